This is an optimization exercise on Yosys and OpenROAD, whose aim is a short achievable clock period and few clock cycles, not a production implementation.
The RTL was checked by simulation tests, not by an equivalence proof against the original design.
Runs are listed by start time; runs that overlapped did not see each other's results, and the first one shown may already differ from the original design.
Not every run is shown, and edits may drop behaviour that the tests do not exercise.
Power and IR drop assume default switching activity.

### flow/constraint.sdc
create_clock -name core_clock -period 26.0 [get_ports {clk}]
set_input_delay 5.2000 -clock core_clock [delete_from_list [all_inputs] [get_ports {clk}]]
set_output_delay 5.2000 -clock core_clock [all_outputs]
set_load 0.01 [all_outputs]
### flow/run.sh
#!/bin/bash
# synth_recipe.tcl (not shown) runs the flow's synth.tcl, then flattens the netlist and writes it again
# the make line also repeats each setting of config.mk as NAME=value (left out here)
make -C /OpenROAD-flow-scripts/flow DESIGN_CONFIG=/design/flow/config.mk WORK_HOME=/design/flow/orfs CLKGATE_MAP_FILE= SYNTH_SCRIPT=/design/flow/synth_recipe.tcl finish
### flow/config.mk
export PLATFORM = sky130hd
export DESIGN_NAME = riscvsingle
export DESIGN_NICKNAME = riscvsingle
export VERILOG_FILES = /design/flow/design.v
export SDC_FILE = /design/flow/constraint.sdc
export NUM_CORES = 4
export LEC_CHECK = 0
export CAP_MARGIN = 20
export CORE_MARGIN = 2
export CORE_UTILIZATION = 40
export SLEW_MARGIN = 20
### flow/design.v
module controller(
    input [6:0] op,
    input [2:0] funct3,
    input funct7b5,
    input Zero,
    output [1:0] ResultSrc,
    output MemWrite,
    output PCSrc,
    output ALUSrc,
    output RegWrite,
    output Jump,
    output [2:0] ImmSrc,
    output [2:0] ALUControl
);
    wire [1:0] ALUOp;
    wire Branch;
    maindec md(
        .op(op),
        .ResultSrc(ResultSrc),
        .MemWrite(MemWrite),
        .Branch(Branch),
        .ALUSrc(ALUSrc),
        .RegWrite(RegWrite),
        .Jump(Jump),
        .ImmSrc(ImmSrc),
        .ALUOp(ALUOp)
    );
    aludec ad(
        .opb5(op[5]),
        .funct3(funct3),
        .funct7b5(funct7b5),
        .ALUOp(ALUOp),
        .ALUControl(ALUControl)
    );
    assign PCSrc = (Branch & Zero) | Jump;
endmodule
module aludec(
    input opb5,
    input [2:0] funct3,
    input funct7b5,
    input [1:0] ALUOp,
    output reg [2:0] ALUControl
);
    wire RtypeSub;
    assign RtypeSub = funct7b5 & opb5;  
    always @(*) begin
        case(ALUOp)
            2'b00: ALUControl = 3'b000;  
            2'b01: ALUControl = 3'b001;  
            default: begin
                case(funct3)  
                    3'b000: begin
                        if (RtypeSub)
                            ALUControl = 3'b001;  
                        else
                            ALUControl = 3'b000;  
                    end
                    3'b001: ALUControl = 3'b110;  
                    3'b010: ALUControl = 3'b101;  
                    3'b110: ALUControl = 3'b011;  
                    3'b111: ALUControl = 3'b010;  
                    default: ALUControl = 3'b000;  
                endcase
            end
        endcase
    end
endmodule
module maindec(
    input [6:0] op,
    output reg [1:0] ResultSrc,
    output reg MemWrite,
    output reg Branch,
    output reg ALUSrc,
    output reg RegWrite,
    output reg Jump,
    output reg [2:0] ImmSrc,
    output reg [1:0] ALUOp
);
    always @(*) begin
        ResultSrc = 2'b00;
        MemWrite = 1'b0;
        Branch = 1'b0;
        ALUSrc = 1'b0;
        RegWrite = 1'b0;
        Jump = 1'b0;
        ImmSrc = 3'b000;
        ALUOp = 2'b00;
        case(op)
            7'b0000011: begin  
                RegWrite = 1'b1;
                ImmSrc = 3'b000;
                ALUSrc = 1'b1;
                MemWrite = 1'b0;
                ResultSrc = 2'b01;
                Branch = 1'b0;
                ALUOp = 2'b00;
                Jump = 1'b0;
            end
            7'b0100011: begin  
                RegWrite = 1'b0;
                ImmSrc = 3'b001;
                ALUSrc = 1'b1;
                MemWrite = 1'b1;
                ResultSrc = 2'b00;
                Branch = 1'b0;
                ALUOp = 2'b00;
                Jump = 1'b0;
            end
            7'b0110011: begin  
                RegWrite = 1'b1;
                ImmSrc = 3'b000;
                ALUSrc = 1'b0;
                MemWrite = 1'b0;
                ResultSrc = 2'b00;
                Branch = 1'b0;
                ALUOp = 2'b10;
                Jump = 1'b0;
            end
            7'b1100011: begin  
                RegWrite = 1'b0;
                ImmSrc = 3'b010;
                ALUSrc = 1'b0;
                MemWrite = 1'b0;
                ResultSrc = 2'b00;
                Branch = 1'b1;
                ALUOp = 2'b01;
                Jump = 1'b0;
            end
            7'b0010011: begin  
                RegWrite = 1'b1;
                ImmSrc = 3'b000;
                ALUSrc = 1'b1;
                MemWrite = 1'b0;
                ResultSrc = 2'b00;
                Branch = 1'b0;
                ALUOp = 2'b10;
                Jump = 1'b0;
            end
            7'b1101111: begin  
                RegWrite = 1'b1;
                ImmSrc = 3'b011;
                ALUSrc = 1'b0;
                MemWrite = 1'b0;
                ResultSrc = 2'b10;
                Branch = 1'b0;
                ALUOp = 2'b00;
                Jump = 1'b1;
            end
            7'b0110111: begin  
                RegWrite = 1'b1;
                ImmSrc = 3'b100;   
                ALUSrc = 1'b0;     
                MemWrite = 1'b0;
                ResultSrc = 2'b11;  
                Branch = 1'b0;
                ALUOp = 2'b00;    
                Jump = 1'b0;
            end
            default: begin
            end
        endcase
    end
endmodule
module datapath(
    input clk, reset,
    input [1:0] ResultSrc,
    input PCSrc, ALUSrc,
    input RegWrite,
    input [2:0] ImmSrc,
    input [2:0] ALUControl,
    output Zero,
    output [31:0] PC,
    input [31:0] Instr,
    output [31:0] ALUResult, WriteData,
    input [31:0] ReadData
);
    wire [31:0] PCNext, PCPlus4, PCTarget;
    wire [31:0] ImmExt;
    wire [31:0] SrcA, SrcB;
    wire [31:0] Result;
    wire Cout;
    flopr #(32) pcreg(
        .clk(clk),
        .reset(reset),
        .d(PCNext),
        .q(PC)
    );
    adder pcadd4(
        .a(PC),
        .b(32'd4),
        .y(PCPlus4)
    );
    adder pcaddbranch(
        .a(PC),
        .b(ImmExt),
        .y(PCTarget)
    );
    mux2 #(32) pcmux(
        .d0(PCPlus4),
        .d1(PCTarget),
        .s(PCSrc),
        .y(PCNext)
    );
    regfile rf(
        .clk(clk),
        .we3(RegWrite),
        .a1(Instr[19:15]),
        .a2(Instr[24:20]),
        .a3(Instr[11:7]),
        .wd3(Result),
        .rd1(SrcA),
        .rd2(WriteData)
    );
    extend ext(
        .instr(Instr[31:7]),
        .immsrc(ImmSrc),
        .immext(ImmExt)
    );
    mux2 #(32) srcbmux(
        .d0(WriteData),
        .d1(ImmExt),
        .s(ALUSrc),
        .y(SrcB)
    );
    alu alu(
        .a(SrcA),
        .b(SrcB),
        .select(ALUControl),
        .out(ALUResult),
        .zero(Zero),
        .Cout(Cout) 
    );
    mux3 #(32) resultmux(
        .d0(ALUResult),
        .d1(ReadData),
        .d2(PCPlus4),
        .d3(ImmExt),
        .s(ResultSrc),
        .y(Result)
    );
endmodule
module regfile(
    input clk,
    input we3,
    input [4:0] a1, a2, a3,
    input [31:0] wd3,
    output [31:0] rd1, rd2
);
    reg [31:0] registers[31:0];
    assign rd1 = (a1 == 5'b0) ? 32'b0 : registers[a1];  
    assign rd2 = (a2 == 5'b0) ? 32'b0 : registers[a2];  
    always @(posedge clk) begin
        if (we3 && (a3 != 5'b0)) begin
            registers[a3] <= wd3;
        end
    end
endmodule
module alu #(parameter N = 32)(
    output [N-1:0] out,
    output Cout,
    output zero,  
    input [N-1:0] a, b,
    input [2:0] select
);
    wire slt_xnor_to_and, slt_xor_to_and, slt_not_to_and, slt_and_to_xor, slt_xor_to_zero;
    wire [N-1:0] slt_zero_extender, add_not_to_mux, add_mux_to_sum, add_sum;
    wire [N-1:0] or_or, and_and, sll_sll ;      
    wire Cout_internal;
    assign add_not_to_mux = ~b;
    mux_2x1 mux2(.out(add_mux_to_sum), .a(b), .b(add_not_to_mux), .select(select[0]));
    adder_32 ad(.out(add_sum), .Cout(Cout_internal), .a(a), .b(add_mux_to_sum), .Cin(select[0]));
    assign slt_xnor_to_and = ~(a[N-1]^b[N-1]^select[0]);
    assign slt_xor_to_and = a[N-1]^add_sum[N-1];
    assign slt_not_to_and = ~select[1];
    assign slt_and_to_xor = slt_xnor_to_and & slt_xor_to_and & slt_not_to_and;
    assign slt_xor_to_zero = slt_and_to_xor ^ add_sum[N-1];
    zero_extender ze(.in(slt_xor_to_zero), .out(slt_zero_extender));
    assign or_or = a | b;
    assign and_and = a & b;
    assign sll_sll = a << b[4:0];  
    wire [N-1:0] in4 = {N{1'b0}};  
    wire [N-1:0] in7 = {N{1'b0}};
    mux_8x1 mux8(
        .out(out), 
        .in0(add_sum), 
        .in1(add_sum), 
        .in2(and_and), 
        .in3(or_or), 
        .in4(in4),      
        .in5(slt_zero_extender), 
        .in6(sll_sll),      
        .in7(in7),      
        .select(select)
    );
    assign Cout = Cout_internal;
    assign zero = (out == {N{1'b0}});
endmodule
module full_adder (
    input A,
    input B,
    input Cin,
    output Sum,
    output Cout
);
    assign Sum = A ^ B ^ Cin;
    assign Cout = (A & B) | (B & Cin) | (A & Cin);
endmodule
module adder_32 #(parameter N=32) (
    output [N-1:0] out,
    output Cout,
    input [N-1:0] a, b,
    input Cin
);
    wire [N:0] carry; 
    assign carry[0] = Cin;
    genvar i;
    generate
        for (i = 0; i < N; i = i + 1) begin : full_adder_block
            full_adder fa (
                .A(a[i]),
                .B(b[i]),
                .Cin(carry[i]),
                .Sum(out[i]),
                .Cout(carry[i+1])
            );
        end
    endgenerate
    assign Cout = carry[N];
endmodule
module mux_2x1 #(parameter N = 32) (
    output [N-1:0] out,
    input [N-1:0] a, b,
    input select
);
    assign out = select ? b : a;  
endmodule
module mux_8x1 #(parameter N = 32) (
    output reg [N-1:0] out,
    input [N-1:0] in0, in1, in2, in3, in4, in5, in6, in7,
    input [2:0] select
);
    always @(*) begin
        case (select)
            3'b000: out = in0;
            3'b001: out = in1;
            3'b010: out = in2;
            3'b011: out = in3;
            3'b100: out = in4;
            3'b101: out = in5;
            3'b110: out = in6;
            3'b111: out = in7;
            default: out = {N{1'b0}};  
        endcase
    end
endmodule
module zero_extender #(parameter in_width= 1, out_width=32) (
    input [in_width-1:0] in,
    output [out_width-1:0] out
);
    assign out = { {out_width-in_width{1'b0}}, in };
endmodule
module adder(
    input [31:0] a, b, 
    output [31:0] y
);
    assign y = a + b;
endmodule
module extend(
    input [31:7] instr,
    input [2:0] immsrc,
    output reg [31:0] immext
);
    always @(*) begin
        case(immsrc)
            3'b000: immext = {{20{instr[31]}}, instr[31:20]};
            3'b001: immext = {{20{instr[31]}}, instr[31:25], instr[11:7]};
            3'b010: immext = {{20{instr[31]}}, instr[7], instr[30:25], instr[11:8], 1'b0};
            3'b011: immext = {{12{instr[31]}}, instr[19:12], instr[20], instr[30:21], 1'b0};
            3'b100: immext = {instr[31:12], 12'b0};
            default: immext = 32'b0;  
        endcase
    end
endmodule
module flopr #(parameter WIDTH = 8)(
    input clk, reset,
    input [WIDTH-1:0] d,
    output reg [WIDTH-1:0] q
);
    always @(posedge clk or posedge reset) begin
        if (reset)
            q <= 0;
        else
            q <= d;
    end
endmodule
module mux2 #(parameter WIDTH = 8)(
    input [WIDTH-1:0] d0, d1,
    input s,
    output [WIDTH-1:0] y
);
    assign y = s ? d1 : d0;
endmodule
module mux3 #(parameter WIDTH = 8)(
    input [WIDTH-1:0] d0, d1, d2, d3,
    input [1:0] s,
    output [WIDTH-1:0] y
);
    assign y = (s == 2'b00) ? d0 :
               (s == 2'b01) ? d1 :
               (s == 2'b10) ? d2 : d3;   
endmodule
module riscvsingle(
    input clk, reset,
    output [31:0] PC,
    input [31:0] Instr,
    output MemWrite,
    output [31:0] ALUResult, WriteData,
    input [31:0] ReadData
);
    wire ALUSrc, RegWrite, Jump, Zero, PCSrc;
    wire [1:0] ResultSrc;
    wire [2:0] ALUControl, ImmSrc;
    controller c(
        .op(Instr[6:0]),
        .funct3(Instr[14:12]),
        .funct7b5(Instr[30]),
        .Zero(Zero),
        .ResultSrc(ResultSrc),
        .MemWrite(MemWrite),
        .PCSrc(PCSrc),
        .ALUSrc(ALUSrc),
        .RegWrite(RegWrite),
        .Jump(Jump),
        .ImmSrc(ImmSrc),
        .ALUControl(ALUControl)
    );
    datapath dp(
        .clk(clk),
        .reset(reset),
        .ResultSrc(ResultSrc),
        .PCSrc(PCSrc),
        .ALUSrc(ALUSrc),
        .RegWrite(RegWrite),
        .ImmSrc(ImmSrc),
        .ALUControl(ALUControl),
        .Zero(Zero),
        .PC(PC),
        .Instr(Instr),
        .ALUResult(ALUResult),
        .WriteData(WriteData),
        .ReadData(ReadData)
    );
endmodule
==> results of run 1 <==
[cells by family (layout without fill, tap and decap cells)]
| group | count (synthesis) | in the layout | synth area share, % |
|---|---|---|---|
| DFF | 1056 | 1056 | 55.7 |
| adders and majority gates | 85 | 85 | 2.20 |
| muxes | 781 | 781 | 23.2 |
| buffers and inverters | 318 | 703 | 3.13 |
| xor gates and xnor gates | 90 | 90 | 1.39 |
| and+or+nand+nor | 713 | 713 | 6.00 |
| AOI/OAI and AO/OA | 646 | 646 | 8.31 |
| other | 1 | 35 | 0.00662 |
[per-stage QoR]
step	util [%]	TNS (ns)	cell area (um^2)	hold slack [ns]	total power, W
4_1_cts	46.5	0	65500	0.626	0.00514
6_report	46.5	0	65600	0.617	0.00515
5_1_grt	46.5	0	65600	0.667	0.00531
3_5_place_dp	43.8	-0.514	61800	0.613	0.00354
2_1_floorplan	-	0	56700	0.597	0.00295
3_3_place_gp	43.8	-0.326	61800	0.613	0.00353
[what timing repair did]
| item | 4_1_cts | 5_1_grt |
|---|---|---|
| hold buffers | 0 | 0 |
| cloned | 1 | 0 |
| setup buffers | 3 | 0 |
| endpoints found under the setup margin | 1 | 1 |
| pin swaps | 11 | 5 |
| gates resized for setup | 22 | 14 |
[cells in the final DEF (no fill, tap or decap), types with 33 or more instances in the layout]
cell type / n
mux4_2: 412
o221ai_1: 44
xnor2_1: 59
nor2_1: 151
a21oi_1: 103
nand4_1: 36
nand3_1: 71
a21o_1: 33
a221oi_1: 48
clkbuf_16: 112
mux2_2: 109
ha_1: 34
buf_4: 283
inv_1: 39
clkdlybuf4s50_1: 151
a22oi_1: 56
edfxtp_1: 1024
nand2_1: 237
o22ai_1: 42
o21ai_0: 66
mux2i_1: 249
[where the power goes]
part	internal, W	leakage (nW)	switching (W)
combinational	0.000479	10.8	0.000856
clock	0.000910	1.74	0.000697
sequential	0.00216	9.62	0.0000486
total	0.00355	22.2	0.00160
[per-layer routing]
metal / vias to the layer above / share of wire (%)
li1: 15765 / -
met1: 20885 / 39
met2: 2587 / 45
met3: 531 / 11
met4: 12 / 5.2
met5: - / 0.034
[cell type report]
class	count	area, um^2
Clock buffer	134	2890
Antenna cell	3	7.51
Fill cell	12182	75500
Multi-Input combinational cell	2347	23900
Tap cell	1890	2360
Timing Repair Buffer	457	3970
Clock inverter	68	718
Sequential cell	1056	31600
Inverter	44	165
[state kept, by name (all words and copies together), names as in the netlist]
name	flops
dp.pcreg.q	32
dp.rf.registers	1024
[worst reg2reg max path, delay by kind of cell, from the launching register on]
family | cells | cell delay (ns)
AND/OR/NAND/NOR | 4 | 0.57
adder cells (fa/ha/maj) | 30 | 11.27
flip-flops | 1 | 0.38
buffers and inverters | 5 | 0.90
multiplexers | 2 | 0.67
XOR/XNOR | 4 | 0.83
AO/OA/AOI/OAI | 6 | 1.45
[worst max-delay path by stage]
stage                         to  cells past startpoint
global placement    ALUResult[0]                     48
CTS                 ALUResult[0]                     48
detailed placement  ALUResult[0]                     48
global route        ALUResult[0]                     48
floorplan           ALUResult[0]                     49
finish              ALUResult[0]                     48
==> out/qor.txt, run 1 <==
FF-to-FF setup slack: 9.80 ns
Nature of the critical path endpoint: output pin
Worst r2r dst: dp.pcreg.q[0]$_DFFE_PP0P_
Cts bufs inserted: 112
Synth area leader: edfxtp_1
CP Launch Type: primary input
YS warnings: 6
Sequential share of the synthesized area: 55.7%
Required time of the critical path: 20.80 ns
Setup ws final: 0.559 ns
I/O pin total: 163
Synth top area cells: edfxtp_1 54%, mux4_2 16%, mux2i_1 4.4%
Placed insts: 5,789
Setup Skew: 0.0370 ns
Primary FF master, synth: edfxtp_1
GRT met3 Usage: 6.33%
Met2 usage: 45.4%
Hold Path Origin: dp.pcreg.q[2]$_DFF_PP0_
Die Y: 380 um
# rows: 138
CP max-delay cell: mux4_2
Largest net degree at the start of global routing: 81
Most frequent cell after synthesis: edfxtp_1
Crit path buf inv count: 7
Class of the worst hold path: reg -> reg
Least-Margin Pin Slew: 1.18 ns
TritonCTS clock tree: built
Leak: 22.2 nW
GPL Wtd Cong: 0.997
Die outline area: 145,000 um^2
Yosys reg bits: 1,056
Crit Path Class: in -> out
VDD IR max: 0.0000657 V
Count of cell types in the netlist: 104
CP dominant cell by count: fa_2
DPL Wire Length: 137,000 um
Power per cell area: 78.5 nW/um^2
First-pass GRT wire length: 302,000 um
Unrepaired setup endpoints after global routing: false
Fin. Hold Viols: 0
Port bufs: 162
Die Width: 380 um
CP peak stage delay: 0.56 ns
Total grt overflow: 0
Status: finished clean
Clock-pin slew on the worst setup and hold paths: 0.06 ns
H-tree depth: 3
Syn avg cell area: 15.3 um^2
Clock Latency Late Sink: 0.75 ns
Final setup viols: 0
Hold Crit Depth: 2
Vias in the first global route: 39,044
GR Util met1: 40.0%
Core area: 141,000 um^2
DR vias: 39,780
Wire per inst: 35.9 um
Crit path from: Instr[22]
DRT Pass-1 Iters: 6
CP arrival: 20.24 ns
Synth top cells by count: 1,024 x edfxtp_1, 412 x mux4_2, 250 x mux2i_1, 237 x nand2_1, 178 x nor2_1
Initial Util: 40.1%
Cell Area, Synth: 56,600 um^2
Crit-path max FO: 22
Asr flop ratio synth: 3.03%
DRC violations left: 0
Fmax: 39.3 MHz
WL final: 216,000 um
Tmin final: 25.44 ns
Reg-to-reg startpoint: dp.rf.registers[4][1]$_DFFE_PP_
Nets: 4,149
Crit-path leading delay family: adder cells
Area share of the leading cell type in the synthesized netlist: 54.3%
Antenna violations before repair: 6
Hold EP: dp.pcreg.q[2]$_DFF_PP0_
Final period util: 97.8%
Number of synthesized flops with an enable pin: 1,024
Max cap viols: 0
Dpl ws: -0.514 ns
Reg2reg path depth: 51
Syn Inst Count: 3,690
Layout cell share with drive strength beyond 1: 27.5%
Post-route ant nets: 0
Max-slew violations: 0
Clock Tree Buf Depth: 3
Clock root buffer: clkbuf_16
Total track usage: 29.4%
Layout Cells excl Fill: 5,999
Busiest grt layer: met2
P&R area growth vs syn: 15.9%
Slew HR: 21.0%
Vias per cell: 6.63
Num Clock Sinks: 1,056
DR iter-0 viols: 5,620
Testbench counts, summed over its fixed seeds: cycles 60,147.
==> run 2: changes to the inputs <==
==> flow/design.v (replaced) <==
module decoder(
    input  [31:0] ir,
    output isR, isI, isLW, isSW, isBEQ, isJAL, isLUI,
    output useRs1, useRs2, wr,
    output [2:0] aluop,
    output [31:0] imm
);
    wire [6:0] op = ir[6:0];
    assign isR   = (op == 7'b0110011);
    assign isI   = (op == 7'b0010011);
    assign isLW  = (op == 7'b0000011);
    assign isSW  = (op == 7'b0100011);
    assign isBEQ = (op == 7'b1100011);
    assign isJAL = (op == 7'b1101111);
    assign isLUI = (op == 7'b0110111);
    assign useRs1 = isR | isI | isLW | isSW | isBEQ;
    assign useRs2 = isR | isSW | isBEQ;
    assign wr = (isR | isI | isLW | isJAL | isLUI) & (ir[11:7] != 5'd0);
    reg [2:0] aop;
    always @(*) begin
        aop = 3'b000;
        if (isR | isI) begin
            case (ir[14:12])
                3'b000: aop = (isR & ir[30]) ? 3'b001 : 3'b000;
                3'b001: aop = 3'b110;
                3'b010: aop = 3'b101;
                3'b110: aop = 3'b011;
                3'b111: aop = 3'b010;
                default: aop = 3'b000;
            endcase
        end
    end
    assign aluop = aop;
    assign imm = isSW  ? {{20{ir[31]}}, ir[31:25], ir[11:7]} :
                 isLUI ? {ir[31:12], 12'b0} :
                         {{20{ir[31]}}, ir[31:20]};
endmodule
module datapath(
    input clk, reset,
    output [31:0] PC,
    input [31:0] Instr,
    output MemWrite,
    output [31:0] ALUResult, WriteData,
    input [31:0] ReadData
);
    reg [31:0] pcF;
    reg        vD;
    reg [31:0] irD, pcD, pc4D;
    reg        vE, wrE, ldE, swE;
    reg [4:0]  rdE;
    reg [2:0]  opE;
    reg [31:0] aE, bE, sE;
    reg        laE, lbE, lsE;
    reg        wrM, ldM, swM;
    reg [4:0]  rdM;
    reg [31:0] rM, wdM;
    reg        vW;
    reg [4:0]  rdW;
    reg [31:0] ldW;
    assign PC = pcF;
    assign ALUResult = rM;
    assign WriteData = wdM;
    assign MemWrite = swM;
    wire [31:0] pcF4 = pcF + 32'd4;
    wire        btb_v   [0:15];
    wire [5:0]  btb_tag [0:15];
    wire [31:0] btb_tgt [0:15];
    wire [1:0]  btb_ctr [0:15];
    wire [3:0] fidx = pcF[5:2];
    wire fhit = btb_v[fidx] & (btb_tag[fidx] == pcF[11:6]) & btb_ctr[fidx][1];
    wire [31:0] predF = fhit ? btb_tgt[fidx] : pcF4;
    wire isR, isI, isLW, isSW, isBEQ, isJAL, isLUI, useRs1, useRs2, wrD;
    wire [2:0] aluopD;
    wire [31:0] immD;
    decoder dec(
        .ir(irD), .isR(isR), .isI(isI), .isLW(isLW), .isSW(isSW), .isBEQ(isBEQ),
        .isJAL(isJAL), .isLUI(isLUI), .useRs1(useRs1), .useRs2(useRs2), .wr(wrD),
        .aluop(aluopD), .imm(immD)
    );
    wire [4:0] rs1 = irD[19:15];
    wire [4:0] rs2 = irD[24:20];
    wire [4:0] rdD = irD[11:7];
    wire [31:0] rfv [0:31];
    assign rfv[0] = 32'd0;
    wire weM = wrM & ~ldM;
    genvar gi;
    generate
        for (gi = 1; gi < 32; gi = gi + 1) begin : rf
            reg [31:0] r;
            always @(posedge clk) begin
                if (weM && rdM == gi)
                    r <= rM;
                else if (vW && rdW == gi)
                    r <= ldW;
            end
            assign rfv[gi] = r;
        end
    endgenerate
    wire [31:0] resE;
    wire e1 = wrE & (rdE == rs1);
    wire e2 = wrE & (rdE == rs2);
    wire m1 = wrM & (rdM == rs1);
    wire m2 = wrM & (rdM == rs2);
    wire w1 = vW & (rdW == rs1);
    wire w2 = vW & (rdW == rs2);
    wire [31:0] fwd1 = e1 ? resE : (m1 & ~ldM) ? rM : w1 ? ldW : rfv[rs1];
    wire [31:0] fwd2 = e2 ? resE : (m2 & ~ldM) ? rM : w2 ? ldW : rfv[rs2];
    wire l1 = ~e1 & m1 & ldM;
    wire l2 = ~e2 & m2 & ldM;
    wire stall = vD & ( (ldE & ((useRs1 & e1) | (useRs2 & e2)))
                      | (isBEQ & (l1 | l2)) );
    wire [31:0] offD = isJAL ? {{12{irD[31]}}, irD[19:12], irD[20], irD[30:21], 1'b0}
                             : {{20{irD[31]}}, irD[7], irD[30:25], irD[11:8], 1'b0};
    wire [31:0] tgtD = pcD + offD;
    wire mt = (tgtD != pcF);
    wire mn = (pc4D != pcF);
    wire eq = (fwd1 == fwd2);
    wire takenD = isJAL | (isBEQ & eq);
    wire go = vD & ~stall;
    wire mispred = go & (takenD ? mt : mn);
    wire [31:0] nextD = takenD ? tgtD : pc4D;
    always @(posedge clk or posedge reset) begin
        if (reset) begin
            pcF <= 32'd0;
            vD <= 1'b0;
        end else if (mispred) begin
            pcF <= nextD;
            vD <= 1'b0;
        end else if (!stall) begin
            pcF <= predF;
            vD <= 1'b1;
        end
    end
    always @(posedge clk) begin
        if (!stall) begin
            irD <= Instr;
            pcD <= pcF;
            pc4D <= pcF4;
        end
    end
    wire [3:0] didx = pcD[5:2];
    wire dhit = btb_v[didx] & (btb_tag[didx] == pcD[11:6]);
    wire [1:0] dctr = btb_ctr[didx];
    wire btb_we = go & (isBEQ | isJAL);
    wire [1:0] nctr = takenD ? (isJAL ? 2'b11 : !dhit ? 2'b10 : (dctr == 2'b11) ? 2'b11 : dctr + 2'b01)
                             : (!dhit ? 2'b00 : (dctr == 2'b00) ? 2'b00 : dctr - 2'b01);
    generate
        for (gi = 0; gi < 16; gi = gi + 1) begin : btb
            reg        v;
            reg [5:0]  tag;
            reg [31:0] tgt;
            reg [1:0]  ctr;
            always @(posedge clk or posedge reset) begin
                if (reset)
                    v <= 1'b0;
                else if (btb_we && takenD && didx == gi)
                    v <= 1'b1;
            end
            always @(posedge clk) begin
                if (btb_we && didx == gi) begin
                    if (takenD) begin
                        tag <= pcD[11:6];
                        tgt <= tgtD;
                    end
                    ctr <= nctr;
                end
            end
            assign btb_v[gi] = v;
            assign btb_tag[gi] = tag;
            assign btb_tgt[gi] = tgt;
            assign btb_ctr[gi] = ctr;
        end
    endgenerate
    always @(posedge clk or posedge reset) begin
        if (reset) begin
            vE <= 1'b0;
            wrE <= 1'b0;
            ldE <= 1'b0;
            swE <= 1'b0;
        end else begin
            vE <= go;
            wrE <= go & wrD;
            ldE <= go & isLW;
            swE <= go & isSW;
        end
    end
    always @(posedge clk) begin
        if (go) begin
            rdE <= rdD;
            opE <= aluopD;
            aE <= isJAL ? pcD : isLUI ? 32'd0 : fwd1;
            bE <= isR ? fwd2 : isJAL ? 32'd4 : immD;
            sE <= fwd2;
            laE <= l1 & ~isJAL & ~isLUI;
            lbE <= l2 & isR;
            lsE <= l2;
        end
    end
    wire [31:0] opA = laE ? ldW : aE;
    wire [31:0] opB = lbE ? ldW : bE;
    wire [31:0] opS = lsE ? ldW : sE;
    wire sub = opE[0];
    wire [31:0] bx = sub ? ~opB : opB;
    wire [31:0] sum = opA + bx + {31'd0, sub};
    wire lt = (opA[31] ^ opB[31]) ? opA[31] : sum[31];
    reg [31:0] res;
    always @(*) begin
        case (opE)
            3'b010: res = opA & opB;
            3'b011: res = opA | opB;
            3'b101: res = {31'd0, lt};
            3'b110: res = opA << opB[4:0];
            default: res = sum;
        endcase
    end
    assign resE = res;
    always @(posedge clk or posedge reset) begin
        if (reset) begin
            wrM <= 1'b0;
            ldM <= 1'b0;
            swM <= 1'b0;
        end else begin
            wrM <= wrE;
            ldM <= ldE;
            swM <= swE;
        end
    end
    always @(posedge clk) begin
        rdM <= rdE;
        rM <= resE;
        wdM <= opS;
    end
    always @(posedge clk or posedge reset) begin
        if (reset)
            vW <= 1'b0;
        else
            vW <= wrM & ldM;
    end
    always @(posedge clk) begin
        rdW <= rdM;
        ldW <= ReadData;
    end
endmodule
module riscvsingle(
    input clk, reset,
    output [31:0] PC,
    input [31:0] Instr,
    output MemWrite,
    output [31:0] ALUResult, WriteData,
    input [31:0] ReadData
);
    datapath dp(
        .clk(clk),
        .reset(reset),
        .PC(PC),
        .Instr(Instr),
        .MemWrite(MemWrite),
        .ALUResult(ALUResult),
        .WriteData(WriteData),
        .ReadData(ReadData)
    );
endmodule
==> run 2 against run 1 <==
  * Non-clock buffer count increased by 125
  * Setup slack gained 15 ns
  * First-iteration DRC count grew to 3.2 times the previous value
  * Critical path type is now reg -> reg
  * Critical endpoint is now dp.btb[1].tgt[16]$_DFFE_PP_
  * Largest cell class unchanged
  * Highest routed layer unchanged
==> out/qor.txt, run 2 <==
DR WL met2: 255,000 um
Dpl ws: 16.05 ns
Clock Latency Late Sink: 0.97 ns
Power per cell area: 94.1 nW/um^2
Setup bufs post-CTS: 0
Total grt overflow: 0
Asr flop ratio synth: 2.81%
Setup TNS Final: 0 ns
Num Clock Sinks: 1,995
Clock root buffer: clkbuf_16
Wire per inst: 49.9 um
Clock-pin slew on the worst setup and hold paths: 0.06 ns
# rows: 187
TritonCTS clock tree: built
Cts bufs inserted: 226
Class of the worst hold path: reg -> reg
Placed insts: 11,714
Reg-to-reg startpoint: dp.lbE$_DFFE_PP_
Top flop regs: dp.rf.r (992), dp.btb.tgt (512), dp.btb.tag (96)
Count of cell types in the netlist: 106
Worst r2r dst: dp.btb[1].tgt[16]$_DFFE_PP_
Uppermost layer routed: met5
VDD IR max: 0.0000951 V
Total track usage: 44.6%
P&R area growth vs syn: 14.4%
Commonest non-fill, non-tap cell in the layout: edfxtp_1
CP Launch Type: flop
Layout Cells excl Fill: 12,182
Required time of the critical path: 26.51 ns
Max FFs per register: 992
Vias per cell: 7.53
Die outline area: 265,000 um^2
Synth top cells by count: 1,833 x edfxtp_1, 1,029 x mux2_2, 828 x a22oi_1, 680 x clkbuf_1, 424 x nand2_1
Post-CTS sizing: 0
Cts hold-fix bufs: 0
Largest net degree at the start of global routing: 71
Setup Skew: 0.110 ns
Routed metal-1 wire length: 212,000 um
Antenna violations before repair: 75
Hold Path Origin: dp.rdE[1]$_DFFE_PP_
DR vias: 91,755
Max-slew violations: 0
H-tree depth: 4
DPL Wire Length: 385,000 um
DRT Pass-1 Iters: 11
Layout cell share with drive strength beyond 1: 23.5%
Slew HR: 8.70%
Core area: 259,000 um^2
Most frequent cell after synthesis: edfxtp_1
Commonest non-fill, non-tap cells in the layout: 1,833 x edfxtp_1, 1,029 x mux2_2, 828 x a22oi_1
Max cap viols: 0
Die Y: 515 um
Leak: 40.3 nW
Setup ws final: 15.82 ns
Tmin final: 10.18 ns
DRC violations left: 0
Power, Total: 0.0112 W
Synth top area cells: edfxtp_1 53%, mux2_2 11%, a22oi_1 6.0%
Cell Area, Synth: 104,000 um^2
Fmax: 98.2 MHz
Final setup viols: 0
Post-route ant nets: 0
Top reg by flops: dp.rf.r
Crit path from: dp.lbE$_DFFE_PP_
Crit Path Class: reg -> reg
Filler instances: 23,424
DR iter-0 viols: 18,256
FF-to-FF setup slack: 15.82 ns
First-pass GRT wire length: 797,000 um
Hold EP: dp.rdM[1]$_DFF_P_
Reg2reg path depth: 22
Met3 WL post-DR: 79,500 um
Die Width: 515 um
Port bufs: 162
Least-Margin Pin Slew: 1.37 ns
GPL Wtd Cong: 1.04
Final period util: 39.2%
WL final: 608,000 um
Synth area leader: edfxtp_1
CP arrival: 10.69 ns
Nature of the critical path endpoint: flop
YS warnings: 2
I/O pin total: 163
Area share of the leading cell type in the synthesized netlist: 52.8%
Vias in the first global route: 84,560
Clock Tree Buf Depth: 4
Syn avg cell area: 12.2 um^2
Status: finished clean
Nets: 8,679
Primary FF master, synth: edfxtp_1
Hold Crit Depth: 0
Crit-path max FO: 49
Sequential share of the synthesized area: 56.2%
Yosys reg bits: 1,995
Unrepaired setup endpoints after global routing: false
Fin. Hold Viols: 0
Number of synthesized flops with an enable pin: 1,833
Initial Util: 40.2%
Syn Inst Count: 8,557
Final Core Density: 46.0%
-- run 2: cell types whose count changed after synthesis, sizes merged, moves of 198 or more --
cell / previous run / this run
a22oi: 58 / 828
o21ai: 82 / 280
edfxtp: 1024 / 1833
mux2: 115 / 1030
mux4: 412 / 1
clkbuf: 107 / 682
and3: 22 / 322
nand3: 71 / 270
-- run 2: how the worst max path moves through the flow --
stage                                        endpoint  slack, ns
final                     dp.btb[1].tgt[16]$_DFFE_PP_      15.82
after detailed placement   dp.btb[8].tag[3]$_DFFE_PP_      16.05
after global placement     dp.btb[8].tag[3]$_DFFE_PP_      15.89
after floorplan            dp.btb[0].tag[0]$_DFFE_PP_      17.77
after CTS                 dp.btb[1].tgt[16]$_DFFE_PP_      16.03
after global routing       dp.btb[1].tgt[8]$_DFFE_PP_      15.61
-- run 2: cell type report --
class	count	area [um^2]	area share, %
clock inverter	115	1250	1.05
sequential	1995	58600	49.1
inverter	102	388	0.325
timing repair buffer	582	5030	4.22
multi-input combinational	5638	43600	36.5
tap	3402	4260	3.57
antenna	58	145	0.122
clock buffer	290	6080	5.10
-- run 2: stage by stage --
| step | instance area (um^2) | hold slack [ns] |
|---|---|---|
| 2_1_floorplan | 104000 | 0.329 |
| 3_3_place_gp | 111000 | 0.429 |
| 3_5_place_dp | 112000 | 0.427 |
| 4_1_cts | 119000 | 0.441 |
| 5_1_grt | 119000 | 0.466 |
| 6_report | 119000 | 0.446 |
-- run 2: power breakdown --
part           internal (W)  switching [W]  total, W
clock network       0.00188        0.00140   0.00329
registers           0.00394       0.000224   0.00416
logic               0.00109        0.00269   0.00378
total               0.00691        0.00432    0.0112
-- run 2: routing by layer --
metal / vias up / global-route usage, %
met5: - / 0
met1: 46047 / 53.9
met4: 24 / 35.1
li1: 34040 / -
met2: 8897 / 65.2
met3: 2747 / 14.6
-- run 2: cell families (layout without fill, tap and decap cells) --
family          after synthesis  count (layout)  share of synthesized area, %
buf+inv                     924            1089                          3.43
fa+ha+maj                    76              76                         0.907
xor+xnor                    200             200                          1.68
other cells                   0              58                             0
flops                      1995            1995                          56.2
mux                        1155            1155                          12.3
compound gates             2258            2258                          15.7
simple gates               1949            1949                          9.72
-- run 2: critical path, stage by stage (launching register included) --
cell	delay [ns]
edfxtp_1	0.33
buf_4	0.54
mux2_2	0.58
mux2i_1	0.64
fa_1	0.33
nand2b_1	0.17
a21oi_1	0.14
o311ai_0	0.66
nand2_1	0.19
a31oi_1	0.28
xnor2_1	0.17
o21ai_0	0.72
buf_4	0.28
inv_1	0.06
o22ai_1	0.34
o2111ai_1	0.28
nor4_1	0.46
nand4_4	0.34
o21ai_4	0.22
buf_4	0.61
nand3_2	0.86
nor2_4	0.92
buf_4	0.52
Testbench counts for the RTL of run 2, summed over its fixed seeds: cycles 63,804.
==> run 3: changes to the inputs <==
--- a/flow/config.mk
+++ b/flow/config.mk
@@ -6,4 +6,5 @@
 export NUM_CORES = 4
 export LEC_CHECK = 0
+export ABC_CLOCK_PERIOD_IN_PS = 5000
 export CAP_MARGIN = 20
 export CORE_MARGIN = 2
==> run 3 against run 2 <==
  * Non-clock buffer count unchanged
  * Sequential power barely moved
  * Critical path depth did not move
  * Wire length is the same
  * Power is the same
  * Global-route usage unchanged
  * Final cell count is the same
  * Count of clock-buffer cells in the layout unchanged
==> out/qor.txt, run 3 <==
Status: finished clean
WL final: 608,000 um
Fmax: 98.2 MHz
H-tree depth: 4
Nature of the critical path endpoint: flop
DRT Pass-1 Iters: 11
Num Clock Sinks: 1,995
DR iter-0 viols: 18,256
Primary FF master, synth: edfxtp_1
Synth top area cells: edfxtp_1 53%, mux2_2 11%, a22oi_1 6.0%
CP dominant cell by count: buf_4
Cts bufs inserted: 226
Fin. Hold Viols: 0
Antenna violations before repair: 75
Commonest non-fill, non-tap cell in the layout: edfxtp_1
Total track usage: 44.6%
CP arrival: 10.69 ns
Cts hold-fix bufs: 0
Final setup viols: 0
Clock Tree Buf Depth: 4
Vias per cell: 7.53
Clock Latency Late Sink: 0.97 ns
Top flop regs: dp.rf.r (992), dp.btb.tgt (512), dp.btb.tag (96)
Reg-to-reg startpoint: dp.lbE$_DFFE_PP_
Largest net degree at the start of global routing: 71
DPL Wire Length: 385,000 um
Setup ws final: 15.82 ns
Required time of the critical path: 26.51 ns
Yosys reg bits: 1,995
Clock root buffer: clkbuf_16
I/O pin total: 163
Slew HR: 8.70%
Total grt overflow: 0
WHS: 0.446 ns
CP Launch Type: flop
Syn avg cell area: 12.2 um^2
Crit path from: dp.lbE$_DFFE_PP_
First-pass GRT wire length: 797,000 um
Synth area leader: edfxtp_1
Count of cell types in the netlist: 106
YS warnings: 2
Die Y: 515 um
# rows: 187
GPL Wtd Cong: 1.04
Crit Path Class: reg -> reg
Critical path, cell by cell: buf_4 -> mux2_2 -> mux2i_1 -> fa_1 -> nand2b_1 -> a21oi_1 -> o311ai_0 -> nand2_1 -> a31oi_1 -> xnor2_1 -> o21ai_0 -> buf_4 -> inv_1 -> o22ai_1 -> o2111ai_1 -> nor4_1 -> nand4_4 -> o21ai_4 -> buf_4 -> nand3_2 -> nor2_4 -> buf_4
Crit-path leading delay family: simple AND/OR/NAND/NOR gates
Layout Cells excl Fill: 12,182
Post-CTS sizing: 0
Max-slew violations: 0
TritonCTS clock tree: built
Max cap viols: 0
Tmin final: 10.18 ns
Syn Inst Count: 8,557
Post-route ant nets: 0
Hold Path Origin: dp.rdE[1]$_DFFE_PP_
Crit-path max FO: 49
CP peak stage delay: 0.92 ns
Commonest non-fill, non-tap cells in the layout: 1,833 x edfxtp_1, 1,029 x mux2_2, 828 x a22oi_1
Vias in the first global route: 84,560
Die Width: 515 um
Asr flop ratio synth: 2.81%
Wire per inst: 49.9 um
Unrepaired setup endpoints after global routing: false
Class of the worst hold path: reg -> reg
Leak: 40.3 nW
Initial Util: 40.2%
Core area: 259,000 um^2
Most frequent cell after synthesis: edfxtp_1
Number of synthesized flops with an enable pin: 1,833
Top reg by flops: dp.rf.r
Synth top cells by count: 1,833 x edfxtp_1, 1,029 x mux2_2, 828 x a22oi_1, 680 x clkbuf_1, 424 x nand2_1
VDD IR max: 0.0000951 V
Final period util: 39.2%
Port bufs: 162
Setup bufs post-CTS: 0
Crit path buf inv count: 5
Sequential share of the synthesized area: 56.2%
Max FFs per register: 992
Area share of the leading cell type in the synthesized netlist: 52.8%
P&R area growth vs syn: 14.4%
Power per cell area: 94.1 nW/um^2
DR vias: 91,755
Cell Area, Synth: 104,000 um^2
Dpl ws: 16.05 ns
Setup TNS Final: 0 ns
Layout cell share with drive strength beyond 1: 23.5%
Setup Skew: 0.110 ns
Die outline area: 265,000 um^2
Nets: 8,679
Clock-pin slew on the worst setup and hold paths: 0.06 ns
Placed insts: 11,714
Least-Margin Pin Slew: 1.37 ns
CP max-delay cell: nor2_4
DRC violations left: 0
-- run 3: cell counts after synthesis --
Identical to the previous run, type by type.
-- run 3: worst paths after layout --
kind / cells past startpoint / slack [ns] / endpoint
max reg2reg: 22 / 15.82 / dp.btb[1].tgt[16]$_DFFE_PP_
max: 22 / 15.82 / dp.btb[1].tgt[16]$_DFFE_PP_
max in group asynchronous: 3 / 20.24 / dp.pcF[23]$_DFFE_PP0P_
min reg2reg: 0 / 0.45 / dp.rdM[1]$_DFF_P_
min in group asynchronous: 2 / 4.60 / dp.swM$_DFF_PP0_
min: 0 / 0.45 / dp.rdM[1]$_DFF_P_
-- run 3: cells by family (layout without fill, tap and decap cells) --
| kind of cell | count (synthesis) | in the layout | share of synthesized area, % |
|---|---|---|---|
| buffers and inverters | 924 | 1089 | 3.43 |
| flip-flops | 1995 | 1995 | 56.2 |
| adder cells (fa/ha/maj) | 76 | 76 | 0.907 |
| other | 0 | 58 | 0 |
| XOR/XNOR | 200 | 200 | 1.68 |
| multiplexers | 1155 | 1155 | 12.3 |
| AO/OA/AOI/OAI | 2258 | 2258 | 15.7 |
| AND/OR/NAND/NOR | 1949 | 1949 | 9.72 |
-- run 3: layer usage --
layer | global-route usage [%] | vias to the layer above | part of all wire [%]
met5 | 0 | - | 0.024
met4 | 35.1 | 24 | 10
met3 | 14.6 | 2747 | 13
met2 | 65.2 | 8897 | 42
met1 | 53.9 | 46047 | 35
li1 | - | 34040 | -
-- run 3: cell type report --
cell class	count	area, um^2
sequential	1995	58600
clock inverter	115	1250
fill	23424	140000
clock buffer	290	6080
inverter	102	388
multi-input combinational	5638	43600
timing repair buffer	582	5030
antenna	58	145
tap	3402	4260
-- run 3: power breakdown --
part           total (W)  switching (W)  internal [W]
Combinational    0.00378        0.00269       0.00109
Sequential       0.00416       0.000224       0.00394
Clock            0.00329        0.00140       0.00188
-- run 3: metrics by stage --
step | power, W | area (um^2) | util [%]
5_1_grt | 0.0114 | 119000 | 45.9
3_3_place_gp | 0.00783 | 111000 | 42.9
6_report | 0.0112 | 119000 | 46.0
2_1_floorplan | 0.00602 | 104000 | -
3_5_place_dp | 0.00785 | 112000 | 43.0
4_1_cts | 0.0111 | 119000 | 45.9
-- run 3: worst reg2reg max path: cells and delay by family, from the launching register on --
kind	cells	cell delay (ns)
AOI/OAI and AO/OA	7	2.65
buffers and inverters	5	2.02
adders and majority gates	1	0.33
xor gates and xnor gates	1	0.17
and+or+nand+nor	6	2.99
muxes	2	1.28
DFF	1	0.33
==> run 4: changes to the inputs <==
--- a/flow/design.v
+++ b/flow/design.v
@@ -47,8 +47,10 @@
     reg        vD;
     reg [31:0] irD, pcD, pc4D;
+    reg        foldD;
     reg        vE, wrE, ldE, swE;
     reg [4:0]  rdE;
     reg [2:0]  opE;
-    reg [31:0] aE, bE, sE;
+    reg [31:0] aE, bE, bxE, sE;
+    reg        subE;
     reg        laE, lbE, lsE;
     reg        wrM, ldM, swM;
@@ -63,11 +65,21 @@
     assign MemWrite = swM;
     wire [31:0] pcF4 = pcF + 32'd4;
-    wire        btb_v   [0:15];
-    wire [5:0]  btb_tag [0:15];
-    wire [31:0] btb_tgt [0:15];
-    wire [1:0]  btb_ctr [0:15];
-    wire [3:0] fidx = pcF[5:2];
-    wire fhit = btb_v[fidx] & (btb_tag[fidx] == pcF[11:6]) & btb_ctr[fidx][1];
-    wire [31:0] predF = fhit ? btb_tgt[fidx] : pcF4;
+    wire        btb_v   [0:7];
+    wire [6:0]  btb_tag [0:7];
+    wire [31:0] btb_tgt [0:7];
+    wire [1:0]  btb_ctr [0:7];
+    wire        btb_tkv [0:7];
+    wire [31:0] btb_tki [0:7];
+    wire        btb_ntv [0:7];
+    wire [31:0] btb_nti [0:7];
+    wire [2:0] fidx = pcF[4:2];
+    wire fhit = btb_v[fidx] & (btb_tag[fidx] == pcF[11:5]) & btb_ctr[fidx][1];
+    wire        fld_v   [0:7];
+    wire [26:0] fld_tag [0:7];
+    wire [29:0] fld_tgt [0:7];
+    wire [2:0] gidx = pcF[4:2];
+    wire ghit = fld_v[gidx] & (fld_tag[gidx] == pcF[31:5]);
+    wire foldF = ~fhit & ghit;
+    wire [31:0] predF = fhit ? btb_tgt[fidx] : ghit ? {fld_tgt[gidx], 2'b00} : pcF4;
     wire isR, isI, isLW, isSW, isBEQ, isJAL, isLUI, useRs1, useRs2, wrD;
     wire [2:0] aluopD;
@@ -104,8 +116,14 @@
     wire w1 = vW & (rdW == rs1);
     wire w2 = vW & (rdW == rs2);
-    wire [31:0] fwd1 = e1 ? resE : (m1 & ~ldM) ? rM : w1 ? ldW : rfv[rs1];
-    wire [31:0] fwd2 = e2 ? resE : (m2 & ~ldM) ? rM : w2 ? ldW : rfv[rs2];
+    wire [31:0] o1 = (m1 & ~ldM) ? rM : w1 ? ldW : rfv[rs1];
+    wire [31:0] o2 = (m2 & ~ldM) ? rM : w2 ? ldW : rfv[rs2];
+    wire [31:0] fwd1 = e1 ? resE : o1;
+    wire [31:0] fwd2 = e2 ? resE : o2;
     wire l1 = ~e1 & m1 & ldM;
     wire l2 = ~e2 & m2 & ldM;
+    wire eqE;
+    wire same = (rs1 == rs2);
+    wire [31:0] kD = e1 ? o2 : o1;
+    wire eq = same | ((e1 | e2) ? eqE : (o1 == o2));
     wire stall = vD & ( (ldE & ((useRs1 & e1) | (useRs2 & e2)))
                       | (isBEQ & (l1 | l2)) );
@@ -115,9 +133,15 @@
     wire mt = (tgtD != pcF);
     wire mn = (pc4D != pcF);
-    wire eq = (fwd1 == fwd2);
     wire takenD = isJAL | (isBEQ & eq);
     wire go = vD & ~stall;
-    wire mispred = go & (takenD ? mt : mn);
+    wire mispred = go & (takenD ? mt : (mn & ~foldD));
     wire [31:0] nextD = takenD ? tgtD : pc4D;
+    wire [2:0] didx = pcD[4:2];
+    wire dhit = btb_v[didx] & (btb_tag[didx] == pcD[11:5]);
+    wire altv = dhit & (takenD ? btb_tkv[didx] : btb_ntv[didx]);
+    wire [31:0] alti = takenD ? btb_tki[didx] : btb_nti[didx];
+    wire [31:0] tgt4D = pc4D + offD;
+    wire [31:0] pc8D = pc4D + 32'd4;
+    wire [31:0] next4D = takenD ? tgt4D : pc8D;
     always @(posedge clk or posedge reset) begin
         if (reset) begin
@@ -125,6 +149,6 @@
             vD <= 1'b0;
         end else if (mispred) begin
-            pcF <= nextD;
-            vD <= 1'b0;
+            pcF <= altv ? next4D : nextD;
+            vD <= altv;
         end else if (!stall) begin
             pcF <= predF;
@@ -133,35 +157,76 @@
     end
     always @(posedge clk) begin
-        if (!stall) begin
+        if (mispred) begin
+            irD <= alti;
+            foldD <= 1'b0;
+            pcD <= nextD;
+            pc4D <= next4D;
+        end else if (!stall) begin
             irD <= Instr;
+            foldD <= foldF;
             pcD <= pcF;
             pc4D <= pcF4;
         end
     end
-    wire [3:0] didx = pcD[5:2];
-    wire dhit = btb_v[didx] & (btb_tag[didx] == pcD[11:6]);
     wire [1:0] dctr = btb_ctr[didx];
-    wire btb_we = go & (isBEQ | isJAL);
-    wire [1:0] nctr = takenD ? (isJAL ? 2'b11 : !dhit ? 2'b10 : (dctr == 2'b11) ? 2'b11 : dctr + 2'b01)
-                             : (!dhit ? 2'b00 : (dctr == 2'b00) ? 2'b00 : dctr - 2'b01);
+    reg        uwe, utk, ujal, uhit, ufold;
+    reg [2:0]  uidx;
+    reg [6:0]  utag;
+    reg [31:0] utgt;
+    reg [1:0]  uctr;
+    always @(posedge clk or posedge reset) begin
+        if (reset)
+            uwe <= 1'b0;
+        else
+            uwe <= go & (isBEQ | isJAL);
+    end
+    always @(posedge clk) begin
+        utk <= takenD;
+        ujal <= isJAL;
+        uhit <= dhit;
+        ufold <= foldD;
+        uidx <= didx;
+        utag <= pcD[11:5];
+        utgt <= tgtD;
+        uctr <= dctr;
+    end
+    wire [31:0] uins = vD ? irD : Instr;
+    wire btb_we = uwe;
+    wire takenU = utk;
+    wire [1:0] nctr = utk ? (ujal ? 2'b11 : !uhit ? 2'b10 : (uctr == 2'b11) ? 2'b11 : uctr + 2'b01)
+                          : ((uctr == 2'b00) ? 2'b00 : uctr - 2'b01);
     generate
-        for (gi = 0; gi < 16; gi = gi + 1) begin : btb
-            reg        v;
-            reg [5:0]  tag;
-            reg [31:0] tgt;
+        for (gi = 0; gi < 8; gi = gi + 1) begin : btb
+            reg        v, tkv, ntv;
+            reg [6:0]  tag;
+            reg [31:0] tgt, tki, nti;
             reg [1:0]  ctr;
             always @(posedge clk or posedge reset) begin
-                if (reset)
+                if (reset) begin
                     v <= 1'b0;
-                else if (btb_we && takenD && didx == gi)
-                    v <= 1'b1;
+                    tkv <= 1'b0;
+                    ntv <= 1'b0;
+                end else if (btb_we && uidx == gi) begin
+                    if (takenU) begin
+                        v <= 1'b1;
+                        tkv <= 1'b1;
+                        if (!uhit)
+                            ntv <= 1'b0;
+                    end else if (uhit && !ufold) begin
+                        ntv <= 1'b1;
+                    end
+                end
             end
             always @(posedge clk) begin
-                if (btb_we && didx == gi) begin
-                    if (takenD) begin
-                        tag <= pcD[11:6];
-                        tgt <= tgtD;
+                if (btb_we && uidx == gi) begin
+                    if (takenU) begin
+                        tag <= utag;
+                        tgt <= utgt;
+                        tki <= uins;
+                    end else if (uhit && !ufold) begin
+                        nti <= uins;
                     end
-                    ctr <= nctr;
+                    if (takenU || uhit)
+                        ctr <= nctr;
                 end
             end
@@ -170,6 +235,47 @@
             assign btb_tgt[gi] = tgt;
             assign btb_ctr[gi] = ctr;
+            assign btb_tkv[gi] = tkv;
+            assign btb_tki[gi] = tki;
+            assign btb_ntv[gi] = ntv;
+            assign btb_nti[gi] = nti;
         end
     endgenerate
+    reg        gwe;
+    reg [29:0] gkey, gtgt;
+    always @(posedge clk or posedge reset) begin
+        if (reset)
+            gwe <= 1'b0;
+        else
+            gwe <= go & isJAL & (rdD == 5'd0);
+    end
+    wire [31:0] pcDm4 = pcD - 32'd4;
+    always @(posedge clk) begin
+        gkey <= pcDm4[31:2];
+        gtgt <= tgtD[31:2];
+    end
+    generate
+        for (gi = 0; gi < 8; gi = gi + 1) begin : fld
+            reg        v;
+            reg [26:0] tag;
+            reg [29:0] tgt;
+            always @(posedge clk or posedge reset) begin
+                if (reset)
+                    v <= 1'b0;
+                else if (gwe && gkey[2:0] == gi)
+                    v <= 1'b1;
+            end
+            always @(posedge clk) begin
+                if (gwe && gkey[2:0] == gi) begin
+                    tag <= gkey[29:3];
+                    tgt <= gtgt;
+                end
+            end
+            assign fld_v[gi] = v;
+            assign fld_tag[gi] = tag;
+            assign fld_tgt[gi] = tgt;
+        end
+    endgenerate
+    wire [31:0] bD = isR ? fwd2 : isJAL ? 32'd4 : immD;
+    wire subD = (aluopD == 3'b001) | (aluopD == 3'b101);
     always @(posedge clk or posedge reset) begin
         if (reset) begin
@@ -190,5 +296,7 @@
             opE <= aluopD;
             aE <= isJAL ? pcD : isLUI ? 32'd0 : fwd1;
-            bE <= isR ? fwd2 : isJAL ? 32'd4 : immD;
+            bE <= bD;
+            bxE <= subD ? ~bD : bD;
+            subE <= subD;
             sE <= fwd2;
             laE <= l1 & ~isJAL & ~isLUI;
@@ -200,8 +308,23 @@
     wire [31:0] opB = lbE ? ldW : bE;
     wire [31:0] opS = lsE ? ldW : sE;
-    wire sub = opE[0];
-    wire [31:0] bx = sub ? ~opB : opB;
+    wire sub = subE;
+    wire [31:0] bx = lbE ? (ldW ^ {32{subE}}) : bxE;
     wire [31:0] sum = opA + bx + {31'd0, sub};
     wire lt = (opA[31] ^ opB[31]) ? opA[31] : sum[31];
+    wire [31:0] tk = opA ^ bx ^ kD;
+    wire [31:0] mj = (opA & bx) | (opA & tk) | (bx & tk);
+    wire eqadd = ~(tk[0] ^ sub) & (&(tk[31:1] ~^ mj[30:0]));
+    wire [31:0] shl = opA << opB[4:0];
+    reg er;
+    always @(*) begin
+        case (opE)
+            3'b010: er = ~|((opA & opB) ^ kD);
+            3'b011: er = ~|((opA | opB) ^ kD);
+            3'b101: er = (kD == {31'd0, lt});
+            3'b110: er = (shl == kD);
+            default: er = eqadd;
+        endcase
+    end
+    assign eqE = er;
     reg [31:0] res;
     always @(*) begin
@@ -210,5 +333,5 @@
             3'b011: res = opA | opB;
             3'b101: res = {31'd0, lt};
-            3'b110: res = opA << opB[4:0];
+            3'b110: res = shl;
             default: res = sum;
         endcase
==> flow/flow/run.sh (new file) <==
#!/bin/bash
# Standard ORFS layout, with timing repair asked to leave extra setup slack
# (the clock and I/O constraints are the standard flow's, unchanged).
set -euo pipefail
bash standard.sh SETUP_SLACK_MARGIN=20 finish > make.log 2>&1
==> flow/standard.sh (new file) <==
#!/bin/bash
# synth_recipe.tcl (not shown) runs the flow's synth.tcl, then flattens the netlist and writes it again
# the make line also repeats each setting of config.mk as NAME=value (left out here)
make -C /OpenROAD-flow-scripts/flow DESIGN_CONFIG=/design/flow/config.mk WORK_HOME=/design/flow/orfs CLKGATE_MAP_FILE= SYNTH_SCRIPT=/design/flow/synth_recipe.tcl "${@:-finish}"
--- a/flow/config.mk
+++ b/flow/config.mk
@@ -6,7 +6,6 @@
 export NUM_CORES = 4
 export LEC_CHECK = 0
-export ABC_CLOCK_PERIOD_IN_PS = 5000
 export CAP_MARGIN = 20
 export CORE_MARGIN = 2
-export CORE_UTILIZATION = 40
+export CORE_UTILIZATION = 30
 export SLEW_MARGIN = 20
removed: flow/run.sh
==> run 4 against run 3 <==
  * Sequential share of layout area shrank 2.4 points
  * Combinational power rose to 3.5 times the previous value
  * Clock skew is 0.028 ns lower
  * First-iteration DRC count increased by 36%
==> out/qor.txt, run 4 <==
DRT Pass-1 Iters: 17
Die Width: 694 um
Clock Tree Buf Depth: 4
Power per cell area: 136 nW/um^2
Port bufs: 162
Crit path from: dp.pcF[2]$_DFFE_PP0P_
Count of cell types in the netlist: 115
P&R area growth vs syn: 22.0%
DR vias: 123,208
Synth area leader: edfxtp_1
Crit-path max FO: 2
CP peak stage delay: 0.55 ns
Nature of the critical path endpoint: output pin
Fin. Hold Viols: 0
Hold Crit Depth: 0
Total track usage: 29.7%
Commonest non-fill, non-tap cells in the layout: 2,524 x edfxtp_1, 1,177 x mux2_2, 904 x and3_1
Crit-path leading delay family: flip-flops
Yosys reg bits: 2,775
Area of placed instances: 153,000 um^2
Clock Latency Late Sink: 1.01 ns
Post-route ant nets: 0
Worst r2r dst: dp.irD[24]$_DFFE_PP_
Sequential power share: 25.7%
Antenna violations before repair: 114
Class of the worst hold path: reg -> reg
Top reg by flops: dp.rf.r
Leak: 61.7 nW
Reg-to-reg startpoint: dp.irD[23]$_DFFE_PP_
Synth top area cells: edfxtp_1 53%, mux2_2 9.3%, and3_1 4.0%
First-pass GRT wire length: 990,000 um
Max cap viols: 0
DR iter-0 viols: 24,898
Final setup viols: 0
Least-Margin Pin Slew: 1.38 ns
DRC violations left: 0
Unrepaired setup endpoints after global routing: true
Cts bufs inserted: 304
Multi-input combinational cell area: 61,200 um^2
Syn avg cell area: 12.3 um^2
Nets: 12,209
Cts hold-fix bufs: 0
Die outline area: 481,000 um^2
Most frequent cell after synthesis: edfxtp_1
Core area: 474,000 um^2
VDD IR max: 0.0000916 V
Placed insts: 17,420
WL final: 755,000 um
Net Sw Frac: 46.7%
Fin area: 174,000 um^2
Max-slew violations: 0
I/O pin total: 163
Crit Path Class: reg -> out
Die Y: 694 um
Crit path buf inv count: 1
Vias in the first global route: 111,436
Max FFs per register: 992
Int Power: 0.0127 W
Sequential share of the synthesized area: 56.8%
Tmin final: 6.90 ns
Filler instances: 45,388
Reg area: 81,400 um^2
Total grt overflow: 0
Syn Inst Count: 11,652
# rows: 253
Area share of the leading cell type in the synthesized netlist: 53.1%
YS warnings: 2
Layout Cells excl Fill: 18,577
Layout cell share with drive strength beyond 1: 28.8%
CP max-delay cell: dfrtp_4
GPL Wtd Cong: 1.03
Slew HR: 7.77%
Initial Util: 30.1%
Clock-pin slew on the worst setup and hold paths: 0.07 ns
P_sw: 0.0111 W
Clock root buffer: clkbuf_16
CP Launch Type: flop
Final period util: 26.5%
Vias per cell: 6.63
Wire per inst: 40.6 um
Primary FF master, synth: edfxtp_1
Num Clock Sinks: 2,775
Hold EP: dp.swM$_DFF_PP0_
Largest net degree at the start of global routing: 83
Critical path, cell by cell: buf_6
DPL Wire Length: 436,000 um
Setup Skew: 0.0819 ns
Number of synthesized flops with an enable pin: 2,524
Logic pwr share: 55.8%
Setup TNS Final: 0 ns
FF-to-FF setup slack: 19.24 ns
Asr flop ratio synth: 2.38%
Status: finished clean
Commonest non-fill, non-tap cell in the layout: edfxtp_1
Hold Path Origin: dp.swE$_DFF_PP0_
Cell Area, Synth: 143,000 um^2
Clock power share: 18.4%
TritonCTS clock tree: built
Required time of the critical path: 20.80 ns
Fmax: 145 MHz
Reg2reg path depth: 24
H-tree depth: 5
Synth top cells by count: 2,524 x edfxtp_1, 1,180 x mux2_2, 924 x and3_1, 887 x clkbuf_1, 653 x nand2_1
CP arrival: 1.70 ns
## run 4: layout make-up
cell class | count | share of cell area [%]
timing repair inverter | 3 | 0.0208
multi-input combinational | 7647 | 35.2
tap | 6247 | 4.49
timing repair buffer | 1130 | 7.57
clock inverter | 138 | 0.708
inverter | 143 | 0.341
antenna | 78 | 0.112
sequential | 2775 | 46.7
clock buffer | 416 | 4.87
## run 4: layer usage
layer | track usage [%] | up-vias | share of wire, % | routed length (um)
met3 | 13.7 | 3725 | 16 | 117000
met1 | 35.2 | 61066 | 34 | 258000
met2 | 41.9 | 11848 | 40 | 306000
li1 | - | 46472 | - | -
met5 | 3.54 | - | 0.36 | 2710
met4 | 20.8 | 97 | 9.4 | 70900
## run 4: worst max path at each step
stage / to / slack (ns) / depth (start not counted)
2_1_floorplan: dp.irD[0]$_DFFE_PP_ / 20.00 / 26
3_3_place_gp: dp.irD[28]$_DFFE_PP_ / 16.22 / 25
3_5_place_dp: dp.irD[2]$_DFFE_PP_ / 16.21 / 25
4_1_cts: PC[20] / 19.05 / 1
5_1_grt: PC[2] / 19.08 / 1
6_report: PC[2] / 19.10 / 1
## run 4: timing repair
action                      CTS  global route
gates cloned                 96            17
pin swaps                   129           118
resized for setup          1496           381
setup endpoints to repair   485           356
setup buffers               270           141
## run 4: power by group through the flow
stage / Clock [W] / Combinational, W / Sequential (W)
2_1_floorplan: 0 / 0.00581 / 0.00594
3_3_place_gp: 0 / 0.0101 / 0.00617
6_report: 0.00438 / 0.0133 / 0.00611
3_5_place_dp: 0 / 0.0101 / 0.00618
5_1_grt: 0.00455 / 0.0133 / 0.00614
4_1_cts: 0.00439 / 0.0120 / 0.00609
## run 4: logic make-up (layout without fill, tap and decap cells)
| kind of cell | Yosys count | count (layout) | share of synthesized area, % |
|---|---|---|---|
| flops | 2775 | 2775 | 56.8 |
| xor+xnor | 512 | 512 | 3.17 |
| simple gates | 3067 | 3080 | 11.3 |
| other cells | 0 | 78 | 0 |
| buf+inv | 1249 | 1830 | 3.58 |
| mux | 1379 | 1379 | 10.8 |
| fa+ha+maj | 139 | 139 | 1.40 |
| compound gates | 2531 | 2537 | 12.9 |
## run 4: metrics by stage
step	total power [W]	utilization [%]	hold slack, ns	setup WS, ns
5_1_grt	0.0240	36.7	0.395	19.08
3_3_place_gp	0.0163	32.1	0.336	16.22
3_5_place_dp	0.0163	32.2	0.336	16.21
6_report	0.0238	36.7	0.374	19.10
4_1_cts	0.0224	36.0	0.364	19.05
2_1_floorplan	0.0117	-	0.326	20.00
Testbench counts for the RTL of run 4, summed over its fixed seeds: cycles 53,071.
==> run 5: changes to the inputs <==
==> flow/design.v (replaced) <==
module decoder(
    input  [31:0] ir,
    output isR, isI, isLW, isSW, isBEQ, isJAL, isLUI,
    output useRs1, useRs2, wr,
    output [2:0] aluop,
    output [31:0] imm
);
    wire [6:0] op = ir[6:0];
    assign isR   = (op == 7'b0110011);
    assign isI   = (op == 7'b0010011);
    assign isLW  = (op == 7'b0000011);
    assign isSW  = (op == 7'b0100011);
    assign isBEQ = (op == 7'b1100011);
    assign isJAL = (op == 7'b1101111);
    assign isLUI = (op == 7'b0110111);
    assign useRs1 = isR | isI | isLW | isSW | isBEQ;
    assign useRs2 = isR | isSW | isBEQ;
    assign wr = (isR | isI | isLW | isJAL | isLUI) & (ir[11:7] != 5'd0);
    reg [2:0] aop;
    always @(*) begin
        aop = 3'b000;
        if (isR | isI) begin
            case (ir[14:12])
                3'b000: aop = (isR & ir[30]) ? 3'b001 : 3'b000;
                3'b001: aop = 3'b110;
                3'b010: aop = 3'b101;
                3'b110: aop = 3'b011;
                3'b111: aop = 3'b010;
                default: aop = 3'b000;
            endcase
        end
    end
    assign aluop = aop;
    assign imm = isSW  ? {{20{ir[31]}}, ir[31:25], ir[11:7]} :
                 isLUI ? {ir[31:12], 12'b0} :
                         {{20{ir[31]}}, ir[31:20]};
endmodule
module predec(
    input  [31:0] ir,
    output [143:0] pd
);
    wire isR, isI, isLW, isSW, isBEQ, isJAL, isLUI, useRs1, useRs2, wr;
    wire [2:0] aluop;
    wire [31:0] imm;
    decoder dec(
        .ir(ir), .isR(isR), .isI(isI), .isLW(isLW), .isSW(isSW), .isBEQ(isBEQ),
        .isJAL(isJAL), .isLUI(isLUI), .useRs1(useRs1), .useRs2(useRs2), .wr(wr),
        .aluop(aluop), .imm(imm)
    );
    wire sub = (aluop == 3'b001) | (aluop == 3'b101);
    wire opok = ~aluop[2];
    wire fz = isR | isI | isLUI | isSW;
    wire [31:0] off = isJAL ? {{12{ir[31]}}, ir[19:12], ir[20], ir[30:21], 1'b0}
                            : {{20{ir[31]}}, ir[7], ir[30:25], ir[11:8], 1'b0};
    wire [31:0] s1 = 32'd1 << ir[19:15];
    wire [31:0] s2 = 32'd1 << ir[24:20];
    assign pd = {isR, isI, isLW, isSW, isBEQ, isJAL, isLUI, useRs1, useRs2, wr, aluop, sub, opok, fz,
                 imm, off, s1, s2};
endmodule
module datapath(
    input clk, reset,
    output [31:0] PC,
    input [31:0] Instr,
    output MemWrite,
    output [31:0] ALUResult, WriteData,
    input [31:0] ReadData
);
    genvar gi;
    reg [31:0] pcF, pcFn;
    wire [31:0] pcFi = ~pcFn;
    reg        vD;
    reg [31:0] irD, pcD, pc4D;
    reg [143:0] pdD;
    reg        foldD;
    reg        fuD, bprD;
    reg [31:0] bwD, bpc4D, btgD;
    reg        daD, dbD, bsmD;
    reg [4:0]  rkD;
    reg [31:0] skD;
    reg        vE, wrE, ldE, swE, fzE;
    reg [4:0]  rdE;
    reg [2:0]  opE;
    reg [31:0] aE, bE, bxE, sE, pcE;
    reg        subE;
    reg        laE, lbE, lsE;
    reg        fuE, fpE, bprE, bsmE;
    reg [31:0] bvkE, btgE, btg4E, bpc4E, bpc8E;
    reg        wrM, ldM, swM;
    reg [4:0]  rdM;
    reg [31:0] rM, rMn, wdM;
    wire [31:0] rMi = ~rMn;
    reg        vW;
    reg [4:0]  rdW;
    reg [31:0] ldW;
    assign PC = pcF;
    assign ALUResult = rM;
    assign WriteData = wdM;
    assign MemWrite = swM;
    wire [31:0] pcF4;
    inc4 incF(.x(pcFi), .y(pcF4));
    wire [2:0] fidx = pcFi[4:2];
    wire lowF = (pcFi[31:12] == 20'd0);
    wire        fld_v   [0:7];
    wire [6:0]  fld_tag [0:7];
    wire [9:0]  fld_tgt [0:7];
    wire ghit = fld_v[fidx] & (fld_tag[fidx] == pcFi[11:5]) & lowF;
    wire [31:0] gtgtF = {20'd0, fld_tgt[fidx], 2'b00};
    wire        ft_v   [0:7];
    wire [6:0]  ft_tag [0:7];
    wire [31:0] ft_bw  [0:7];
    wire [9:0]  ft_bp4 [0:7];
    wire [9:0]  ft_tgt [0:7];
    wire [1:0]  ft_ctr [0:7];
    wire        ft_tkv [0:7];
    wire [31:0] ft_tki [0:7];
    wire        ft_ntv [0:7];
    wire [31:0] ft_nti [0:7];
    wire hhit = ft_v[fidx] & (ft_tag[fidx] == pcFi[11:5]) & lowF;
    wire hpt = ft_ctr[fidx][1];
    wire [31:0] hbpc4 = {20'd0, ft_bp4[fidx], 2'b00};
    wire [31:0] htgt = {20'd0, ft_tgt[fidx], 2'b00};
    wire foldF = ~hhit & ghit;
    wire [31:0] predF = hhit ? (hpt ? htgt : hbpc4) :
                        ghit ? gtgtF : pcF4;
    wire isR, isI, isLW, isSW, isBEQ, isJAL, isLUI, useRs1, useRs2, wrD, subD, opok, fzD;
    wire [2:0] aluopD;
    wire [31:0] immD, offD, s1D, s2D;
    assign {isR, isI, isLW, isSW, isBEQ, isJAL, isLUI, useRs1, useRs2, wrD, aluopD, subD, opok, fzD,
            immD, offD, s1D, s2D} = pdD;
    wire [143:0] pdF;
    predec pF(.ir(Instr), .pd(pdF));
    wire [31:0] bwF = ft_bw[fidx];
    wire [4:0] rb1F = bwF[19:15];
    wire [4:0] rb2F = bwF[24:20];
    wire wrF = pdF[134];
    wire daF = wrF & (Instr[11:7] == rb1F);
    wire dbF = wrF & (Instr[11:7] == rb2F);
    wire [4:0] rkF = daF ? rb2F : rb1F;
    wire [4:0] rs1 = irD[19:15];
    wire [4:0] rs2 = irD[24:20];
    wire [4:0] rdD = irD[11:7];
    wire [31:0] rfv [0:31];
    assign rfv[0] = 32'd0;
    wire weM = wrM & ~ldM;
    generate
        for (gi = 1; gi < 32; gi = gi + 1) begin : rf
            reg [31:0] r;
            always @(posedge clk) begin
                if (weM && rdM == gi)
                    r <= rMi;
                else if (vW && rdW == gi)
                    r <= ldW;
            end
            assign rfv[gi] = r;
        end
    endgenerate
    wire [31:0] resE;
    wire e1 = wrE & (rdE == rs1);
    wire e2 = wrE & (rdE == rs2);
    wire m1 = wrM & (rdM == rs1);
    wire m2 = wrM & (rdM == rs2);
    wire w1 = vW & (rdW == rs1);
    wire w2 = vW & (rdW == rs2);
    reg [31:0] rd1, rd2;
    integer ri;
    always @(*) begin
        rd1 = 32'd0;
        rd2 = 32'd0;
        for (ri = 1; ri < 32; ri = ri + 1) begin
            rd1 = rd1 | (rfv[ri] & {32{s1D[ri]}});
            rd2 = rd2 | (rfv[ri] & {32{s2D[ri]}});
        end
    end
    wire [31:0] o1 = (m1 & ~ldM) ? rMi : w1 ? ldW : rd1;
    wire [31:0] o2 = (m2 & ~ldM) ? rMi : w2 ? ldW : rd2;
    wire [31:0] fwd1 = e1 ? resE : o1;
    wire [31:0] fwd2 = e2 ? resE : o2;
    wire l1 = ~e1 & m1 & ldM;
    wire l2 = ~e2 & m2 & ldM;
    wire eqE;
    wire same = (rs1 == rs2);
    wire [31:0] kD = e1 ? o2 : o1;
    wire eq = same | ((e1 | e2) ? eqE : (o1 == o2));
    wire da = daD;
    wire db = dbD;
    wire [4:0] rk = rkD;
    wire ek = wrE & (rdE == rk);
    wire mk = wrM & (rdM == rk);
    wire wk = vW & (rdW == rk);
    reg [31:0] rdk;
    always @(*) begin
        rdk = 32'd0;
        for (ri = 1; ri < 32; ri = ri + 1)
            rdk = rdk | (rfv[ri] & {32{skD[ri]}});
    end
    wire [31:0] bvkR = (mk & ~ldM) ? rMi : wk ? ldW : rdk;
    wire [31:0] bvk = ek ? resE : bvkR;
    wire kdep = da & db;
    wire stallB = fuD & ~kdep & ((ek & ldE) | (~ek & mk & ldM));
    wire stall = vD & ( (ldE & ((useRs1 & e1) | (useRs2 & e2)))
                      | (isBEQ & (l1 | l2))
                      | stallB );
    wire [31:0] tgtD;
    ksadd addT(.a(pcD), .b(offD), .cin(1'b0), .s(tgtD));
    wire tgtok;
    addeq eqT(.a(pcD), .b(offD), .k(pcFi), .eq(tgtok));
    wire mt = ~tgtok;
    wire mn = (pc4D != pcFi);
    wire takenD = isJAL | (isBEQ & eq);
    wire go = vD & ~stall;
    wire mispD = go & ~fuD & (takenD ? mt : (mn & ~foldD));
    wire [31:0] nextD = takenD ? tgtD : pc4D;
    wire [2:0] didx = pcD[4:2];
    wire rslv = opok & ~(useRs1 & (e1 | l1)) & ~(isR & (e2 | l2)) & (kdep | ~(ek | (mk & ldM)));
    wire [31:0] aRD = isLUI ? 32'd0 : o1;
    wire [31:0] bRD = isR ? o2 : immD;
    wire [31:0] bxRD = subD ? ~bRD : bRD;
    wire eqKD;
    rescmp cmpF(.a(aRD), .b(bRD), .bx(bxRD), .sub(subD), .lt(1'b0), .shl(32'd0), .op(aluopD), .k(bvkR), .eq(eqKD));
    wire eqBD = bsmD | eqKD;
    wire [31:0] btg4D, bpc8D;
    inc4 incB1(.x(btgD), .y(btg4D));
    inc4 incB2(.x(bpc4D), .y(bpc8D));
    wire [31:0] nextFD = eqBD ? btgD : bpc4D;
    wire [31:0] next4FD = eqBD ? btg4D : bpc8D;
    wire fdhit = ft_v[didx] & (ft_tag[didx] == pcD[11:5]) & (pcD[31:12] == 20'd0);
    wire altvFD = fdhit & (eqBD ? ft_tkv[didx] : ft_ntv[didx]);
    wire [31:0] altiFD = eqBD ? ft_tki[didx] : ft_nti[didx];
    wire [143:0] pdTFD, pdNFD;
    predec pTFD(.ir(ft_tki[didx]), .pd(pdTFD));
    predec pNFD(.ir(ft_nti[didx]), .pd(pdNFD));
    wire misFD = go & fuD & rslv & (eqBD != bprD);
    wire eqKB;
    wire eqB = bsmE | eqKB;
    wire mispB = fuE & (eqB != bprE);
    wire [31:0] nextB = eqB ? btgE : bpc4E;
    wire [31:0] next4B = eqB ? btg4E : bpc8E;
    wire [2:0] eidx = pcE[4:2];
    wire ehit = ft_v[eidx] & (ft_tag[eidx] == pcE[11:5]) & (pcE[31:12] == 20'd0);
    wire altvB = ehit & (eqB ? ft_tkv[eidx] : ft_ntv[eidx]);
    wire [31:0] altiB = eqB ? ft_tki[eidx] : ft_nti[eidx];
    wire [143:0] pdTB, pdNB;
    predec pTB(.ir(ft_tki[eidx]), .pd(pdTB));
    predec pNB(.ir(ft_nti[eidx]), .pd(pdNB));
    wire goK = go & ~mispB;
    wire [240:0] gD = {irD, pdD, foldD, pcD, pc4D};
    wire [240:0] gF = {Instr, pdF, foldF, pcFi, pcF4};
    wire [240:0] gNS = stall ? gD : gF;
    wire [240:0] gTFD = {ft_tki[didx], pdTFD, 1'b0, btgD, btg4D};
    wire [240:0] gNFD = {ft_nti[didx], pdNFD, 1'b0, bpc4D, bpc8D};
    wire [240:0] gTB = {ft_tki[eidx], pdTB, 1'b0, btgE, btg4E};
    wire [240:0] gNB = {ft_nti[eidx], pdNB, 1'b0, bpc4E, bpc8E};
    wire fdc = go & fuD & rslv;
    wire [240:0] gY1 = (fdc & ~bprD) ? gTFD : gNS;
    wire [240:0] gY0 = (fdc & bprD) ? gNFD : gNS;
    wire [240:0] gVD = eqBD ? gY1 : gY0;
    wire [240:0] gW1 = (fuE & ~bprE) ? gTB : gVD;
    wire [240:0] gW0 = (fuE & bprE) ? gNB : gVD;
    always @(posedge clk)
        {irD, pdD, foldD, pcD, pc4D} <= eqB ? gW1 : gW0;
    always @(posedge clk) begin
        if (!stall) begin
            bprD <= hpt;
            bwD <= ft_bw[fidx];
            daD <= daF;
            dbD <= dbF;
            bsmD <= (rb1F == rb2F);
            rkD <= rkF;
            skD <= 32'd1 << rkF;
            bpc4D <= hbpc4;
            btgD <= htgt;
        end
    end
    wire dnc = go & ~fuD;
    wire [31:0] PN = stall ? pcFi : predF;
    wire vN = stall ? vD : 1'b1;
    wire altvT = fdhit & ft_tkv[didx];
    wire altvN = fdhit & ft_ntv[didx];
    wire [31:0] P1 = (dnc & mt) ? tgtD : PN;
    wire [31:0] P0 = (dnc & mn & ~foldD) ? pc4D : PN;
    wire [31:0] Q1 = (fdc & ~bprD) ? (altvT ? btg4D : btgD) : PN;
    wire [31:0] Q0 = (fdc & bprD) ? (altvN ? bpc8D : bpc4D) : PN;
    wire v1 = (dnc & mt) ? 1'b0 : vN;
    wire v0 = (dnc & mn & ~foldD) ? 1'b0 : vN;
    wire u1 = (fdc & ~bprD) ? altvT : vN;
    wire u0 = (fdc & bprD) ? altvN : vN;
    wire [31:0] PD = fuD ? (eqBD ? Q1 : Q0) : (takenD ? P1 : P0);
    wire vDd = fuD ? (eqBD ? u1 : u0) : (takenD ? v1 : v0);
    wire altvTB = ehit & ft_tkv[eidx];
    wire altvNB = ehit & ft_ntv[eidx];
    wire [31:0] R1 = (fuE & ~bprE) ? (altvTB ? btg4E : btgE) : PD;
    wire [31:0] R0 = (fuE & bprE) ? (altvNB ? bpc8E : bpc4E) : PD;
    wire x1 = (fuE & ~bprE) ? altvTB : vDd;
    wire x0 = (fuE & bprE) ? altvNB : vDd;
    always @(posedge clk) begin
        if (reset) begin
            pcF <= 32'd0;
            pcFn <= 32'hffffffff;
            vD <= 1'b0;
            fuD <= 1'b0;
        end else begin
            pcF <= eqB ? R1 : R0;
            pcFn <= ~(eqB ? R1 : R0);
            vD <= eqB ? x1 : x0;
            fuD <= ~(mispB | misFD | mispD) & (stall ? fuD : hhit);
        end
    end
    reg ufold;
    always @(posedge clk)
        ufold <= foldD;
    wire [31:0] uins = vD ? irD : Instr;
    reg        gwe;
    reg [9:0]  gkey, gtgt;
    always @(posedge clk) begin
        if (reset)
            gwe <= 1'b0;
        else
            gwe <= goK & isJAL & (rdD == 5'd0) & ~fuD
                   & (pcDm4[31:12] == 20'd0) & (tgtD[31:12] == 20'd0);
    end
    wire [31:0] pcDm4 = pcD - 32'd4;
    always @(posedge clk) begin
        gkey <= pcDm4[11:2];
        gtgt <= tgtD[11:2];
    end
    generate
        for (gi = 0; gi < 8; gi = gi + 1) begin : fld
            reg        v;
            reg [6:0]  tag;
            reg [9:0]  tgt;
            always @(posedge clk) begin
                if (reset)
                    v <= 1'b0;
                else if (gwe && gkey[2:0] == gi)
                    v <= 1'b1;
            end
            always @(posedge clk) begin
                if (gwe && gkey[2:0] == gi) begin
                    tag <= gkey[9:3];
                    tgt <= gtgt;
                end
            end
            assign fld_v[gi] = v;
            assign fld_tag[gi] = tag;
            assign fld_tgt[gi] = tgt;
        end
    endgenerate
    reg        ctk;
    reg        cwe;
    reg [9:0]  ckey, cbp4, ctgt;
    reg [31:0] cbw;
    always @(posedge clk) begin
        if (reset)
            cwe <= 1'b0;
        else
            cwe <= goK & isBEQ & ~fuD & vE & fzE & ~fpE & (e1 | e2)
                   & (pcE[31:12] == 20'd0) & (pc4D[31:12] == 20'd0) & (tgtD[31:12] == 20'd0);
    end
    always @(posedge clk) begin
        ctk <= takenD;
        ckey <= pcE[11:2];
        cbp4 <= pc4D[11:2];
        ctgt <= tgtD[11:2];
        cbw <= irD;
    end
    reg        rwe, rtk, rmis, rsv;
    reg [9:0]  rkey;
    reg [31:0] rsw;
    always @(posedge clk) begin
        if (reset)
            rwe <= 1'b0;
        else
            rwe <= fuE;
    end
    always @(posedge clk) begin
        rtk <= eqB;
        rmis <= mispB;
        rkey <= pcE[11:2];
        rsw <= irD;
        rsv <= vD;
    end
    wire [31:0] rins = rmis ? uins : rsw;
    wire rinsv = rmis | rsv;
    reg        qwe, qtk;
    reg [9:0]  qkey;
    always @(posedge clk) begin
        if (reset)
            qwe <= 1'b0;
        else
            qwe <= goK & fuD & rslv;
    end
    always @(posedge clk) begin
        qtk <= eqBD;
        qkey <= pcD[11:2];
    end
    wire mwe = rwe | qwe;
    wire [9:0] mkey = rwe ? rkey : qkey;
    wire mtk = rwe ? rtk : qtk;
    wire [31:0] mins = rwe ? rins : uins;
    wire minsv = rwe ? rinsv : 1'b1;
    wire mhit = ft_v[mkey[2:0]] & (ft_tag[mkey[2:0]] == mkey[9:3]);
    wire [1:0] mctr = ft_ctr[mkey[2:0]];
    wire [1:0] mnctr = mtk ? ((mctr == 2'b11) ? 2'b11 : mctr + 2'b01)
                           : ((mctr == 2'b00) ? 2'b00 : mctr - 2'b01);
    generate
        for (gi = 0; gi < 8; gi = gi + 1) begin : ft
            reg        v, tkv, ntv;
            reg [6:0]  tag;
            reg [31:0] bw, tki, nti;
            reg [9:0]  bp4, tgt;
            reg [1:0]  ctr;
            always @(posedge clk) begin
                if (reset) begin
                    v <= 1'b0;
                    tkv <= 1'b0;
                    ntv <= 1'b0;
                end else if (cwe && ckey[2:0] == gi) begin
                    v <= 1'b1;
                    tkv <= ctk;
                    ntv <= ~ctk & ~ufold;
                end else if (mwe && mhit && mkey[2:0] == gi) begin
                    if (mtk)
                        tkv <= minsv;
                    else
                        ntv <= minsv;
                end
            end
            always @(posedge clk) begin
                if (cwe && ckey[2:0] == gi) begin
                    tag <= ckey[9:3];
                    bw <= cbw;
                    bp4 <= cbp4;
                    tgt <= ctgt;
                    ctr <= ctk ? 2'b10 : 2'b01;
                    if (ctk)
                        tki <= uins;
                    else
                        nti <= uins;
                end else if (mwe && mhit && mkey[2:0] == gi) begin
                    ctr <= mnctr;
                    if (mtk)
                        tki <= mins;
                    else
                        nti <= mins;
                end
            end
            assign ft_v[gi] = v;
            assign ft_tag[gi] = tag;
            assign ft_bw[gi] = bw;
            assign ft_bp4[gi] = bp4;
            assign ft_tgt[gi] = tgt;
            assign ft_ctr[gi] = ctr;
            assign ft_tkv[gi] = tkv;
            assign ft_tki[gi] = tki;
            assign ft_ntv[gi] = ntv;
            assign ft_nti[gi] = nti;
        end
    endgenerate
    wire [31:0] bD = isR ? fwd2 : isJAL ? 32'd4 : immD;
    always @(posedge clk) begin
        if (reset) begin
            vE <= 1'b0;
            wrE <= 1'b0;
            ldE <= 1'b0;
            swE <= 1'b0;
            fuE <= 1'b0;
            fpE <= 1'b0;
            fzE <= 1'b0;
        end else begin
            vE <= goK;
            wrE <= goK & wrD;
            ldE <= goK & isLW;
            swE <= goK & isSW;
            fuE <= goK & fuD & ~rslv;
            fpE <= goK & fuD;
            fzE <= fzD;
        end
    end
    always @(posedge clk) begin
        if (go) begin
            rdE <= rdD;
            opE <= aluopD;
            pcE <= pcD;
            aE <= isJAL ? pcD : isLUI ? 32'd0 : fwd1;
            bE <= bD;
            bxE <= subD ? ~bD : bD;
            subE <= subD;
            sE <= fwd2;
            laE <= l1 & ~isJAL & ~isLUI;
            lbE <= l2 & isR;
            lsE <= l2;
            bprE <= bprD;
            bsmE <= bsmD;
            bvkE <= bvk;
            btgE <= btgD;
            btg4E <= btg4D;
            bpc4E <= bpc4D;
            bpc8E <= bpc8D;
        end
    end
    wire [31:0] opA = laE ? ldW : aE;
    wire [31:0] opB = lbE ? ldW : bE;
    wire [31:0] opS = lsE ? ldW : sE;
    wire sub = subE;
    wire [31:0] bx = lbE ? (ldW ^ {32{subE}}) : bxE;
    wire [31:0] sum;
    ksadd addE(.a(opA), .b(bx), .cin(sub), .s(sum));
    wire lt = (opA[31] ^ opB[31]) ? opA[31] : sum[31];
    wire [31:0] shl = opA << opB[4:0];
    reg [31:0] res;
    always @(*) begin
        case (opE)
            3'b010: res = opA & opB;
            3'b011: res = opA | opB;
            3'b101: res = {31'd0, lt};
            3'b110: res = shl;
            default: res = sum;
        endcase
    end
    assign resE = res;
    rescmp cmpD(.a(opA), .b(opB), .bx(bx), .sub(sub), .lt(lt), .shl(shl), .op(opE), .k(kD), .eq(eqE));
    rescmp cmpB(.a(opA), .b(opB), .bx(bx), .sub(sub), .lt(lt), .shl(shl), .op(opE), .k(bvkE), .eq(eqKB));
    always @(posedge clk) begin
        if (reset) begin
            wrM <= 1'b0;
            ldM <= 1'b0;
            swM <= 1'b0;
        end else begin
            wrM <= wrE;
            ldM <= ldE;
            swM <= swE;
        end
    end
    always @(posedge clk) begin
        rdM <= rdE;
        rM <= resE;
        rMn <= ~resE;
        wdM <= opS;
    end
    always @(posedge clk) begin
        if (reset)
            vW <= 1'b0;
        else
            vW <= wrM & ldM;
    end
    always @(posedge clk) begin
        rdW <= rdM;
        ldW <= ReadData;
    end
endmodule
module rescmp(
    input [31:0] a, b, bx,
    input sub, lt,
    input [31:0] shl,
    input [2:0] op,
    input [31:0] k,
    output reg eq
);
    wire [31:0] tk = a ^ bx ^ k;
    wire [31:0] mj = (a & bx) | (a & tk) | (bx & tk);
    wire eqadd = ~(tk[0] ^ sub) & (&(tk[31:1] ~^ mj[30:0]));
    always @(*) begin
        case (op)
            3'b010: eq = ~|((a & b) ^ k);
            3'b011: eq = ~|((a | b) ^ k);
            3'b101: eq = (k == {31'd0, lt});
            3'b110: eq = (shl == k);
            default: eq = eqadd;
        endcase
    end
endmodule
module ksadd(
    input [31:0] a, b,
    input cin,
    output [31:0] s
);
    wire [31:0] p = a ^ b;
    wire [31:0] g = a & b;
    wire [31:0] gl [0:5];
    wire [31:0] pl [0:5];
    assign gl[0] = {g[31:1], g[0] | (p[0] & cin)};
    assign pl[0] = p;
    genvar l, i;
    generate
        for (l = 0; l < 5; l = l + 1) begin : lv
            for (i = 0; i < 32; i = i + 1) begin : bt
                if (i >= (1 << l)) begin : cb
                    assign gl[l+1][i] = gl[l][i] | (pl[l][i] & gl[l][i - (1 << l)]);
                    assign pl[l+1][i] = pl[l][i] & pl[l][i - (1 << l)];
                end else begin : pt
                    assign gl[l+1][i] = gl[l][i];
                    assign pl[l+1][i] = pl[l][i];
                end
            end
        end
    endgenerate
    assign s = p ^ {gl[5][30:0], cin};
endmodule
module inc4(
    input [31:0] x,
    output [31:0] y
);
    genvar i;
    assign y[1:0] = x[1:0];
    assign y[2] = ~x[2];
    generate
        for (i = 3; i < 32; i = i + 1) begin : bt
            assign y[i] = x[i] ^ (&x[i-1:2]);
        end
    endgenerate
endmodule
module addeq(
    input [31:0] a, b, k,
    output eq
);
    wire [31:0] t = a ^ b ^ k;
    wire [31:0] m = (a & b) | (a & t) | (b & t);
    assign eq = ~t[0] & (&(t[31:1] ~^ m[30:0]));
endmodule
module riscvsingle(
    input clk, reset,
    output [31:0] PC,
    input [31:0] Instr,
    output MemWrite,
    output [31:0] ALUResult, WriteData,
    input [31:0] ReadData
);
    datapath dp(
        .clk(clk),
        .reset(reset),
        .PC(PC),
        .Instr(Instr),
        .MemWrite(MemWrite),
        .ALUResult(ALUResult),
        .WriteData(WriteData),
        .ReadData(ReadData)
    );
endmodule
--- a/flow/config.mk
+++ b/flow/config.mk
@@ -8,4 +8,5 @@
 export CAP_MARGIN = 20
 export CORE_MARGIN = 2
-export CORE_UTILIZATION = 30
+export CORE_UTILIZATION = 20
+export PLACE_DENSITY = 0.3
 export SLEW_MARGIN = 20
==> run 5 against run 4 <==
  * Power is 19% lower
  * Critical path type unchanged
  * Sequential power is 3.8% lower
  * Sequential share of layout area is 9.7 points lower
  * Synthesized cell count is 49% higher
  * Non-clock buffer count is 604 higher
  * Wire length is 79% higher
  * Clock skew is 0.053 ns higher
  * Global-route usage is 0.76 points higher
  * Count of clock-buffer cells in the layout is 78 higher
  * Sequential cell count is 60 higher
==> out/qor.txt, run 5 <==
Status: finished clean
DRC violations left: 0
CP arrival: 1.56 ns
DR WL met2: 562,000 um
Uppermost layer routed: met5
Syn Inst Count: 17,401
Fin. Hold Viols: 0
Most frequent cell after synthesis: edfxtp_1
Filler instances: 88,547
Asr flop ratio synth: 0%
Final period util: 26.0%
Crit Path Class: reg -> out
Cts hold-fix bufs: 0
DRT Pass-1 Iters: 13
CP peak stage delay: 0.39 ns
Nature of the critical path endpoint: output pin
GPL Wtd Cong: 0.949
Fmax: 148 MHz
Least-Margin Pin Slew: 1.32 ns
Cell Area, Synth: 167,000 um^2
Unrepaired setup endpoints after global routing: true
Reg area: 79,900 um^2
First-pass GRT wire length: 1,710,000 um
Hold Crit Depth: 0
Leak: 73.5 nW
Number of synthesized flops with an enable pin: 2,258
Area of placed instances: 185,000 um^2
Setup TNS Final: 0 ns
CP max-delay cell: dfxtp_4
Area share of the leading cell type in the synthesized netlist: 40.6%
VDD IR max: 0.0000604 V
Setup Skew: 0.134 ns
Primary FF master, synth: edfxtp_1
Setup ws final: 19.24 ns
Critical path, cell by cell: buf_6
CP Launch Type: flop
Port bufs: 162
Final setup viols: 0
Count of cell types in the netlist: 116
DPL Wire Length: 860,000 um
Max cap viols: 0
Die Y: 917 um
Met3 WL post-DR: 138,000 um
Crit path buf inv count: 1
DR iter-0 viols: 28,818
Wire per inst: 45.8 um
Max-slew violations: 0
Initial Util: 20.1%
Power per cell area: 89.4 nW/um^2
Class of the worst hold path: reg -> reg
Required time of the critical path: 20.80 ns
Die Width: 917 um
Largest net degree at the start of global routing: 115
I/O pin total: 163
Multi-input combinational cell area: 88,800 um^2
Clock Tree Buf Depth: 4
Clock-pin slew on the worst setup and hold paths: 0.06 ns
Clock root buffer: clkbuf_16
DR vias: 174,216
Routed metal-1 wire length: 552,000 um
Slew HR: 12.1%
Core area: 832,000 um^2
Synth top cells by count: 2,258 x edfxtp_1, 1,769 x nor2_1, 1,508 x nand2_1, 1,446 x a21oi_1, 1,244 x clkbuf_1
Crit-path max FO: 1
Final Core Density: 25.9%
Num Clock Sinks: 2,835
Dpl ws: 15.94 ns
Vias in the first global route: 157,794
Crit-path leading delay family: flip-flops
Reg2reg path depth: 23
P&R area growth vs syn: 29.2%
TritonCTS clock tree: built
H-tree depth: 5
Vias per cell: 5.91
Syn avg cell area: 9.59 um^2
Synth area leader: edfxtp_1
Commonest non-fill, non-tap cell in the layout: edfxtp_1
CP Depth: 1
Synth top area cells: edfxtp_1 41%, dfxtp_1 6.9%, a22oi_1 5.4%
Total grt overflow: 0
Post-route ant nets: 0
Yosys reg bits: 2,835
Commonest non-fill, non-tap cells in the layout: 2,258 x edfxtp_1, 1,597 x nor2_1, 1,435 x nand2_1
Total track usage: 30.4%
Tmin final: 6.76 ns
Fin area: 216,000 um^2
Sequential share of the synthesized area: 47.6%
Clock Latency Late Sink: 1.14 ns
Die outline area: 841,000 um^2
Max FFs per register: 992
Nets: 18,165
Layout cell share with drive strength beyond 1: 23.0%
Top flop regs: dp.rf.r (992), dp.ft.nti (256), dp.ft.tki (256)
Cts bufs inserted: 370
WL final: 1,350,000 um
Top reg by flops: dp.rf.r
Antenna violations before repair: 172
# rows: 335
YS warnings: 4
==> run 5: cell types whose count changed after synthesis, sizes merged, moves of 208 or more <==
cell / before / now
a2111oi: 237 / 16
a21oi: 360 / 1448
a221oi: 94 / 309
a22o: 43 / 251
a22oi: 522 / 1191
and3: 924 / 96
clkbuf: 888 / 1272
dfxtp: 185 / 577
edfxtp: 2524 / 2258
inv: 140 / 396
mux2: 1185 / 209
nand2: 655 / 1511
nor2: 529 / 1772
o21ai: 438 / 1245
==> run 5: metrics by stage <==
stage	power (W)	cells	hold WS, ns
CTS	0.0187	29144	0.378
detailed placement	0.0127	27877	0.365
global route	0.0196	29346	0.378
finish	0.0193	29462	0.386
floorplan	0.00886	17401	0.326
global placement	0.0127	27865	0.366
==> run 5: path summary, 6_finish.rpt <==
kind                        startpoint               endpoint  slack (ns)
setup reg to reg    dp.pdD[25]$_DFF_P_  dp.pcF[10]$_SDFF_PP0_       19.36
hold reg to reg    dp.pcE[5]$_DFFE_PP_     dp.rkey[3]$_DFF_P_        0.39
hold / removal     dp.pcE[5]$_DFFE_PP_     dp.rkey[3]$_DFF_P_        0.39
setup / recovery  dp.pcF[6]$_SDFF_PP0_                  PC[6]       19.24
==> run 5: final cells by class <==
cell class / instances / area share [%]
timing repair buffer: 1734 / 8.75
antenna: 135 / 0.157
multi-input combinational: 12536 / 41.2
clock buffer: 494 / 4.66
timing repair inverter: 9 / 0.0732
sequential: 2835 / 37.1
clock inverter: 197 / 0.887
tap: 11121 / 6.46
inverter: 401 / 0.750
==> run 5: timing repair <==
item | 4_1_cts | 5_1_grt
cloned | 74 | 22
buffers inserted | 502 | 161
gates resized for setup | 2058 | 794
endpoints found under the setup margin | 805 | 712
pin swaps | 354 | 388
==> run 5: cells by family after synthesis <==
family	count (synthesis)	synth area share [%]
AO/OA/AOI/OAI	5983	23.9
XOR/XNOR	686	3.60
adder cells (fa/ha/maj)	213	2.17
buffers and inverters	2041	4.77
flip-flops	2835	47.6
multiplexers	614	4.33
AND/OR/NAND/NOR	5029	13.7
==> run 5: worst register-to-register path, cell delays in order, from the launching register on <==
cell and delay [ns]:
dfxtp_4 0.69, buf_6 0.55, a22oi_1 0.16, nand4_1 0.16
nor2_1 0.05, buf_4 0.14, nand3_4 0.27, o21ai_0 0.22
o221ai_2 0.30, buf_4 0.24, clkinvlp_4 0.23, fa_1 0.56
xnor2_2 0.22, nor4_1 0.31, nand4_1 0.19, nor4_4 0.46
nand3_2 0.20, o21ai_4 0.20, a21o_4 0.22, nor2_4 0.05
buf_12 0.17, o211ai_1 0.47, a31o_2 0.39, nor2b_1 0.17
==> run 5: report_power, final <==
group / internal, W / switching, W
registers: 0.00530 / 0.000576
clock network: 0.00293 / 0.00238
logic: 0.00236 / 0.00573
total: 0.0106 / 0.00869
==> run 5: routing by layer <==
layer,GRT usage [%],vias to the layer above
met5,0.0786,-
met4,17.1,34
met3,8.75,3523
met2,44.5,13291
met1,40.1,89744
li1,-,67624
Testbench counts for the RTL of run 5, summed over its fixed seeds: cycles 37,622.

==> static timing again, ports no longer ideal <==
In the flow no input, the clock included, has a driving cell. The finished layouts below were timed again as built, in two steps.
Step 1, drivers: a clkbuf_16 drives clk and a buf_2 each remaining input, both assumed.
Step 2 times the ports against the registers' clock, not the clock port: input delays grow and output delays shrink by t, the midpoint of the rising clock arrivals with the driver on.
Three values: ideal ports, drivers, drivers and shift; two values: the first two.
| run | shift t [ns] | slack for setup (ns) | worst register clock-pin slew, ns | cell pins on the clock port's net |
|---|---|---|---|---|
| run 1 | 0.819 | 0.559 / 0.463 / 0.463 | 0.08 / 0.08 | 1 |
| run 2 | 1.021 | 15.821 / 15.821 / 15.821 | 0.08 / 0.08 | 1 |
| run 3 | 1.021 | 15.821 / 15.821 / 15.821 | 0.08 / 0.08 | 1 |
| run 4 | 1.081 | 19.099 / 18.990 / 19.159 | 0.07 / 0.07 | 1 |
| run 5 | 1.212 | 19.239 / 19.097 / 18.137 | 0.08 / 0.08 | 1 |
After both steps setup and hold are still met in every run listed. For run 5, which loses most, drivers alone change the setup slack by -0.142 ns; drivers and shift together by -1.102 ns.
